Source: an optimization exercise on an open RTL-to-GDS flow (aim: a short achievable clock period and few clock cycles per item). Production flows keep margins and buffers that such runs may drop.
Function was checked by simulation only, so behaviour that the tests miss may differ from the original.
The runs stand in the order in which they began. Some may have run side by side, so a run need not build on the results above it, and the first need not be the original design.
The series may have gaps, and a smaller design here may also do less where the tests do not look.
In runs 6 to 8 the design's own scripts or RTL, not TritonCTS, make the clock network.
The clock input has no modelled driver; a real chip could not lean on it and would need a root buffer or a full tree.
No activity file was given, so power comes from the tool's default toggle rates.

==> flow/design.v <==
`timescale 1ns / 1ps
module process(
    input clk,                 
    input rst,                 
    input [23:0] in_pix,     
    output reg [5:0] row, col,      
    output reg out_we,              
    output reg [23:0] out_pix,     
    output reg mirror_done,         
    output reg gray_done,         
    output reg filter_done);     
	reg [5:0] index_row, index_col;
   reg [5:0] state, next_state;
	reg[24:0] temp_pix_low, temp_pix_high;
	reg[23:0] temp_pix;
	reg[7:0] MAX, MIN;
	reg[8:0] medie;
	reg[7:0] r, g, b;
	reg [2:0] filter_state;
   always @(posedge clk) begin
   if (rst) begin
		state = 0;
		next_state = 0;
		index_row = 0;
		index_col = 0;
		row = 0;
		col = 0;
		mirror_done = 0;
		gray_done = 0;
		filter_done = 0;
		out_we = 0;
   end else begin
	state = next_state;
       case(state) 
			0 : begin  
								out_we = 0;    
								row = index_row;
								col = index_col; 
								next_state = 1;
								end 
			1 : begin  
								temp_pix_low = in_pix;
								next_state = 2;
								end 					
			2 : begin  
								row = 63 - index_row;
								next_state = 3;
								end 
			3 : begin  
								temp_pix_high = in_pix;
								next_state = 4;
								end 
			4 : begin  
								out_we = 1;
								out_pix = temp_pix_low;
								next_state = 5;
								end 
			5 : begin  
								out_we = 0;
								row = index_row;
								next_state = 6;
								end 
			6: begin  
								out_we = 1;
								out_pix = temp_pix_high;
								next_state = 7;
								end 
			7: begin  
							out_we = 0;
							index_col = index_col + 1;
							next_state = 8;
							end 
			8: begin  
							if(index_col == 0) begin
								index_row  = index_row + 1;
							end
							next_state = 9;
							end 
			9: begin  
						if(index_col == 0 && index_row == 32) begin 
								mirror_done = 1;
								index_col = 0;
								index_row = 0;
								next_state = 10;
						end else begin 
										next_state = 0;
									end 
					end
			10  : begin  
						row = index_row;
						col = index_col;
						next_state = 11;
					end 
			11	: begin  
						temp_pix = in_pix;
						next_state = 12;
					end
			12 : begin  
						r = temp_pix >> 16;
						g = temp_pix >> 8;
						b = temp_pix;
						next_state = 13;
					end
			13 : begin  
						MIN = (r < g) ? (r < b) ? r : b : (g < b) ? g : b;
						MAX = (r > g) ? (r > b) ? r : b : (g > b) ? g : b;
						next_state = 14;
					end
			14 : begin  
						medie = (MAX + MIN)/2;
						temp_pix = 0;
						next_state = 15;
					end
			15 : begin  
						temp_pix = medie << 8;
						next_state = 16;
					end
			16 : begin  
						out_we = 1;
						out_pix = temp_pix;
						next_state = 17;
					end
			17: begin  
							out_we = 0;
							index_col = index_col + 1;
							next_state = 18;
							end 
			18: begin  
							if(index_col == 0) begin
								index_row  = index_row + 1;
							end
							next_state = 19;
							end 
			19: begin  
						if(index_col == 0 && index_row == 0) begin 
								gray_done = 1;
								index_col = 0;
								index_row = 0;
								next_state = 20;
						end else begin 
										next_state = 10;
									end 
					end
		 20: begin  
			  filter_done = 0; 
			  index_col = 0;  
			  next_state = 21;
		 end
			21: begin  
					 filter_state = 0;
					 next_state = 22;
					end
			22: begin  
						 out_we = 0; 
						 row = index_row;
						 col = index_col;
						 next_state = 23;
					end
			23: begin  
						 temp_pix_low = in_pix;
						 next_state = 24;
					end
			24: begin  
						 filter_state = 2;
						 next_state = 25;
					end
			25: begin  
					 temp_pix_high = in_pix;
					 if (index_row > 0 && index_row < 63 && index_col > 0 && index_col < 63) begin
						  temp_pix = temp_pix_low + (9 * temp_pix_high) - in_pix;
						  if (temp_pix < 0) begin
								temp_pix = 0;
						  end else if (temp_pix > 255) begin
								temp_pix = 255;
						  end
					 end else begin
						  temp_pix = temp_pix_high;
					 end
					 out_we = 1;
					 out_pix = temp_pix;
					 next_state = 26;
				end
			26: begin
						 out_we = 0;
						 filter_state = 0;
						 index_col = index_col + 1;
						 next_state = (index_col == 0) ? 27 : 22;
					end
		27: begin  
			if (index_row == 0 && index_col == 0) begin
				filter_done = 1; 
				index_col = 0;
				index_row = 0;
				next_state = 28;
			end else begin
				next_state = 21;
			end
		end
		28: begin
		end
		endcase
   end
	end
endmodule
==> flow/run.sh <==
#!/bin/bash
# synth_recipe.tcl (not shown) runs the flow's synth.tcl, then flattens the netlist and writes it again
# the make line also repeats each setting of config.mk as NAME=value (left out here)
make -C /OpenROAD-flow-scripts/flow DESIGN_CONFIG=/design/flow/config.mk WORK_HOME=/design/flow/orfs CLKGATE_MAP_FILE= SYNTH_SCRIPT=/design/flow/synth_recipe.tcl finish
==> flow/config.mk <==
export PLATFORM = sky130hd
export DESIGN_NAME = process
export DESIGN_NICKNAME = process
export VERILOG_FILES = /design/flow/design.v
export SDC_FILE = /design/flow/constraint.sdc
export NUM_CORES = 4
export LEC_CHECK = 0
export CAP_MARGIN = 20
export CORE_MARGIN = 2
export CORE_UTILIZATION = 40
export PLACE_DENSITY = 0.6
export SLEW_MARGIN = 20
==> flow/constraint.sdc <==
create_clock -name core_clock -period 6.5 [get_ports {clk}]
set_input_delay 1.3000 -clock core_clock [delete_from_list [all_inputs] [get_ports {clk}]]
set_output_delay 1.3000 -clock core_clock [all_outputs]
set_load 0.01 [all_outputs]
==> results of run 1 <==
repair_timing:
item,CTS,global route
setup endpoints to repair,0,1
hold buffers,0,0
resized for setup,0,1
final timing paths:
check                             from                   end  slack [ns]  cells past startpoint
max                          in_pix[6]  out_pix[2]$_DFFE_PP_        0.36                     16
max reg2reg  temp_pix_low[9]$_DFFE_PP_  out_pix[2]$_DFFE_PP_        1.50                     15
min              temp_pix[0]$_DFFE_PP_        b[0]$_DFFE_PP_        0.46                      0
min reg2reg      temp_pix[0]$_DFFE_PP_        b[0]$_DFFE_PP_        0.46                      0
metrics by stage:
stage | instance area, sq um | util | setup slack, ns | hold slack, ns
2_1_floorplan | 11800 | - | 0.888 | 0.425
3_3_place_gp | 13300 | 0.462 | 0.00674 | 0.443
3_5_place_dp | 13300 | 0.462 | -0.103 | 0.441
4_1_cts | 14000 | 0.484 | 0.352 | 0.464
5_1_grt | 14000 | 0.484 | 0.0879 | 0.472
6_report | 14000 | 0.484 | 0.362 | 0.461
power groups by stage:
| stage | Clock, mW | Sequential [mW] | Combinational, mW |
|---|---|---|---|
| 2_1_floorplan | 0 | 1.45 | 1.73 |
| 3_3_place_gp | 0 | 1.47 | 2.56 |
| 3_5_place_dp | 0 | 1.47 | 2.58 |
| 4_1_cts | 1.09 | 1.44 | 2.60 |
| 5_1_grt | 1.14 | 1.46 | 2.89 |
| 6_report | 1.08 | 1.44 | 2.62 |
cells in the final DEF (no fill, tap or decap), types with 9 or more instances in the layout:
cell / count
o21ai_0: 46
dfxtp_1: 33
edfxtp_1: 144
a22o_1: 9
nand4_1: 9
clkbuf_16: 17
nor2_1: 82
ha_1: 102
a221oi_1: 9
clkdlybuf4s50_1: 65
and2_1: 14
inv_1: 177
fa_1: 43
a211oi_1: 11
nand3_1: 23
a21oi_1: 65
nand2b_1: 14
buf_4: 70
nor2b_1: 9
o221ai_1: 10
nand2_1: 98
a21o_1: 16
nor3_1: 21
xnor2_1: 21
a222oi_1: 23
critical path, cell delays in order:
cell and delay [ns]:
clkdlybuf4s50_1 0.65, ha_1 0.31, fa_1 0.54, inv_1 0.06, fa_1 0.53, inv_1 0.05
ha_1 0.39, a21oi_1 0.29, or3b_4 0.43, and3_4 0.19, a2111oi_4 0.32, nand4_2 0.17
nor4_4 0.38, o311ai_4 0.26, o31ai_1 0.34, nand3_1 0.10
kinds of logic (layout without fill, tap and decap cells):
| group | after synthesis | in the layout | share of synthesized area |
|---|---|---|---|
| AOI/OAI and AO/OA | 263 | 263 | 0.163 |
| xor gates and xnor gates | 28 | 28 | 0.0208 |
| adders and majority gates | 145 | 145 | 0.181 |
| buffers and inverters | 227 | 345 | 0.0724 |
| DFF | 177 | 177 | 0.422 |
| muxes | 10 | 10 | 0.00880 |
| and+or+nand+nor | 320 | 320 | 0.132 |
layout make-up:
| class | instances | area, sq um |
|---|---|---|
| inverter | 178 | 668 |
| sequential | 177 | 4980 |
| clock buffer | 17 | 425 |
| multi-input combinational | 766 | 6020 |
| tap | 384 | 480 |
| fill | 2712 | 14900 |
| clock inverter | 15 | 208 |
| timing repair buffer | 135 | 1180 |
synthesized netlist by cell type, drive strengths merged, types with 11 or more instances:
cell type  instances  share of area
a211oi            11         0.0070
inv              177          0.056
xnor2             21          0.016
nor2              83          0.026
o21ai             49          0.021
fa                43          0.073
clkbuf            43          0.014
nand2b            14         0.0074
a21oi             69          0.030
nand3             23         0.0098
and2              14         0.0074
nand2             98          0.031
ha               102           0.11
a222oi            23          0.020
dfxtp             33          0.056
a21o              16          0.010
nor3              25          0.011
edfxtp           144           0.37
state kept, by name, summed over array words and instances (netlist names), 24 cells and up:
| register | flops |
|---|---|
| out_pix | 24 |
| temp_pix | 24 |
| temp_pix_low | 24 |
| temp_pix_high | 24 |
routing by layer:
layer,GRT usage,vias to the layer above,wire (microns),share of wire
met4,0.0503,0,508,0.017
met1,0.297,4478,14600,0.48
met3,0.0238,35,1250,0.041
li1,-,4390,-,-
met5,0,-,0,0
met2,0.308,273,13900,0.46
==> results.txt, run 1 <==
outcome: timing/DRC/antenna clean
first-pass GRT wire length: 48000 microns
Lkg Pwr: 5.79 nW
total global routing overflow: 0
Die W: 176 microns
Worst Path Arrival: 6.31 ns
Peak VDD IR: 0.184 mV
yosys warns: 1
DRC: 0
Setup Buffers After CTS: 0
GRT Total Usage: 0.199
pwr dens: 368 nW/um^2
share of cells above drive strength 1: 0.111
Initial Utilization: 0.409
total design power: 5.14 mW
DR pass1 iterations: 8
Tmin final: 6.14 ns
EDFF count, synth: 144
Worst Setup End Kind: flop
share of power burned in registers: 0.281
Hold Path Class: flop to flop
Post-Syn Area: 11800 sq um
syn nets: 1341
CP Class: primary input to flop
clock latency on the worst-skew pair: 0.44 ns
Syn Area/Cell: 10.1 sq um
antenna violations before repair: 0
Core Area: 28900 sq um
MaxCap Viol Count: 0
RSZ-0062 raised after global routing: no
setup tns final: 0 ns
placed cells: 1640
CP required: 6.67 ns
fmax: 163 MHz
Sw Share: 0.420
Logic pwr share: 0.509
Setup-failing EPs final: 0
largest net degree at the start of global routing: 34
Rel. slew slack: 0.293
Clock transition at path regs: 0.07 ns
Switch Pwr: 2.16 mW
clk sinks: 177
Die Footprint: 30900 sq um
vias: 9176
CP Launch Type: primary input
internal power: 2.98 mW
Slew @ Worst Pin: 1.06 ns
final worst path period share: 0.944
Std-Cell Rows: 62
Die Ht: 176 microns
Final Skew: 0.0220 ns
GP Congestion: 0.861
Synth cell types: 77
sequential element share of the synthesized area: 0.422
H-Tree Level Count: 4
post-detailed-route count of antenna-violating nets: 0
buffer depth of the longest clock path: 2
Final Net Count: 1446
area delta synth->final: 18.3%
Cells after Synth: 1170
final HPWL from detailed placement: 22900 microns
1st-iter DRT viols: 903
Clock Root Buffer: clkbuf_16
Final Max Tran Viols: 0
endpoints failing hold: 0
Vias/cell: 5.49
asr flop ratio synth: 0
Top-Level Pins: 66
crit path max fanout: 9
Post-synth top flop: edfxtp_1
clock tree from TritonCTS: yes
Num CTS Buffers: 17
ANT cells: 0
Final Non-Filler Cells: 1672
Routed wire per std cell: 18.1 microns
I/O Buffers: 65
Clk pwr share: 0.210
vias in the first global route: 8686
Detailed Route WL: 30200 microns
#FFs+latches synth: 177
Testbench counts, summed over its fixed seeds: cycles 1,482,312, images 24.
==> inputs of run 2 (changes only) <==
==> flow/design.v (replaced) <==
`timescale 1ns / 1ps
module process(
    input clk,
    input rst,
    input [23:0] in_pix,
    output reg [5:0] row, col,
    output reg out_we,
    output reg [23:0] out_pix,
    output reg mirror_done,
    output reg gray_done,
    output reg filter_done);
    reg [1:0]  phase;      
    reg        rds;        
    reg        ld;         
    reg        last;       
    reg [11:0] cnt;        
    reg [23:0] in_q;       
    wire [11:0] addr = {row, col};
    wire [7:0] r = in_q[23:16];
    wire [7:0] g = in_q[15:8];
    wire [7:0] b = in_q[7:0];
    wire [7:0] mx = (r > g) ? ((r > b) ? r : b) : ((g > b) ? g : b);
    wire [7:0] mn = (r < g) ? ((r < b) ? r : b) : ((g < b) ? g : b);
    wire [8:0] sum = {1'b0, mx} + {1'b0, mn};
    always @(posedge clk) begin
        in_q <= in_pix;
        if (rst) begin
            row <= 6'd0;
            col <= 6'd0;
            out_we <= 1'b0;
            phase <= 2'd0;
            rds <= 1'b0;
            ld <= 1'b0;
            last <= 1'b0;
            cnt <= 12'd0;
            mirror_done <= 1'b0;
            gray_done <= 1'b0;
            filter_done <= 1'b0;
        end else if (!mirror_done) begin
            out_pix <= in_pix;
            case (phase)
                2'd0: begin
                    row <= ~row;
                    out_we <= 1'b1;
                    phase <= 2'd1;
                end
                2'd1: begin
                    row <= ~row;
                    out_we <= 1'b1;
                    phase <= 2'd2;
                end
                default: begin
                    phase <= 2'd0;
                    out_we <= 1'b0;
                    if (addr == 12'h7FF) begin
                        mirror_done <= 1'b1;
                        {row, col} <= 12'h840;    
                        rds <= 1'b1;
                        ld <= 1'b1;
                        cnt <= 12'd4095;
                    end else begin
                        {row, col} <= addr + 12'd1;
                    end
                end
            endcase
        end else if (!gray_done) begin
            if (ld)
                out_pix <= {8'd0, sum[8:1], 8'd0};
            if (last) begin
                out_we <= 1'b0;
                gray_done <= 1'b1;
                filter_done <= 1'b1;
            end else if (rds) begin
                {row, col} <= addr - 12'd1;
                out_we <= 1'b1;
                rds <= 1'b0;
                ld <= 1'b1;
            end else begin
                cnt <= cnt - 12'd1;
                if (cnt == 12'd1) begin
                    {row, col} <= addr + 12'd1;
                    out_we <= 1'b1;
                    last <= 1'b1;
                    ld <= 1'b0;
                end else begin
                    {row, col} <= addr + 12'd2;
                    out_we <= 1'b0;
                    rds <= 1'b1;
                    ld <= 1'b0;
                end
            end
        end else begin
            out_we <= 1'b0;
        end
    end
endmodule
--- a/flow/config.mk
+++ b/flow/config.mk
@@ -6,7 +6,9 @@
 export NUM_CORES = 4
 export LEC_CHECK = 0
+export ABC_CLOCK_PERIOD_IN_PS = 2000
 export CAP_MARGIN = 20
 export CORE_MARGIN = 2
 export CORE_UTILIZATION = 40
 export PLACE_DENSITY = 0.6
+export SETUP_SLACK_MARGIN = 4.3
 export SLEW_MARGIN = 20
==> run 2 against run 1 <==
  * First-iteration DRC count decreased by 60%
  * Combinational power decreased by 84%
  * Routed wire length decreased by 52%
  * Synthesized cell count decreased by 54%
  * Cell count decreased by 52%
==> results.txt, run 2 <==
I/O Buffers: 65 (unchanged)
crit path max fanout: 7 (-2)
min-delay src: phase[0]$_SDFFE_PP0N_
Synth cell types: 64 (-17%)
clock latency on the worst-skew pair: 0.35 ns (-0.09 ns)
Syn Area/Cell: 8.83 sq um (-13%)
Vias/cell: 5.66 (+3.1%)
CP Class: flop to flop
Peak VDD IR: 0.223 mV (+21%)
Setup-failing EPs final: 0 (unchanged)
GP Congestion: 0.923 (+7.2%)
Die W: 113 microns (-36%)
final worst path period share: 0.558 (-0.387)
largest cells by area after synthesis: dfxtp_1, edfxtp_1, ha_1
CP dominant cell by count: a21oi_4
post-detailed-route count of antenna-violating nets: 0 (unchanged)
Final Net Count: 725 (-50%)
Final Max Tran Viols: 0 (unchanged)
biggest regs: in_q x24, out_pix x24, cnt x12
H-Tree Level Count: 3 (-1)
vias in the first global route: 4337 (-50%)
Reg2Reg Setup Slack: 2.88 ns (+1.38 ns)
CP cell instances: inv_4 > ha_4 > nor2b_4 > o211ai_1 > a21o_1 > a21oi_4 > or2_4 > a21oi_4 > or4_4 > fa_2 > nor2b_1 > o21ai_1 > nand2b_1 > a21oi_1 > o21bai_2 > xor2_1 > mux2_2
slowest cell on the critical path: or4_4
GRT Total Usage: 0.220 (+0.0209)
Rel. slew slack: 0.416 (+0.123)
share of cells above drive strength 1: 0.366 (+0.255)
Post-Syn Area: 4730 sq um (-60%)
1st-iter DRT viols: 357 (-60%)
buffer depth of the longest clock path: 2 (unchanged)
Lkg Pwr: 2.60 nW (-55%)
pwr dens: 218 nW/um^2 (-41%)
fmax: 276 MHz (+69%)
Clock transition at path regs: 0.06 ns (about the same)
pre-CTS setup slack: 2.43 ns (+2.53 ns)
clock tree from TritonCTS: yes
Crit. Startpoint: in_q[9]$_DFF_P_
Routed wire per std cell: 18.0 microns (-0.59%)
area leader, netlist: dfxtp_1
first-pass GRT wire length: 22100 microns (-54%)
Tmin final: 3.62 ns (-2.51 ns)
top-count cell post-synth: dfxtp_1
ANT cells: 0 (unchanged)
most frequent cells in the layout: buf_4, nor2_1, a21oi_1, buf_2, nand2_1
Reg-to-Reg Start: in_q[9]$_DFF_P_
RSZ-0062 raised after global routing: yes
Die Footprint: 12700 sq um (-59%)
Initial Utilization: 0.413 (+0.00356)
hold bufs inserted after CTS: 0 (unchanged)
Hold Path Class: flop to flop
reg2reg end: out_pix[13]$_DFFE_PP_
total global routing overflow: 0 (unchanged)
endpoint with the worst hold slack: phase[1]$_SDFFE_PP0N_
FF-to-FF path depth: 17 (+2)
Std-Cell Rows: 39 (-37%)
DR pass1 iterations: 5 (-3)
outcome: timing/DRC/antenna clean
DRC: 0 (unchanged)
largest net degree at the start of global routing: 42 (+24%)
endpoints failing hold: 0 (unchanged)
Top-Level Pins: 66 (unchanged)
syn nets: 600 (-55%)
Die Ht: 113 microns (-36%)
Clock Root Buffer: clkbuf_16
Core Area: 11500 sq um (-60%)
top cells by count, synth: dfxtp_1, nor2_1, a21oi_1, ha_1, nand2_1
asr flop ratio synth: 0 (unchanged)
Worst Path Arrival: 3.72 ns (-2.59 ns)
yosys warns: 1 (unchanged)
vias: 4577 (-50%)
sequential element share of the synthesized area: 0.394 (-0.0288)
Num CTS Buffers: 9 (-8)
final HPWL from detailed placement: 9020 microns (-61%)
area delta synth->final: 42.2%
Post-synth top flop: dfxtp_1
CP required: 6.60 ns (-0.07 ns)
antenna violations before repair: 0 (unchanged)
hold path depth: 2 (+2)
Detailed Route WL: 14500 microns (-52%)
#FFs+latches synth: 81 (-54%)
CP Launch Type: flop
clk sinks: 81 (-54%)
commonest non-fill, non-tap cell in the layout: buf_4
Final Skew: 0.00702 ns (-0.0150 ns)
post-route setup slack: 2.88 ns (+2.51 ns)
total design power: 1.47 mW (-71%)
MaxCap Viol Count: 0 (unchanged)
worst stage delay on the critical path: 0.52 ns (-0.13 ns)
top-area cell type share of the netlist area: 0.241 (-0.125)
setup tns final: 0 ns (unchanged)
Worst Setup End Kind: flop
EDFF count, synth: 24 (-83%)
Cells after Synth: 536 (-54%)
Slew @ Worst Pin: 0.874 ns (-0.185 ns)
[run 2: cell count changes in the layout (fill, tap and decap cells not counted), sizes merged, moves of 27 or more]
cell           delta
buf              +36
clkdlybuf4s50    -38
edfxtp          -120
fa               -42
ha               -65
inv             -155
nand2            -61
nor2             -27
[run 2: final cells by class]
type | count | area (sq um)
Clock buffer | 9 | 225
Fill cell | 997 | 4740
Multi-Input combinational cell | 400 | 3070
Clock inverter | 7 | 47.5
Sequential cell | 81 | 1940
Tap cell | 143 | 179
Inverter | 31 | 123
Timing Repair Buffer | 138 | 1150
[run 2: worst max-delay path: cells and delay by family, from the launching register on]
kind	cells	cell delay, ns
AO/OA/AOI/OAI	7	0.96
XOR/XNOR	1	0.08
adder cells (fa/ha/maj)	2	0.60
buffers and inverters	1	0.04
flip-flops	1	0.38
multiplexers	1	0.26
AND/OR/NAND/NOR	5	1.07
[run 2: metrics by stage]
| step | cell area (sq um) | std cells | hold WS [ns] | utilization |
|---|---|---|---|---|
| finish | 6730 | 809 | 0.490 | 0.587 |
| detailed placement | 5520 | 722 | 0.471 | 0.481 |
| global placement | 5520 | 722 | 0.463 | 0.481 |
| global route | 6730 | 809 | 0.518 | 0.587 |
| CTS | 6310 | 784 | 0.486 | 0.550 |
| floorplan | 4790 | 536 | 0.450 | - |
[run 2: what timing repair did]
item                                    4_1_cts  5_1_grt
endpoints found under the setup margin       95       64
gates cloned                                  1        3
setup buffers                                45       22
pin swaps                                    45       41
resized for setup                           235       49
[run 2: routing by layer]
layer | share of wire | global-route usage
met5 | 0 | 0
met1 | 0.42 | 0.266
met2 | 0.50 | 0.382
met4 | 0.022 | 0.0748
met3 | 0.061 | 0.0578
[run 2: worst max path at each step]
stage,endpoint,slack (ns),cells after the start
after CTS,out_pix[13]$_DFFE_PP_,2.89,17
after global placement,out_pix[13]$_DFFE_PP_,2.47,17
after detailed placement,out_pix[13]$_DFFE_PP_,2.43,17
after floorplan,out_pix[13]$_DFFE_PP_,2.96,18
after global routing,out_pix[15]$_DFFE_PP_,2.71,19
final,out_pix[13]$_DFFE_PP_,2.88,17
[run 2: cells by family (layout without fill, tap and decap cells)]
kind of cell	after synthesis	count (layout)	synth area share
DFF	81	81	0.394
muxes	7	7	0.0164
AOI/OAI and AO/OA	153	153	0.204
xor gates and xnor gates	22	22	0.0407
and+or+nand+nor	179	180	0.198
buffers and inverters	56	185	0.0452
adders and majority gates	38	38	0.102
[run 2: where the power goes]
group,switching [mW],internal [mW],leakage (nW)
Combinational,0.218,0.209,1.76
Sequential,0.0214,0.546,0.718
Clock,0.217,0.258,0.131
Total,0.456,1.01,2.60
Testbench counts for the RTL of run 2, summed over its fixed seeds: cycles 344,040, images 24.
==> inputs of run 3 (changes only) <==
==> flow/design.v (replaced) <==
`timescale 1ns / 1ps
module process(
    input clk,
    input rst,
    input [23:0] in_pix,
    output reg [5:0] row, col,
    output reg out_we,
    output reg [23:0] out_pix,
    output reg mirror_done,
    output reg gray_done,
    output reg filter_done);
    reg        mm;         
    reg        gm;         
    reg [1:0]  ph;         
    reg        rds;        
    reg        e1, e2;     
    reg [11:0] ptr;        
    reg [23:0] in_q;
    reg [7:0]  mx, mn;
    wire [7:0] r = in_q[23:16];
    wire [7:0] g = in_q[15:8];
    wire [7:0] b = in_q[7:0];
    wire rg = r > g;
    wire rb = r > b;
    wire gb = g > b;
    wire [8:0] sum = {1'b0, mx} + {1'b0, mn};
    always @(posedge clk) begin
        in_q <= in_pix;
        mx <= rg ? (rb ? r : b) : (gb ? g : b);
        mn <= rg ? (gb ? b : g) : (rb ? b : r);
        out_pix <= mm ? in_pix : {8'd0, sum[8:1], 8'd0};
    end
    wire [11:0] inc = ptr + 12'd1;
    always @(posedge clk) begin
        if (rst) begin
            mm <= 1'b1;
            gm <= 1'b0;
            ph <= 2'd0;
            rds <= 1'b0;
            e1 <= 1'b0;
            e2 <= 1'b0;
            ptr <= 12'd0;
            {row, col} <= 12'd0;
            out_we <= 1'b0;
            mirror_done <= 1'b0;
            gray_done <= 1'b0;
            filter_done <= 1'b0;
        end else if (mm) begin
            case (ph)
                2'd0: begin
                    {row, col} <= {1'b1, ~ptr[10:6], ptr[5:0]};
                    out_we <= 1'b1;
                    ph <= 2'd1;
                end
                2'd1: begin
                    {row, col} <= {1'b0, ptr[10:0]};
                    out_we <= 1'b1;
                    ph <= 2'd2;
                end
                default: begin
                    {row, col} <= inc;
                    ptr <= inc;
                    out_we <= 1'b0;
                    ph <= 2'd0;
                    if (ptr[10:0] == 11'h7FF) begin
                        mm <= 1'b0;
                        gm <= 1'b1;
                        rds <= 1'b1;
                        mirror_done <= 1'b1;
                    end
                end
            endcase
        end else if (gm) begin
            if (e2) begin
                out_we <= 1'b0;
                gm <= 1'b0;
                gray_done <= 1'b1;
                filter_done <= 1'b1;
            end else if (e1) begin
                {row, col} <= ptr;
                out_we <= 1'b1;
                e2 <= 1'b1;
            end else if (rds) begin
                {row, col} <= ptr - 12'd1;
                out_we <= 1'b1;
                rds <= 1'b0;
            end else begin
                out_we <= 1'b0;
                if (ptr == 12'h7FE) begin
                    e1 <= 1'b1;
                end else begin
                    {row, col} <= inc;
                    ptr <= inc;
                    rds <= 1'b1;
                end
            end
        end else begin
            out_we <= 1'b0;
        end
    end
endmodule
==> flow/flow/run.sh (new file) <==
#!/bin/bash
# Standard layout, with the port buffers inserted as buf_4 instead of the
# smallest buffer.
cp standard.sh standard_copy.log
cp synth_recipe.tcl synth_recipe_copy.log
export BUFFER_PORTS_ARGS="-buffer_cell sky130_fd_sc_hd__buf_4"
bash standard.sh > standard.log 2>&1
==> flow/standard.sh (new file) <==
#!/bin/bash
# synth_recipe.tcl (not shown) runs the flow's synth.tcl, then flattens the netlist and writes it again
# the make line also repeats each setting of config.mk as NAME=value (left out here)
make -C /OpenROAD-flow-scripts/flow DESIGN_CONFIG=/design/flow/config.mk WORK_HOME=/design/flow/orfs CLKGATE_MAP_FILE= SYNTH_SCRIPT=/design/flow/synth_recipe.tcl "${@:-finish}"
--- a/flow/config.mk
+++ b/flow/config.mk
@@ -6,9 +6,9 @@
 export NUM_CORES = 4
 export LEC_CHECK = 0
-export ABC_CLOCK_PERIOD_IN_PS = 2000
+export ABC_CLOCK_PERIOD_IN_PS = 1500
 export CAP_MARGIN = 20
 export CORE_MARGIN = 2
 export CORE_UTILIZATION = 40
 export PLACE_DENSITY = 0.6
-export SETUP_SLACK_MARGIN = 4.3
+export SETUP_SLACK_MARGIN = 4.5
 export SLEW_MARGIN = 20
removed: flow/run.sh
==> run 3 against run 2 <==
  * Still clean
  * Clock power is about 20% higher
  * Sequential power is 19% higher
  * Final area is 4.9% lower
  * Die area shrank 2.0%
  * Setup slack gained 1.5 ns
  * Worst hold slack worse by 0.029 ns
  * Core utilization down 2.4 points
  * Clock skew down 0.00060 ns
  * Via count down 9.5%
  * Non-clock buffer count shrank 36
  * Global-route usage fell by 2.6 points
  * Routed wire length fell by 19%
  * Largest cell class unchanged
==> results.txt, run 3 <==
asr flop ratio synth: 0 (unchanged)
crit path max fanout: 3 (-4)
#FFs+latches synth: 98 (+21%)
CP required: 5.20 ns (-1.40 ns)
clk sinks: 98 (+21%)
Post-Syn Area: 4630 sq um (-2.1%)
commonest non-fill, non-tap cell in the layout: buf_4
CP endpoint: filter_done
Reg2Reg Setup Slack: 4.45 ns (+1.57 ns)
Slew @ Worst Pin: 0.426 ns (-0.448 ns)
antenna violations before repair: 0 (unchanged)
share of power burned in registers: 0.435 (+0.049)
post-detailed-route count of antenna-violating nets: 0 (unchanged)
Std-Cell Rows: 39 (unchanged)
clock latency on the worst-skew pair: 0.35 ns (about the same)
MaxCap Viol Count: 0 (unchanged)
hold path depth: 2 (unchanged)
clock tree from TritonCTS: yes
Lkg Pwr: 2.68 nW (+2.8%)
I/O Buffers: 65 (unchanged)
Clock transition at path regs: 0.07 ns (about the same)
Cells after Synth: 518 (-3.4%)
area delta synth->final: 38.1%
post-route setup slack: 4.38 ns (+1.50 ns)
total global routing overflow: 0 (unchanged)
Reg-to-Reg Start: in_q[9]$_DFF_P_
Peak VDD IR: 0.176 mV (-21%)
Critical Path Stages: 1 (-16)
setup tns final: 0 ns (unchanged)
worst path bufs/invs: 1 (unchanged)
Final Skew: 0.00642 ns (-0.000599 ns)
Post-synth top flop: dfxtp_1
CP delay by family, top: flip-flops
Final Non-Filler Cells: 751 (-7.2%)
Final Max Tran Viols: 0 (unchanged)
pre-CTS setup slack: 4.08 ns (+1.66 ns)
syn nets: 579 (-3.5%)
DR pass1 iterations: 5 (unchanged)
yosys warns: 1 (unchanged)
Top-Level Pins: 66 (unchanged)
Sw Share: 0.258 (-0.0531)
Clk pwr share: 0.368 (+0.045)
pwr dens: 242 nW/um^2 (+11%)
sequential element share of the synthesized area: 0.424 (+0.0300)
Crit. Startpoint: filter_done$_SDFFE_PP0P_
outcome: timing/DRC/antenna clean
FF+latch area: 2060 sq um (+6.0%)
final worst path period share: 0.326 (-0.231)
Tmin final: 2.12 ns (-1.50 ns)
area of the multi-input gates: 2720 sq um (-11%)
vias in the first global route: 3898 (-10%)
fmax: 472 MHz (+71%)
Cell Area, Placed: 5230 sq um (-5.2%)
Setup-failing EPs final: 0 (unchanged)
final HPWL from detailed placement: 7910 microns (-12%)
endpoints failing hold: 0 (unchanged)
post-route cell area: 6400 sq um (-4.9%)
GP Congestion: 0.940 (+1.9%)
first-pass GRT wire length: 19400 microns (-12%)
top-count cell post-synth: dfxtp_1
Num CTS Buffers: 9 (unchanged)
H-Tree Level Count: 3 (unchanged)
largest net degree at the start of global routing: 38 (-9.5%)
reg2reg end: mx[7]$_DFF_P_
Vias/cell: 5.52 (-2.5%)
GRT Total Usage: 0.194 (-0.0261)
vias: 4142 (-9.5%)
DRC: 0 (unchanged)
internal power: 1.15 mW (+14%)
Final Net Count: 664 (-8.4%)
Die Footprint: 12500 sq um (-2.0%)
layout filler cell count: 992 (-0.50%)
Worst Setup End Kind: output pin
biggest regs: in_q x24, out_pix x24, ptr x12
CP cell instances: buf_6
Core Area: 11400 sq um (-0.85%)
EDFF count, synth: 0 (-100%)
worst stage delay on the critical path: 0.36 ns (-0.16 ns)
Die Ht: 112 microns (-1.0%)
slowest cell on the critical path: dfxtp_4
top-area cell type share of the netlist area: 0.424 (+0.182)
Synth cell types: 58 (-9.4%)
Initial Utilization: 0.407 (-0.00515)
Hold Path Class: flop to flop
Die W: 112 microns (-1.0%)
Rel. slew slack: 0.716 (+0.299)
buffer depth of the longest clock path: 2 (unchanged)
Clock Root Buffer: clkbuf_16
largest cells by area after synthesis: dfxtp_1, ha_1, a21oi_1
1st-iter DRT viols: 238 (-33%)
share of cells above drive strength 1: 0.383 (+0.0169)
ANT cells: 0 (unchanged)
Syn Area/Cell: 8.94 sq um (+1.3%)
FF-to-FF path depth: 9 (-8)
CP Class: flop to output pin
Routed wire per std cell: 15.7 microns (-12%)
Logic pwr share: 0.197 (-0.094)
CP Launch Type: flop
placed cells: 699 (-3.2%)
Switch Pwr: 399 uW (-12%)
most frequent cells in the layout: buf_4, dfxtp_2, buf_6, nor2_1, dfxtp_1
area leader, netlist: dfxtp_1
RSZ-0062 raised after global routing: yes
Detailed Route WL: 11800 microns (-19%)
top cells by count, synth: dfxtp_1, nor2_1, a21oi_1, ha_1, nand2_1
Worst Path Arrival: 0.82 ns (-2.90 ns)
[run 3: cell types whose count changed in the layout (fill, tap and decap cells not counted), sizes merged, moves of 6 or more]
cell           delta
a221o             +7
clkdlybuf4s50    -27
dfxtp            +41
edfxtp           -24
o22ai            -12
and2             +16
nor2             -11
a21oi            -18
o221a             +8
or3              +11
a31oi            -12
buf               -6
nor2b            -16
[run 3: area by class of cell]
| type | instances | area share |
|---|---|---|
| clock buffer | 12 | 0.0385 |
| clock inverter | 4 | 0.0117 |
| inverter | 29 | 0.0180 |
| multi-input combinational | 363 | 0.426 |
| sequential | 98 | 0.322 |
| tap | 143 | 0.0280 |
| timing repair buffer | 102 | 0.156 |
[run 3: cell families (layout without fill, tap and decap cells)]
group / after synthesis / count (layout) / synth area share
fa+ha+maj: 35 / 35 / 0.0962
flops: 98 / 98 / 0.424
mux: 7 / 7 / 0.0154
xor+xnor: 16 / 16 / 0.0303
simple gates: 180 / 180 / 0.200
compound gates: 124 / 125 / 0.183
buf+inv: 58 / 147 / 0.0519
[run 3: routing by layer]
layer  vias up  GRT usage  share of wire
met5         -          0              0
met4         0     0.0749          0.017
met3        21     0.0479          0.073
met2       178      0.270           0.40
met1      1908      0.289           0.51
li1       2035          -              -
[run 3: worst min-delay path by stage]
stage                   startpoint                   to
2_1_floorplan      gm$_SDFFE_PP0P_      gm$_SDFFE_PP0P_
3_3_place_gp   row[1]$_SDFFE_PP0P_  row[1]$_SDFFE_PP0P_
3_5_place_dp   row[1]$_SDFFE_PP0P_  row[1]$_SDFFE_PP0P_
4_1_cts        row[1]$_SDFFE_PP0P_  row[1]$_SDFFE_PP0P_
5_1_grt        col[2]$_SDFFE_PP0P_  col[2]$_SDFFE_PP0P_
6_report       row[1]$_SDFFE_PP0P_  row[1]$_SDFFE_PP0P_
[run 3: power by group through the flow]
stage          Clock [mW]  Combinational (mW)  Sequential, mW
2_1_floorplan           0               0.186           0.683
3_3_place_gp            0               0.259           0.683
3_5_place_dp            0               0.264           0.685
4_1_cts             0.585               0.291           0.675
5_1_grt             0.603               0.339           0.680
6_report            0.571               0.305           0.674
[run 3: through the flow]
stage / util / hold WS (ns) / total power [mW]
2_1_floorplan: - / 0.467 / 0.869
3_3_place_gp: 0.460 / 0.443 / 0.942
3_5_place_dp: 0.460 / 0.448 / 0.949
4_1_cts: 0.541 / 0.462 / 1.55
5_1_grt: 0.563 / 0.497 / 1.62
6_report: 0.563 / 0.462 / 1.55
[run 3: repair_timing]
item | in CTS | in global routing
buffers inserted | 19 | 12
cloned | 5 | 0
hold buffers | 0 | 0
endpoints found under the setup margin | 82 | 84
pin swaps | 29 | 26
gates resized for setup | 118 | 49
Testbench counts for the RTL of run 3, summed over its fixed seeds: cycles 344,064, images 24.
==> inputs of run 4 (changes only) <==
==> flow/run.sh (new file) <==
#!/bin/bash
# synth_recipe.tcl (not shown) runs the flow's synth.tcl, then flattens the netlist and writes it again
# the make line also repeats each setting of config.mk as NAME=value (left out here)
make -C /OpenROAD-flow-scripts/flow DESIGN_CONFIG=/design/flow/config.mk WORK_HOME=/design/flow/orfs CLKGATE_MAP_FILE= SYNTH_SCRIPT=/design/flow/synth_recipe.tcl finish
removed: flow/flow/run.sh
removed: flow/standard.sh
==> run 4 against run 3 <==
  * Sequential share of layout area grew 0.17 points
  * Total power shrank 2.9%
  * Die area is the same
  * Cell count shrank 0.93%
  * Critical path type unchanged
  * Sequential power is essentially flat
  * Maximum frequency grew 0.42%
  * Register-to-register slack gained 0.03 ns
  * Highest routed layer unchanged
  * Via count shrank 2.6%
  * Area after synthesis is the same
  * Global-route usage shrank 0.34 points
==> results.txt, run 4 <==
outcome: timing/DRC/antenna clean
Hold Path Class: flop to flop
Initial Utilization: 0.407 (unchanged)
Num CTS Buffers: 9 (unchanged)
EDFF count, synth: 0 (unchanged)
pwr dens: 237 nW/um^2 (-2.3%)
Core Area: 11400 sq um (unchanged)
most frequent cells in the layout: dfxtp_1, nor2_1, dfxtp_2, nand2_1, ha_1
Tmin final: 2.11 ns (-0.00884 ns)
DRC: 0 (unchanged)
vias in the first global route: 3839 (-1.5%)
vias: 4034 (-2.6%)
GRT Total Usage: 0.191 (-0.00336)
CP delay by family, top: flip-flops
I/O Buffers: 65 (unchanged)
setup tns final: 0 ns (unchanged)
worst path bufs/invs: 1 (unchanged)
first-pass GRT wire length: 19200 microns (-0.99%)
Syn Area/Cell: 8.94 sq um (unchanged)
sequential element share of the synthesized area: 0.424 (unchanged)
top cells by count, synth: dfxtp_1, nor2_1, a21oi_1, ha_1, nand2_1
Reg2Reg Setup Slack: 4.48 ns (+0.03 ns)
Rel. slew slack: 0.682 (-0.0339)
#FFs+latches synth: 98 (unchanged)
min-delay src: row[1]$_SDFFE_PP0P_
Setup-failing EPs final: 0 (unchanged)
MaxCap Viol Count: 0 (unchanged)
CP Class: flop to output pin
Reg-to-Reg Start: ptr[3]$_SDFFE_PP0P_
hold bufs inserted after CTS: 0 (unchanged)
CP cell instances: buf_6
hold path depth: 2 (unchanged)
Clock Root Buffer: clkbuf_16
top-area cell type share of the netlist area: 0.424 (unchanged)
Routed wire per std cell: 16.1 microns (+2.1%)
WL met3: 740 microns (-14%)
area delta synth->final: 37.4%
ANT cells: 0 (unchanged)
Final Net Count: 658 (-0.90%)
area of the multi-input gates: 2790 sq um (+2.3%)
commonest non-fill, non-tap cell in the layout: dfxtp_1
Post-Syn Area: 4630 sq um (unchanged)
FF-to-FF path depth: 6 (-3)
Final Max Tran Viols: 0 (unchanged)
Clock transition at path regs: 0.07 ns (about the same)
Slew @ Worst Pin: 0.473 ns (+0.0473 ns)
area leader, netlist: dfxtp_1
CP required: 5.20 ns (about the same)
Detailed Route WL: 12000 microns (+1.2%)
syn nets: 579 (unchanged)
Synth cell types: 58 (unchanged)
GP Congestion: 0.925 (-1.6%)
reg2reg end: row[1]$_SDFFE_PP0P_
endpoints failing hold: 0 (unchanged)
fmax: 474 MHz (+0.42%)
layout filler cell count: 1062 (+7.1%)
total design power: 1.51 mW (-2.9%)
Util after Layout: 0.560 (-0.00297)
Std-Cell Rows: 39 (unchanged)
Peak VDD IR: 0.135 mV (-23%)
Worst Setup End Kind: output pin
clock latency on the worst-skew pair: 0.34 ns (about the same)
final worst path period share: 0.325 (-0.00136)
Top-Level Pins: 66 (unchanged)
Worst Path Arrival: 0.81 ns (about the same)
slowest cell on the critical path: dfxtp_4
clk sinks: 98 (unchanged)
buffer depth of the longest clock path: 2 (unchanged)
RSZ-0062 raised after global routing: yes
final HPWL from detailed placement: 7910 microns (about the same)
antenna violations before repair: 0 (unchanged)
total global routing overflow: 0 (unchanged)
Met2 Wirelength: 5070 microns (+6.6%)
Vias/cell: 5.42 (-1.7%)
Post-synth top flop: dfxtp_1
yosys warns: 1 (unchanged)
highest routed layer: met4
endpoint with the worst hold slack: row[1]$_SDFFE_PP0P_
largest net degree at the start of global routing: 48 (+26%)
1st-iter DRT viols: 294 (+24%)
crit path max fanout: 3 (unchanged)
asr flop ratio synth: 0 (unchanged)
Lkg Pwr: 2.61 nW (-2.6%)
clock tree from TritonCTS: yes
share of cells above drive strength 1: 0.333 (-0.0504)
post-detailed-route count of antenna-violating nets: 0 (unchanged)
H-Tree Level Count: 3 (unchanged)
Die Footprint: 12500 sq um (unchanged)
Cells after Synth: 518 (unchanged)
met1 wire length: 6000 microns (-0.23%)
FF+latch area: 2060 sq um (unchanged)
worst stage delay on the critical path: 0.36 ns (about the same)
Final Skew: 0.0104 ns (+0.00399 ns)
CP Launch Type: flop
Die Ht: 112 microns (unchanged)
Die W: 112 microns (unchanged)
top-count cell post-synth: dfxtp_1
largest cells by area after synthesis: dfxtp_1, ha_1, a21oi_1
DR pass1 iterations: 5 (unchanged)
biggest regs: in_q x24, out_pix x24, ptr x12
==> run 4: kinds of logic (layout without fill, tap and decap cells) <==
| family | after synthesis | in the layout | synth area share |
|---|---|---|---|
| buffers and inverters | 58 | 141 | 0.0519 |
| AND/OR/NAND/NOR | 180 | 180 | 0.200 |
| flip-flops | 98 | 98 | 0.424 |
| adder cells (fa/ha/maj) | 35 | 35 | 0.0962 |
| AO/OA/AOI/OAI | 124 | 124 | 0.183 |
| multiplexers | 7 | 7 | 0.0154 |
| XOR/XNOR | 16 | 16 | 0.0303 |
==> run 4: per-stage QoR <==
step | hold WS [ns] | worst slack, ns | instance area (sq um) | cells
after floorplan | 0.467 | 4.38 | 4680 | 518
after CTS | 0.465 | 4.37 | 5960 | 733
final | 0.465 | 4.39 | 6360 | 744
after global routing | 0.497 | 4.35 | 6360 | 744
after global placement | 0.442 | 3.84 | 5400 | 700
after detailed placement | 0.452 | 3.81 | 5400 | 700
==> run 4: power breakdown <==
part           switching [mW]  internal (mW)  total, mW
combinational           0.151          0.166      0.317
clock                   0.220          0.299      0.518
sequential             0.0290          0.643      0.672
total                   0.399           1.11       1.51
==> run 4: worst max-delay path by stage <==
stage | from | end | slack [ns] | depth (start not counted)
after floorplan | ptr[2]$_SDFFE_PP0P_ | row[5]$_SDFFE_PP0P_ | 4.38 | 8
after global placement | rst | row[0]$_SDFFE_PP0P_ | 3.84 | 4
after detailed placement | rst | row[0]$_SDFFE_PP0P_ | 3.81 | 4
after CTS | filter_done$_SDFFE_PP0P_ | gray_done | 4.37 | 1
after global routing | filter_done$_SDFFE_PP0P_ | filter_done | 4.35 | 1
final | filter_done$_SDFFE_PP0P_ | gray_done | 4.39 | 1
==> run 4: layout make-up <==
class / count / area share
flip-flops and latches: 98 / 0.323
repair buffers: 97 / 0.146
inverters: 29 / 0.0187
clock inverters: 5 / 0.0100
clock buffers: 10 / 0.0360
multi-input cells: 362 / 0.438
well taps: 143 / 0.0281
==> run 4: worst reg2reg max path: stages (launching register included) <==
cell and delay, ns:
dfxtp_4 0.35, or4_4 0.53, or4_4 0.48, a211o_1 0.27, o21ai_1 0.07, nand3_1 0.11, a21oi_1 0.13
==> run 4: routing by layer <==
layer / track usage / vias to the layer above
met4: 0.0724 / 0
met5: 0 / -
met3: 0.0441 / 13
met2: 0.274 / 123
met1: 0.279 / 1889
li1: - / 2009
==> run 4: timing repair <==
action                                  4_1_cts  5_1_grt
cloned                                        3        1
gates resized for setup                     246       78
pin swaps                                    30       26
endpoints found under the setup margin       82       85
setup buffers                                15       10
==> inputs of run 5 (changes only) <==
--- a/flow/design.v
+++ b/flow/design.v
@@ -17,17 +17,22 @@
     reg [11:0] ptr;        
     reg [23:0] in_q;
-    reg [7:0]  mx, mn;
+    reg [7:0]  s_rg, s_rb, s_gb;    
+    reg        c_rg, c_rb, c_gb;    
     wire [7:0] r = in_q[23:16];
     wire [7:0] g = in_q[15:8];
     wire [7:0] b = in_q[7:0];
-    wire rg = r > g;
-    wire rb = r > b;
-    wire gb = g > b;
-    wire [8:0] sum = {1'b0, mx} + {1'b0, mn};
+    wire [8:0] rg = {1'b0, r} + {1'b0, g};
+    wire [8:0] rb = {1'b0, r} + {1'b0, b};
+    wire [8:0] gb = {1'b0, g} + {1'b0, b};
+    wire [7:0] gray = (c_rg ^ c_rb) ? s_gb : (c_rg ^ c_gb) ? s_rg : s_rb;
     always @(posedge clk) begin
         in_q <= in_pix;
-        mx <= rg ? (rb ? r : b) : (gb ? g : b);
-        mn <= rg ? (gb ? b : g) : (rb ? b : r);
-        out_pix <= mm ? in_pix : {8'd0, sum[8:1], 8'd0};
+        s_rg <= rg[8:1];
+        s_rb <= rb[8:1];
+        s_gb <= gb[8:1];
+        c_rg <= r > g;
+        c_rb <= r > b;
+        c_gb <= g > b;
+        out_pix <= mm ? in_pix : {8'd0, gray, 8'd0};
     end
     wire [11:0] inc = ptr + 12'd1;
--- a/flow/config.mk
+++ b/flow/config.mk
@@ -9,6 +9,7 @@
 export CAP_MARGIN = 20
 export CORE_MARGIN = 2
-export CORE_UTILIZATION = 40
-export PLACE_DENSITY = 0.6
-export SETUP_SLACK_MARGIN = 4.5
+export CORE_UTILIZATION = 55
+export GPL_TIMING_DRIVEN = 1
+export PLACE_DENSITY = 0.7
+export SETUP_SLACK_MARGIN = 4.6
 export SLEW_MARGIN = 20
==> run 5 against run 4 <==
  * Register-to-register slack better by 0.18 ns
  * Still clean on timing, DRC and antenna
  * Setup slack got worse by 0.029 ns
  * Cell count is 7.8% higher
  * Critical endpoint unchanged
  * Total power down 7.1%
  * Non-clock buffer count decreased by 9
  * Area after synthesis grew 17%
  * Sequential power grew 13%
  * Critical path type unchanged
  * Synthesized cell count rose by 14%
==> results.txt, run 5 <==
outcome: timing/DRC/antenna clean
CP required: 5.20 ns (about the same)
CP Launch Type: flop
Vias/cell: 5.52 (+1.9%)
CP delay by family, top: flip-flops
Initial Utilization: 0.561 (+0.154)
clock tree from TritonCTS: yes
setup tns final: 0 ns (unchanged)
largest net degree at the start of global routing: 33 (-31%)
crit path max fanout: 3 (unchanged)
GP Congestion: 0.896 (-3.1%)
share of cells above drive strength 1: 0.257 (-0.0757)
Post-synth top flop: dfxtp_1
Slew @ Worst Pin: 0.806 ns (+0.333 ns)
DRC: 0 (unchanged)
CP Class: flop to output pin
sequential element share of the synthesized area: 0.402 (-0.0220)
endpoints failing hold: 0 (unchanged)
post-detailed-route count of antenna-violating nets: 0 (unchanged)
Final Non-Filler Cells: 802 (+7.8%)
clk sinks: 109 (+11%)
Synth cell types: 59 (+1.7%)
asr flop ratio synth: 0 (unchanged)
Core Area: 9680 sq um (-15%)
Top-Level Pins: 66 (unchanged)
I/O Buffers: 65 (unchanged)
yosys warns: 1 (unchanged)
MaxCap Viol Count: 0 (unchanged)
Die W: 103 microns (-7.4%)
Std-Cell Rows: 36 (-7.7%)
Hold Path Class: flop to flop
Worst Setup End Kind: output pin
H-Tree Level Count: 3 (unchanged)
total design power: 1.40 mW (-7.1%)
vias: 4430 (+9.8%)
Clock Root Buffer: clkbuf_8
vias in the first global route: 4168 (+8.6%)
Die Footprint: 10700 sq um (-14%)
CP cell instances: buf_6
Peak VDD IR: 0.133 mV (-1.3%)
Tmin final: 2.14 ns (+0.0285 ns)
worst stage delay on the critical path: 0.37 ns (about the same)
clock latency on the worst-skew pair: 0.37 ns (+0.03 ns)
Final Skew: 0.00926 ns (-0.00115 ns)
GRT Total Usage: 0.233 (+0.0421)
pwr dens: 209 nW/um^2 (-12%)
worst path bufs/invs: 1 (unchanged)
top-area cell type share of the netlist area: 0.402 (-0.0220)
slowest cell on the critical path: dfxtp_2
layout filler cell count: 768 (-28%)
placed cells: 765 (+9.3%)
Setup-failing EPs final: 0 (unchanged)
hold bufs inserted after CTS: 0 (unchanged)
buffer depth of the longest clock path: 2 (unchanged)
area leader, netlist: dfxtp_1
fmax: 467 MHz (-1.3%)
most frequent cells in the layout: dfxtp_1, ha_1, nand2_1, nor2_1, o21ai_0
largest cells by area after synthesis: dfxtp_1, ha_1, a21oi_1
RSZ-0062 raised after global routing: yes
Post-Syn Area: 5430 sq um (+17%)
top-count cell post-synth: dfxtp_1
Rel. slew slack: 0.459 (-0.223)
Lkg Pwr: 2.81 nW (+7.6%)
biggest regs: in_q x24, out_pix x24, ptr x12
Final Max Tran Viols: 0 (unchanged)
Cells after Synth: 593 (+14%)
first-pass GRT wire length: 19300 microns (+0.50%)
total global routing overflow: 0 (unchanged)
syn nets: 673 (+16%)
Worst Path Arrival: 0.84 ns (+0.03 ns)
area delta synth->final: 23.1%
Clock transition at path regs: 0.10 ns (+0.03 ns)
final worst path period share: 0.329 (+0.00439)
1st-iter DRT viols: 137 (-53%)
antenna violations before repair: 0 (unchanged)
area of the multi-input gates: 3110 sq um (+11%)
Die Ht: 103 microns (-7.4%)
FF+latch area: 2250 sq um (+9.4%)
commonest non-fill, non-tap cell in the layout: dfxtp_1
top cells by count, synth: dfxtp_1, ha_1, nor2_1, nand2_1, a21oi_1
final HPWL from detailed placement: 9060 microns (+15%)
EDFF count, synth: 0 (unchanged)
DR pass1 iterations: 4 (-1)
Syn Area/Cell: 9.16 sq um (+2.5%)
Routed wire per std cell: 15.9 microns (-1.2%)
Num CTS Buffers: 9 (unchanged)
Detailed Route WL: 12700 microns (+6.5%)
ANT cells: 0 (unchanged)
Final Net Count: 744 (+13%)
#FFs+latches synth: 109 (+11%)
-- run 5: cell types whose count changed in the layout (fill, tap and decap cells not counted), sizes merged, moves of 11 or more --
cell / change
o21ai: +17
dfxtp: +11
ha: +17
or3: -15
nand2: +12
xor2: +18
-- run 5: path summary, 6_finish.rpt --
| path | startpoint | cells after the start | to | slack, ns |
|---|---|---|---|---|
| min reg2reg | mirror_done$_SDFFE_PP0P_ | 2 | mirror_done$_SDFFE_PP0P_ | 0.46 |
| min | mirror_done$_SDFFE_PP0P_ | 2 | mirror_done$_SDFFE_PP0P_ | 0.46 |
| max | gray_done$_SDFFE_PP0P_ | 1 | gray_done | 4.36 |
| max reg2reg | in_q[2]$_DFF_P_ | 8 | s_gb[7]$_DFF_P_ | 4.66 |
-- run 5: report_power, final --
group	leakage, nW	total [mW]	internal (mW)	switching, mW
registers	0.922	0.761	0.723	0.0381
logic	1.80	0.257	0.126	0.131
clock network	0.0864	0.381	0.152	0.229
-- run 5: cells by family (layout without fill, tap and decap cells) --
group | count (synthesis) | in the layout | synth area share
adder cells (fa/ha/maj) | 54 | 54 | 0.128
flip-flops | 109 | 109 | 0.402
XOR/XNOR | 38 | 38 | 0.0612
buffers and inverters | 66 | 142 | 0.0638
AND/OR/NAND/NOR | 175 | 175 | 0.169
AO/OA/AOI/OAI | 151 | 151 | 0.176
-- run 5: per-layer routing --
layer | global-route usage | part of all wire | wire length [microns] | vias up
met3 | 0.0370 | 0.037 | 472 | 38
met2 | 0.404 | 0.51 | 6500 | 109
met1 | 0.285 | 0.42 | 5390 | 2090
met4 | 0.102 | 0.030 | 381 | 0
met5 | 0 | 0 | 0 | -
li1 | - | - | - | 2193
-- run 5: cell type report --
cell class              instances  share of cell area
repair buffers                 88               0.125
flip-flops and latches        109               0.337
inverters                      38              0.0213
clock inverters                 6             0.00711
multi-input cells             418               0.465
clock buffers                  10              0.0206
well taps                     133              0.0249
-- run 5: worst min-delay path, stage by stage (launching register included) --
cell	delay, ns
dfxtp_2	0.34
inv_1	0.04
a21oi_1	0.05
-- run 5: what timing repair did --
action	in CTS	in global routing
gates cloned	0	0
pin swaps	2	11
gates resized for setup	226	61
buffers inserted	8	13
endpoints found under the setup margin	78	74
-- run 5: per-stage QoR --
| step | cell area [sq um] | worst slack [ns] | util | hold slack, ns |
|---|---|---|---|---|
| after detailed placement | 6060 | 3.75 | 0.626 | 0.444 |
| final | 6690 | 4.36 | 0.691 | 0.463 |
| after CTS | 6350 | 4.34 | 0.656 | 0.467 |
| after global placement | 6060 | 3.77 | 0.626 | 0.435 |
| after global routing | 6690 | 4.31 | 0.691 | 0.496 |
| after floorplan | 5440 | 4.66 | - | 0.469 |
Testbench counts for the RTL of run 5, summed over its fixed seeds: cycles 344,064, images 24.
==> inputs of run 6 (changes only) <==
==> flow/flow/run.sh (new file) <==
#!/bin/bash
# Standard layout, except the clock tree: instead of TritonCTS's H-tree
# (root buffer + leaf buffers, two buffer levels), the clock port drives
# NBUF clkbuf_16 buffers in parallel, each feeding one cluster of flip-flops
# (flow/manual_cts.tcl).  Every flip-flop sees one buffer level.
set -uo pipefail
work=$PWD
# copy of the ORFS scripts with clock_tree_synthesis replaced
rm -rf $work/scripts_cts
cp -r $FLOW_HOME/scripts $work/scripts_cts
python3 - <<PY
p = "$work/scripts_cts/cts.tcl"
s = open(p).read()
old = "log_cmd clock_tree_synthesis {*}\$cts_args"
assert old in s
s = s.replace(old, "source $work/flow/manual_cts.tcl")
open(p, "w").write(s)
PY
export MANUAL_CTS_NBUF=${MANUAL_CTS_NBUF:-4}
bash standard.sh SCRIPTS_DIR=$work/scripts_cts finish > standard.log 2>&1
rc=$?
# keep each tool's logs in this folder
cp -r orfs/logs flow_logs 2>/dev/null
exit $rc
==> flow/flow/manual_cts.tcl (new file) <==
# Clock tree: the clock port drives NBUF clkbuf_16 buffers; each drives the
# clock pins of one cluster of flip-flops (k-means on placed locations).
set nbuf $::env(MANUAL_CTS_NBUF)
set block [ord::get_db_block]
set clknet [$block findNet clk]
set master [[ord::get_db] findMaster sky130_fd_sc_hd__clkbuf_16]

set sinks {}
foreach it [$clknet getITerms] {
  set inst [$it getInst]
  set loc [$inst getLocation]
  lappend sinks [list $it [lindex $loc 0] [lindex $loc 1]]
}
set n [llength $sinks]
puts "manual_cts: $n clock sinks, $nbuf buffers"

# initial centres: sinks sorted by x, split evenly
set sorted [lsort -integer -index 1 $sinks]
set cx {}; set cy {}
for {set k 0} {$k < $nbuf} {incr k} {
  set e [lindex $sorted [expr {int(($k + 0.5) * $n / $nbuf)}]]
  lappend cx [lindex $e 1]; lappend cy [lindex $e 2]
}
# k-means, with a soft cap on cluster size
set cap [expr {int(ceil(1.2 * $n / $nbuf))}]
for {set iter 0} {$iter < 30} {incr iter} {
  set assign {}
  set cnt [lrepeat $nbuf 0]
  # assign farthest-first ordering is overkill; greedy by distance with cap
  set pairs {}
  set i 0
  foreach s $sinks {
    for {set k 0} {$k < $nbuf} {incr k} {
      set d [expr {abs([lindex $s 1] - [lindex $cx $k]) + abs([lindex $s 2] - [lindex $cy $k])}]
      lappend pairs [list $d $i $k]
    }
    incr i
  }
  set pairs [lsort -integer -index 0 $pairs]
  set assign [lrepeat $n -1]
  foreach p $pairs {
    lassign $p d i k
    if {[lindex $assign $i] >= 0} continue
    if {[lindex $cnt $k] >= $cap} continue
    lset assign $i $k
    lset cnt $k [expr {[lindex $cnt $k] + 1}]
  }
  set sx [lrepeat $nbuf 0]; set sy [lrepeat $nbuf 0]
  set i 0
  foreach s $sinks {
    set k [lindex $assign $i]
    lset sx $k [expr {[lindex $sx $k] + [lindex $s 1]}]
    lset sy $k [expr {[lindex $sy $k] + [lindex $s 2]}]
    incr i
  }
  for {set k 0} {$k < $nbuf} {incr k} {
    if {[lindex $cnt $k] > 0} {
      lset cx $k [expr {[lindex $sx $k] / [lindex $cnt $k]}]
      lset cy $k [expr {[lindex $sy $k] / [lindex $cnt $k]}]
    }
  }
}
puts "manual_cts: cluster sizes $cnt"

for {set k 0} {$k < $nbuf} {incr k} {
  set bi [odb::dbInst_create $block $master clkbuf_root_$k]
  $bi setLocation [lindex $cx $k] [lindex $cy $k]
  $bi setPlacementStatus PLACED
  set net [odb::dbNet_create $block clknet_root_$k]
  $net setSigType CLOCK
  [$bi findITerm A] connect $clknet
  [$bi findITerm X] connect $net
}
set i 0
foreach s $sinks {
  set it [lindex $s 0]
  set k [lindex $assign $i]
  $it disconnect
  $it connect [$block findNet clknet_root_$k]
  incr i
}
set_propagated_clock [all_clocks]
==> flow/standard.sh (new file) <==
#!/bin/bash
# synth_recipe.tcl (not shown) runs the flow's synth.tcl, then flattens the netlist and writes it again
# the make line also repeats each setting of config.mk as NAME=value (left out here)
make -C /OpenROAD-flow-scripts/flow DESIGN_CONFIG=/design/flow/config.mk WORK_HOME=/design/flow/orfs CLKGATE_MAP_FILE= SYNTH_SCRIPT=/design/flow/synth_recipe.tcl "${@:-finish}"
removed: flow/run.sh
==> run 6 against run 5 <==
  * Highest routed layer unchanged
  * Critical path depth is the same
  * Core utilization decreased by 0.98 points
  * Still clean
  * Global-route usage down 0.96 points
  * Die area unchanged
  * Clock power fell by 28%
  * Total power shrank 7.4%
  * Final area shrank 1.4%
==> results.txt, run 6 <==
CP Class: flop to output pin
vias: 4352 (-1.8%)
MaxCap Viol Count: 0 (unchanged)
Crit. Startpoint: gray_done$_SDFFE_PP0P_
Worst Setup End Kind: output pin
EDFF count, synth: 0 (unchanged)
pwr dens: 197 nW/um^2 (-6.1%)
FF+latch area: 2250 sq um (unchanged)
Post-synth top flop: dfxtp_1
top-count cell post-synth: dfxtp_1
endpoints failing hold: 0 (unchanged)
biggest regs: in_q x24, out_pix x24, ptr x12
CP cell instances: buf_6
commonest non-fill, non-tap cell in the layout: dfxtp_1
Clock transition at path regs: 0.09 ns (about the same)
hold path depth: 2 (unchanged)
Util after Layout: 0.681 (-0.00982)
first-pass GRT wire length: 19200 microns (-0.43%)
Initial Utilization: 0.561 (unchanged)
worst path bufs/invs: 1 (unchanged)
hold slack: 0.459 ns (-0.00397 ns)
Peak VDD IR: 0.144 mV (+8.3%)
worst stage delay on the critical path: 0.37 ns (about the same)
Final Max Tran Viols: 0 (unchanged)
Synth cell types: 59 (unchanged)
met1 wire length: 5420 microns (+0.61%)
WL met3: 485 microns (+2.8%)
slowest cell on the critical path: dfxtp_2
area of the multi-input gates: 3090 sq um (-0.44%)
CP delay by family, top: flip-flops
post-route setup slack: 4.57 ns (+0.211 ns)
Routed wire per std cell: 16.4 microns (+3.0%)
GRT Total Usage: 0.223 (-0.00960)
post-route cell area: 6600 sq um (-1.4%)
Die W: 103 microns (unchanged)
highest routed layer: met4
Setup-failing EPs final: 0 (unchanged)
most frequent cells in the layout: dfxtp_1, ha_1, nand2_1, nor2_1, o21ai_0
top-area cell type share of the netlist area: 0.402 (unchanged)
Std-Cell Rows: 36 (unchanged)
CP required: 5.20 ns (about the same)
Detailed Route WL: 12900 microns (+1.1%)
Worst Path Arrival: 0.63 ns (-0.21 ns)
Die Ht: 103 microns (unchanged)
sequential element share of the synthesized area: 0.402 (unchanged)
FF-to-FF path depth: 7 (-1)
share of cells above drive strength 1: 0.235 (-0.0216)
Met2 Wirelength: 6650 microns (+2.3%)
Critical Path Stages: 1 (unchanged)
ANT cells: 0 (unchanged)
final worst path period share: 0.297 (-0.0324)
Post-Syn Area: 5430 sq um (unchanged)
fmax: 518 MHz (+11%)
min-delay src: mirror_done$_SDFFE_PP0P_
area delta synth->final: 21.4%
CP Launch Type: flop
total design power: 1.30 mW (-7.4%)
Lkg Pwr: 2.75 nW (-2.0%)
placed cells: 765 (unchanged)
total global routing overflow: 0 (unchanged)
RSZ-0062 raised after global routing: yes
yosys warns: 1 (unchanged)
Final Skew: 0.0242 ns (+0.0149 ns)
Rel. slew slack: 0.416 (-0.0428)
final HPWL from detailed placement: 9060 microns (unchanged)
Hold Path Class: flop to flop
pre-CTS setup slack: 3.75 ns (unchanged)
top cells by count, synth: dfxtp_1, ha_1, nor2_1, nand2_1, a21oi_1
syn nets: 673 (unchanged)
Top-Level Pins: 66 (unchanged)
#FFs+latches synth: 109 (unchanged)
GP Congestion: 0.896 (unchanged)
Cells after Synth: 593 (unchanged)
largest cells by area after synthesis: dfxtp_1, ha_1, a21oi_1
asr flop ratio synth: 0 (unchanged)
Syn Area/Cell: 9.16 sq um (unchanged)
Final Non-Filler Cells: 787 (-1.9%)
largest net degree at the start of global routing: 34 (+3.0%)
DR pass1 iterations: 4 (unchanged)
layout filler cell count: 779 (+1.4%)
antenna violations before repair: 0 (unchanged)
Cell Area, Placed: 6060 sq um (unchanged)
1st-iter DRT viols: 182 (+33%)
setup tns final: 0 ns (unchanged)
Slew @ Worst Pin: 0.869 ns (+0.0637 ns)
outcome: timing/DRC/antenna clean
Die Footprint: 10700 sq um (unchanged)
I/O Buffers: 65 (unchanged)
crit path max fanout: 3 (unchanged)
DRC: 0 (unchanged)
area leader, netlist: dfxtp_1
Tmin final: 1.93 ns (-0.211 ns)
Final Net Count: 736 (-1.1%)
Core Area: 9680 sq um (unchanged)
Vias/cell: 5.53 (+0.11%)
Reg-to-Reg Start: ptr[1]$_SDFFE_PP0P_
post-detailed-route count of antenna-violating nets: 0 (unchanged)
vias in the first global route: 4072 (-2.3%)
clock latency on the worst-skew pair: 0.17 ns (-0.20 ns)
run 6: changes by cell type in the layout (fill, tap and decap cells not counted), moves of 2 or more:
cell	before	now
clkbuf_8	10	0
clkbuf_16	0	6
buf_6	27	25
clkinvlp_4	3	0
run 6: cell families (layout without fill, tap and decap cells):
kind of cell,count (synthesis),in the layout,synth area share
AOI/OAI and AO/OA,151,151,0.176
xor gates and xnor gates,38,38,0.0612
adders and majority gates,54,54,0.128
buffers and inverters,66,127,0.0638
DFF,109,109,0.402
and+or+nand+nor,175,175,0.169
run 6: power by group:
group / switching [mW] / total [mW] / internal, mW
combinational: 0.132 / 0.261 / 0.129
clock: 0.160 / 0.273 / 0.114
sequential: 0.0384 / 0.762 / 0.723
total: 0.330 / 1.30 / 0.966
run 6: tightest hold or removal path, cell delays in order (launching register included):
cell and delay (ns):
dfxtp_2 0.34, inv_1 0.04, a21oi_1 0.05
run 6: what timing repair did:
action | 4_1_cts | 5_1_grt
pin swaps | 2 | 6
resized for setup | 228 | 59
cloned | 0 | 2
setup buffers | 7 | 9
hold buffers | 0 | 0
setup endpoints to repair | 77 | 78
run 6: cell type report:
cell class | count | share of cell area
plain buffers | 4 | 0.0152
repair buffers | 85 | 0.127
flip-flops and latches | 109 | 0.341
well taps | 133 | 0.0252
inverters | 38 | 0.0216
multi-input cells | 418 | 0.469
run 6: final timing paths:
kind,endpoint,slack (ns)
min reg2reg,mirror_done$_SDFFE_PP0P_,0.46
max reg2reg,row[2]$_SDFFE_PP0P_,4.66
max,gray_done,4.57
min,mirror_done$_SDFFE_PP0P_,0.46
run 6: per-layer routing:
metal | GRT usage | up-vias
met5 | 0 | -
met4 | 0.0628 | 0
met3 | 0.0155 | 29
met2 | 0.406 | 113
met1 | 0.284 | 2043
li1 | - | 2167
==> inputs of run 7 (changes only) <==
==> flow/design.v (replaced) <==
`timescale 1ns / 1ps
module process(
    input clk,
    input rst,
    input [23:0] in_pix,
    output reg [5:0] row, col,
    output reg out_we,
    output reg [23:0] out_pix,
    output reg mirror_done,
    output reg gray_done,
    output reg filter_done);
    reg s_m0, s_m1, s_m2, s_gr, s_gw, s_e1, s_e2;
    reg mm;                
    reg [11:0] ptr;        
    wire [11:0] ptr_inc = ptr + 12'd1;
    wire [11:0] ptr_dec = ptr - 12'd1;
    reg        at_end;     
    reg [23:0] in_q;
    reg [7:0]  s_rg, s_rb, s_gb;    
    reg        c_rg, c_rb, c_gb;    
    wire [7:0] r = in_q[23:16];
    wire [7:0] g = in_q[15:8];
    wire [7:0] b = in_q[7:0];
    wire [8:0] rg = {1'b0, r} + {1'b0, g};
    wire [8:0] rb = {1'b0, r} + {1'b0, b};
    wire [8:0] gb = {1'b0, g} + {1'b0, b};
    wire [7:0] gray = (c_rg ^ c_rb) ? s_gb : (c_rg ^ c_gb) ? s_rg : s_rb;
    always @(posedge clk) begin
        in_q <= in_pix;
        s_rg <= rg[8:1];
        s_rb <= rb[8:1];
        s_gb <= gb[8:1];
        c_rg <= r > g;
        c_rb <= r > b;
        c_gb <= g > b;
        out_pix <= mm ? in_pix : {8'd0, gray, 8'd0};
    end
    wire adv = s_m2 | (s_gw & !at_end);
    wire m_last = s_m2 & at_end;             
    wire g_last = s_gw & at_end;             
    always @(posedge clk) begin
        if (rst) begin
            s_m0 <= 1'b1;
            s_m1 <= 1'b0;
            s_m2 <= 1'b0;
            s_gr <= 1'b0;
            s_gw <= 1'b0;
            s_e1 <= 1'b0;
            s_e2 <= 1'b0;
            mm <= 1'b1;
            ptr <= 12'd0;
            {row, col} <= 12'd0;
            out_we <= 1'b0;
            mirror_done <= 1'b0;
            gray_done <= 1'b0;
        end else begin
            s_m0 <= s_m2 & !at_end;
            s_m1 <= s_m0;
            s_m2 <= s_m1;
            s_gr <= m_last | (s_gw & !at_end);
            s_gw <= s_gr;
            s_e1 <= g_last;
            s_e2 <= s_e1;
            if (m_last)
                mm <= 1'b0;
            if (adv)
                ptr <= ptr_inc;
            case (1'b1)
                s_m0:        {row, col} <= {1'b1, ~ptr[10:6], ptr[5:0]};
                s_gr:        {row, col} <= ptr_dec;
                s_m2, s_gw:  {row, col} <= ptr_inc;
                default:     {row, col} <= ptr;
            endcase
            out_we <= s_m0 | s_m1 | s_gr | s_e1;
            if (m_last)
                mirror_done <= 1'b1;
            if (s_e2)
                gray_done <= 1'b1;
        end
    end
    always @(posedge clk)
        at_end <= ptr == (mm ? 12'h7FF : 12'h7FE);
    always @(posedge clk) begin
        if (rst)
            filter_done <= 1'b0;
        else if (s_e2 && !mm)
            filter_done <= 1'b1;
    end
endmodule
--- a/flow/flow/run.sh
+++ b/flow/flow/run.sh
@@ -18,4 +18,8 @@
 PY
 export MANUAL_CTS_NBUF=${MANUAL_CTS_NBUF:-4}
+export MANUAL_CTS_CELL=${MANUAL_CTS_CELL:-clkbuf_16}
+# port buffers: empty for the standard choice
+PORT_BUF=${PORT_BUF:-}
+if [[ -n "$PORT_BUF" ]]; then export BUFFER_PORTS_ARGS="-buffer_cell sky130_fd_sc_hd__$PORT_BUF"; fi
 bash standard.sh SCRIPTS_DIR=$work/scripts_cts finish > standard.log 2>&1
 rc=$?
--- a/flow/flow/manual_cts.tcl
+++ b/flow/flow/manual_cts.tcl
@@ -1,8 +1,8 @@
-# Clock tree: the clock port drives NBUF clkbuf_16 buffers; each drives the
+# Clock tree: the clock port drives NBUF buffers (MANUAL_CTS_CELL); each drives the
 # clock pins of one cluster of flip-flops (k-means on placed locations).
 set nbuf $::env(MANUAL_CTS_NBUF)
 set block [ord::get_db_block]
 set clknet [$block findNet clk]
-set master [[ord::get_db] findMaster sky130_fd_sc_hd__clkbuf_16]
+set master [[ord::get_db] findMaster sky130_fd_sc_hd__$::env(MANUAL_CTS_CELL)]
 
 set sinks {}
@@ -23,5 +23,5 @@
 }
 # k-means, with a soft cap on cluster size
-set cap [expr {int(ceil(1.2 * $n / $nbuf))}]
+set cap [expr {int(ceil(1.0 * $n / $nbuf)) + 1}]
 for {set iter 0} {$iter < 30} {incr iter} {
   set assign {}
--- a/flow/config.mk
+++ b/flow/config.mk
@@ -6,5 +6,5 @@
 export NUM_CORES = 4
 export LEC_CHECK = 0
-export ABC_CLOCK_PERIOD_IN_PS = 1500
+export ABC_CLOCK_PERIOD_IN_PS = 1000
 export CAP_MARGIN = 20
 export CORE_MARGIN = 2
@@ -12,4 +12,4 @@
 export GPL_TIMING_DRIVEN = 1
 export PLACE_DENSITY = 0.7
-export SETUP_SLACK_MARGIN = 4.6
+export SETUP_SLACK_MARGIN = 4.7
 export SLEW_MARGIN = 20
==> run 7 against run 6 <==
  * Flip-flop and latch count up 3
  * Die area down 6.6%
  * Clock skew fell by 0.011 ns
  * Clock power grew 3%
  * Sequential share of layout area increased by 4.2 points
  * Sequential power is 2% higher
  * Setup slack better by 0.013 ns
  * Register-to-register slack better by 0.02 ns
  * Highest routed layer unchanged
  * Final area shrank 8.4%
  * Worst hold slack improved by 0.010 ns
  * Routed wire length fell by 15%
==> results.txt, run 7 <==
outcome: timing/DRC/antenna clean
Final Skew: 0.0129 ns (-0.0113 ns)
RSZ-0062 raised after global routing: yes
Tmin final: 1.92 ns (-0.0127 ns)
CP required: 5.20 ns (about the same)
internal power: 958 uW (-0.78%)
crit path max fanout: 2 (-1)
asr flop ratio synth: 0 (unchanged)
DRC: 0 (unchanged)
hold bufs inserted after CTS: 0 (unchanged)
pwr dens: 212 nW/um^2 (+8.0%)
worst path bufs/invs: 1 (unchanged)
vias in the first global route: 3639 (-11%)
Setup-failing EPs final: 0 (unchanged)
Peak VDD IR: 0.142 mV (-1.9%)
worst stage delay on the critical path: 0.34 ns (-0.03 ns)
Die Ht: 99.9 microns (-3.4%)
Cells after Synth: 530 (-11%)
Initial Utilization: 0.574 (+0.0133)
Synth cell types: 51 (-14%)
MaxCap Viol Count: 0 (unchanged)
Logic pwr share: 0.177 (-0.025)
#FFs+latches synth: 112 (+2.8%)
vias: 3764 (-14%)
Routed wire per std cell: 15.7 microns (-3.9%)
antenna violations before repair: 0 (unchanged)
EDFF count, synth: 0 (unchanged)
DR pass1 iterations: 4 (unchanged)
total global routing overflow: 0 (unchanged)
area leader, netlist: dfxtp_1
Rel. slew slack: 0.484 (+0.0676)
share of power burned in registers: 0.605 (+0.017)
slowest cell on the critical path: dfxtp_2
Clk pwr share: 0.219 (+0.008)
placed cells: 682 (-11%)
CP cell instances: buf_6
top-count cell post-synth: dfxtp_1
GP Congestion: 0.843 (-5.9%)
sequential element share of the synthesized area: 0.443 (+0.0417)
ANT cells: 0 (unchanged)
top-area cell type share of the netlist area: 0.443 (+0.0417)
I/O Buffers: 65 (unchanged)
Sw Share: 0.253 (-0.00219)
Final Non-Filler Cells: 696 (-12%)
final HPWL from detailed placement: 7880 microns (-13%)
commonest non-fill, non-tap cell in the layout: dfxtp_1
Slew @ Worst Pin: 0.769 ns (-0.101 ns)
final worst path period share: 0.295 (-0.00196)
CP delay by family, top: flip-flops
Syn Area/Cell: 9.54 sq um (+4.2%)
Top-Level Pins: 66 (unchanged)
setup tns final: 0 ns (unchanged)
Lkg Pwr: 2.60 nW (-5.4%)
Worst Path Arrival: 0.62 ns (about the same)
GRT Total Usage: 0.211 (-0.0120)
first-pass GRT wire length: 17500 microns (-9.2%)
largest net degree at the start of global routing: 37 (+8.8%)
Post-Syn Area: 5060 sq um (-6.9%)
Vias/cell: 5.41 (-2.2%)
Final Net Count: 669 (-9.1%)
yosys warns: 1 (unchanged)
largest cells by area after synthesis: dfxtp_1, ha_1, o21ai_0
Std-Cell Rows: 34 (-5.6%)
CP Launch Type: flop
Final Max Tran Viols: 0 (unchanged)
biggest regs: in_q x24, out_pix x24, ptr x12
endpoints failing hold: 0 (unchanged)
1st-iter DRT viols: 129 (-29%)
Detailed Route WL: 11000 microns (-15%)
Worst Setup End Kind: output pin
Clock transition at path regs: 0.11 ns (+0.02 ns)
Core Area: 8810 sq um (-9.1%)
clock latency on the worst-skew pair: 0.17 ns (about the same)
most frequent cells in the layout: dfxtp_1, nor2_1, ha_1, inv_1, o21ai_0
Post-synth top flop: dfxtp_1
Hold Path Class: flop to flop
Die W: 99.9 microns (-3.4%)
share of cells above drive strength 1: 0.221 (-0.0144)
area delta synth->final: 19.4%
fmax: 522 MHz (+0.66%)
syn nets: 609 (-9.5%)
Switch Pwr: 324 uW (-1.9%)
post-detailed-route count of antenna-violating nets: 0 (unchanged)
top cells by count, synth: dfxtp_1, ha_1, nor2_1, o21ai_0, inv_1
CP Class: flop to output pin
Die Footprint: 9980 sq um (-6.6%)
-- run 7: path summary, 6_finish.rpt --
kind	from	end	slack (ns)	cells after the start
max	gray_done$_SDFFE_PP0P_	gray_done	4.58	1
min	s_e1$_SDFF_PP0_	s_e2$_SDFF_PP0_	0.47	1
max reg2reg	in_q[3]$_DFF_P_	s_gb[6]$_DFF_P_	4.68	7
min reg2reg	s_e1$_SDFF_PP0_	s_e2$_SDFF_PP0_	0.47	1
-- run 7: per-stage QoR --
| step | util | hold slack [ns] | power, mW | area [sq um] | setup slack [ns] |
|---|---|---|---|---|---|
| final | 0.686 | 0.470 | 1.28 | 6040 | 4.58 |
| after global routing | 0.686 | 0.491 | 1.34 | 6040 | 4.55 |
| after CTS | 0.661 | 0.479 | 1.27 | 5820 | 4.58 |
| after detailed placement | 0.648 | 0.455 | 1.01 | 5710 | 4.34 |
| after global placement | 0.648 | 0.450 | 1.00 | 5710 | 3.61 |
| after floorplan | - | 0.433 | 0.925 | 5060 | 4.64 |
-- run 7: kinds of logic (layout without fill, tap and decap cells) --
| logic type | count (synthesis) | after routing | share of synthesized area |
|---|---|---|---|
| AND/OR/NAND/NOR | 152 | 152 | 0.154 |
| multiplexers | 1 | 1 | 0.00223 |
| flip-flops | 112 | 112 | 0.443 |
| adder cells (fa/ha/maj) | 53 | 53 | 0.136 |
| AO/OA/AOI/OAI | 120 | 120 | 0.149 |
| buffers and inverters | 54 | 112 | 0.0510 |
| XOR/XNOR | 38 | 38 | 0.0658 |
-- run 7: per-layer routing --
layer	vias up	global-route usage	wire length [microns]
met4	0	0.0306	134
met5	-	0	0
met1	1753	0.277	4860
li1	1945	-	-
met3	12	0.0132	291
met2	54	0.392	5660
-- run 7: repair_timing --
| item | CTS | global route |
|---|---|---|
| resized for setup | 254 | 43 |
| setup endpoints to repair | 109 | 55 |
| setup buffers | 6 | 4 |
| pin swaps | 12 | 15 |
-- run 7: area by class of cell --
cell class / count / area [sq um]
Multi-Input combinational cell: 364 / 2780
Timing Repair Buffer: 75 / 584
Inverter: 33 / 124
Tap cell: 108 / 135
Sequential cell: 112 / 2310
Buffer: 4 / 100
Fill cell: 751 / 2770
-- run 7: power by group through the flow --
stage	clock network, mW	registers [mW]	logic, mW
after floorplan	0	0.784	0.141
after global placement	0	0.790	0.210
after detailed placement	0	0.792	0.214
after CTS	0.289	0.773	0.212
after global routing	0.309	0.781	0.253
final	0.280	0.775	0.227
Testbench counts for the RTL of run 7, summed over its fixed seeds: cycles 344,064, images 24.
==> inputs of run 8 (changes only) <==
--- a/flow/design.v
+++ b/flow/design.v
@@ -73,8 +73,6 @@
             endcase
             out_we <= s_m0 | s_m1 | s_gr | s_e1;
-            if (m_last)
-                mirror_done <= 1'b1;
-            if (s_e2)
-                gray_done <= 1'b1;
+            mirror_done <= !mm || m_last;
+            gray_done <= !(s_m0 | s_m1 | s_m2 | s_gr | s_gw | s_e1);
         end
     end
@@ -84,5 +82,5 @@
         if (rst)
             filter_done <= 1'b0;
-        else if (s_e2 && !mm)
+        else if (s_e2)
             filter_done <= 1'b1;
     end
--- a/flow/flow/run.sh
+++ b/flow/flow/run.sh
@@ -18,5 +18,5 @@
 PY
 export MANUAL_CTS_NBUF=${MANUAL_CTS_NBUF:-4}
-export MANUAL_CTS_CELL=${MANUAL_CTS_CELL:-clkbuf_16}
+export MANUAL_CTS_CELL=${MANUAL_CTS_CELL:-buf_16}
 # port buffers: empty for the standard choice
 PORT_BUF=${PORT_BUF:-}
==> run 8 against run 7 <==
  * Core utilization fell by 1.0 points
  * Cell count fell by 1.0%
  * Total power rose by 2.5%
  * Critical path depth did not move
  * Clock power rose by about 10%
  * Sequential power barely moved
  * Synthesized cell count fell by 0.57%
  * Routed wire length fell by 1.9%
  * Global-route usage rose by 0.35 points
  * Sequential share of layout area rose by 0.49 points
  * Critical endpoint is now out_pix[18]
==> results.txt, run 8 <==
min-delay src: s_e2$_SDFF_PP0_
CP delay by family, top: flip-flops
share of cells above drive strength 1: 0.196 (-0.0249)
Detailed Route WL: 10700 microns (-1.9%)
commonest non-fill, non-tap cell in the layout: dfxtp_1
worst stage delay on the critical path: 0.33 ns (about the same)
final worst path period share: 0.291 (-0.00418)
yosys warns: 1 (unchanged)
ANT cells: 0 (unchanged)
Synth cell types: 47 (-7.8%)
reg2reg end: s_rg[5]$_DFF_P_
EDFF count, synth: 0 (unchanged)
layout filler cell count: 761 (+1.3%)
DR pass1 iterations: 4 (unchanged)
total global routing overflow: 0 (unchanged)
compound-gate portion of the synthesized area: 0.146 (-0.00278)
CP cell instances: buf_2
CP Class: flop to output pin
Worst Path Arrival: 0.59 ns (-0.03 ns)
endpoints failing hold: 0 (unchanged)
biggest regs: in_q x24, out_pix x24, ptr x12
Std-Cell Rows: 34 (unchanged)
Clock transition at path regs: 0.11 ns (about the same)
top cells by count, synth: dfxtp_1, ha_1, nor2_1, o21ai_0, inv_1
Setup-failing EPs final: 0 (unchanged)
area leader, netlist: dfxtp_1
Hold Path Class: flop to flop
area delta synth->final: 19.0%
first-pass GRT wire length: 17700 microns (+1.4%)
Lkg Pwr: 2.52 nW (-3.2%)
Worst Setup End Kind: output pin
antenna violations before repair: 0 (unchanged)
final HPWL from detailed placement: 7930 microns (+0.65%)
RSZ-0062 raised after global routing: yes
Routed wire per std cell: 15.6 microns (-0.87%)
most frequent cells in the layout: dfxtp_1, nor2_1, ha_1, inv_1, o21ai_0
Slew @ Worst Pin: 0.731 ns (-0.0379 ns)
Die Ht: 99.1 microns (-0.80%)
Rel. slew slack: 0.508 (+0.0238)
clock latency on the worst-skew pair: 0.14 ns (-0.03 ns)
largest family of logic cells by synthesized area: simple AND/OR/NAND/NOR gates
largest net degree at the start of global routing: 36 (-2.7%)
area of the multi-input gates: 2690 sq um (-3.1%)
Top-Level Pins: 66 (unchanged)
sequential element share of the synthesized area: 0.451 (+0.00747)
outcome: timing/DRC/antenna clean
Peak VDD IR: 0.169 mV (+19%)
Final Net Count: 662 (-1.0%)
MaxCap Viol Count: 0 (unchanged)
pwr dens: 222 nW/um^2 (+4.5%)
syn nets: 606 (-0.49%)
setup tns final: 0 ns (unchanged)
hold slack: 0.464 ns (-0.00521 ns)
Vias/cell: 5.61 (+3.6%)
top-count cell post-synth: dfxtp_1
Core Area: 8760 sq um (-0.48%)
1st-iter DRT viols: 146 (+13%)
Final Skew: 0.0111 ns (-0.00181 ns)
FF-to-FF path depth: 7 (unchanged)
area share of fa/ha/maj cells after synthesis: 0.138 (+0.00228)
mux share of post-synthesis cell area: 0.00226 (+0.0000375)
fmax: 529 MHz (+1.4%)
crit path max fanout: 1 (-1)
GRT Total Usage: 0.215 (+0.00347)
worst path bufs/invs: 1 (unchanged)
Die W: 99.1 microns (-0.80%)
Final Max Tran Viols: 0 (unchanged)
post-synthesis xor/xnor area fraction: 0.0687 (+0.00287)
Tmin final: 1.89 ns (-0.0272 ns)
post-detailed-route count of antenna-violating nets: 0 (unchanged)
Cells after Synth: 527 (-0.57%)
DRC: 0 (unchanged)
largest cells by area after synthesis: dfxtp_1, ha_1, xor2_1
post-synthesis simple-gate area fraction: 0.153 (-0.000178)
Syn Area/Cell: 9.44 sq um (-1.1%)
top-area cell type share of the netlist area: 0.451 (+0.00747)
hold path depth: 2 (+1)
Post-Syn Area: 4970 sq um (-1.7%)
endpoint with the worst hold slack: filter_done$_SDFFE_PP0P_
CP required: 5.20 ns (about the same)
Post-synth top flop: dfxtp_1
Initial Utilization: 0.568 (-0.00678)
asr flop ratio synth: 0 (unchanged)
Reg-to-Reg Start: in_q[10]$_DFF_P_
Reg2Reg Setup Slack: 4.64 ns (-0.04 ns)
GP Congestion: 0.883 (+4.7%)
vias: 3862 (+2.6%)
Die Footprint: 9820 sq um (-1.6%)
I/O Buffers: 65 (unchanged)
FF+latch area: 2300 sq um (-0.70%)
vias in the first global route: 3791 (+4.2%)
CP Launch Type: flop
slowest cell on the critical path: dfxtp_1
#FFs+latches synth: 112 (unchanged)
[run 8: power breakdown]
part	internal (mW)	switching (mW)
combinational	0.107	0.120
clock	0.140	0.169
sequential	0.741	0.0375
[run 8: final cells by class]
class                           count  area share
Buffer                              4      0.0186
Inverter                           33      0.0209
Timing Repair Buffer               70      0.0945
Tap cell                          108      0.0228
Multi-Input combinational cell    362       0.455
Sequential cell                   112       0.388
[run 8: worst max-delay path by stage]
stage,startpoint,to,slack [ns],depth (start not counted)
CTS,out_pix[1]$_SDFF_PN0_,out_pix[1],4.59,1
detailed placement,rst,gray_done$_SDFF_PP0_,3.51,2
floorplan,rst,s_m0$_SDFF_PP1_,4.64,3
finish,out_pix[18]$_SDFF_PN0_,out_pix[18],4.61,1
global placement,rst,gray_done$_SDFF_PP0_,3.55,2
global route,out_pix[15]$_DFF_P_,out_pix[15],4.58,1
[run 8: cells by family after synthesis]
group,Yosys count
simple gates,153
compound gates,116
flops,112
buf+inv,53
fa+ha+maj,53
xor+xnor,39
mux,1
[run 8: timing repair]
item | CTS | global route
buffers inserted | 2 | 3
pin swaps | 9 | 12
hold buffers | 0 | 0
endpoints found under the setup margin | 112 | 61
gates resized for setup | 248 | 39
[run 8: layer usage]
metal	track usage	share of wire	vias up
met1	0.272	0.43	1862
met3	0.00843	0.026	13
met4	0.0337	0.016	0
met2	0.412	0.53	77
li1	-	-	1910
met5	0	0	-
[run 8: metrics by stage]
step | worst slack (ns) | area [sq um] | std cells | power (mW) | util
2_1_floorplan | 4.64 | 4990 | 527 | 0.925 | -
3_3_place_gp | 3.55 | 5680 | 680 | 1.00 | 0.648
6_report | 4.61 | 5920 | 689 | 1.31 | 0.676
4_1_cts | 4.59 | 5750 | 686 | 1.31 | 0.656
5_1_grt | 4.58 | 5920 | 689 | 1.38 | 0.676
3_5_place_dp | 3.51 | 5680 | 680 | 1.01 | 0.648
Testbench counts for the RTL of run 8, summed over its fixed seeds: cycles 344,064, images 24.

==> separate check: timing with driven ports <==
The flow's constraints put no driver on any port. The routed layouts listed below were extracted and timed again, unchanged, in two steps.
Step 1, drivers: a clkbuf_16 drives clk and a buf_2 each remaining input, both assumed.
Step 2, shift: input delay + t, output delay - t, t = (earliest + latest rising clock arrival at the registers) / 2. This alone moves slack from input paths to output paths.
Three values: ideal, step 1, step 2; two values: the first two.
run	t, ns	setup slack, ns	worst hold slack (ns)	clock arrival spread, ns	cell pins on the clock port's net
run 1	0.474	0.362 / 0.388 / -0.086	0.461 / 0.461 / 0.461	0.022 / 0.022	1
run 2	0.383	2.876 / 2.876 / 2.876	0.490 / 0.490 / 0.490	0.010 / 0.010	1
run 3	0.381	4.379 / 4.341 / 4.265	0.462 / 0.462 / 0.462	0.007 / 0.008	1
run 4	0.375	4.388 / 4.349 / 4.330	0.465 / 0.465 / 0.465	0.010 / 0.010	1
run 5	0.395	4.360 / 4.327 / 4.294	0.463 / 0.463 / 0.463	0.010 / 0.010	1
run 6	0.244	4.571 / 4.487 / 4.418	0.459 / 0.459 / 0.459	0.026 / 0.025	4
run 7	0.244	4.583 / 4.499 / 4.646	0.470 / 0.470 / 0.470	0.014 / 0.014	4
run 8	0.244	4.610 / 4.502 / 4.633	0.464 / 0.464 / 0.464	0.013 / 0.013	4
With both steps, setup timing fails in run 1, where it was met with ideal ports. For run 1, which loses most, drivers alone change the setup slack by +0.026 ns; drivers and shift together by -0.448 ns.
